This is an optimization exercise on Yosys and OpenROAD, whose aim is a short achievable clock period and few clock cycles, not a production implementation. At most, simulation tests tie the RTL to the original design; equivalence was not proved. The runs stand in the order in which they began. Some may have run side by side, so a run need not build on the results above it, and the first need not be the original design. Not every run is shown, and edits may drop behaviour that the tests do not exercise. The RTL of runs 2 to 4 was laid out without a check of its function. Power and IR drop assume default switching activity.

## flow/config.mk

```make
export PLATFORM = sky130hd
export DESIGN_NAME = mips
export DESIGN_NICKNAME = mips
export VERILOG_FILES = /design/flow/design.v
export SDC_FILE = /design/flow/constraint.sdc
export NUM_CORES = 4
export LEC_CHECK = 0
export CAP_MARGIN = 20
export CORE_MARGIN = 2
export CORE_UTILIZATION = 40
export SLEW_MARGIN = 20
```

## flow/constraint.sdc

```tcl
create_clock -name core_clock -period 10.5 [get_ports {CK}]
set_input_delay 2.1000 -clock core_clock [delete_from_list [all_inputs] [get_ports {CK}]]
set_output_delay 2.1000 -clock core_clock [all_outputs]
set_load 0.01 [all_outputs]
```

## flow/design.v

```verilog
module mips(CK, RESET, DONE, OUTADDR, OUTDATA, OUTVALID, IADDR, INSTR);
	input CK;
	input RESET;
	output DONE;
	output [4:0] OUTADDR;
	output [31:0] OUTDATA;
	output OUTVALID;
	output [31:0] IADDR;
	input [31:0] INSTR;
	reg [31:0] OUTDATA;
	reg DONE;
	reg [4:0] OUTADDR;
	reg OUTVALID;
	reg [31:0] regarray [31:0];
	reg [31:0] dmem [31:0];
	reg [31:0] pc, instruction, pcinc, j_address, simm32, simm32sl2, b_result, readdata1, readdata2, aluout, b_address, nextpc, tempaddress, dataout, writedata;
	reg [27:0] j_shift;
	reg [25:0] j_tempaddress;
	reg [15:0] simm16;
	reg [5:0] opcode, funct;
	reg [4:0] rd, rt, rs, address, writereg;
	reg [1:0] aluop, alucontrol;
	reg outvalidtemp, regdst, jump, branch, memread, memtoreg, memwrite, alusrc, regwrite, aluzero;
	assign IADDR = pc;
	always @ (posedge CK)
	begin
		if (RESET == 1'b1)
		begin
			pc <= 32'd0;
			DONE <= 1'b0;
			OUTVALID <= 1'b0;
		end
		else
		begin
			instruction = INSTR;
			pcinc = pc + 32'h4;
			opcode = instruction[31:26];
			funct = instruction[5:0];
			rd = instruction[15:11];
			rt = instruction[20:16];
			rs = instruction[25:21];
			j_tempaddress = instruction[25:0];
			j_shift = {j_tempaddress,2'b00};
			j_address = {pcinc[31:28],j_shift};
			simm16 = instruction[15:0];
			simm32 = {{16{simm16[15]}},simm16};
			simm32sl2 = simm32 << 2;
			b_result = pcinc + simm32sl2;
			outvalidtemp = 1'b0;
			case(opcode)
			6'h0:  
			begin
				case(funct)
				6'h21:  
				begin
					regdst = 1'b1;
					jump = 1'b0;
					branch = 1'b0;
					memread = 1'b0;
					memtoreg = 1'b0;
					aluop = 2'b10;
					memwrite = 1'b0;
					alusrc = 1'b0;
					regwrite = 1'b1;
				end
				6'h2b:  
				begin
					regdst = 1'b1;
					jump = 1'b0;
					branch = 1'b0;
					memread = 1'b0;
					memtoreg = 1'b0;
					aluop = 2'b10;
					memwrite = 1'b0;
					alusrc = 1'b0;
					regwrite = 1'b1;
				end
				6'h23:  
				begin
					regdst = 1'b1;
					jump = 1'b0;
					branch = 1'b0;
					memread = 1'b0;
					memtoreg = 1'b0;
					aluop = 2'b10;
					memwrite = 1'b0;
					alusrc = 1'b0;
					regwrite = 1'b1;
				end
				6'hc:  
				begin
					regdst = 1'b1;
					jump = 1'b0;
					branch = 1'b0;
					memread = 1'b0;
					memtoreg = 1'b0;
					aluop = 2'b10;
					memwrite = 1'b0;
					alusrc = 1'b0;
					regwrite = 1'b0;
				end
				endcase
			end
			6'h9:  
			begin
				regdst = 1'b0;
				jump = 1'b0;
				branch = 1'b0;
				memread = 1'b0;
				memtoreg = 1'b0;
				aluop = 2'b00;					
				memwrite = 1'b0;					
				alusrc = 1'b1;					
				regwrite = 1'b1;					
			end
			6'h4:  
			begin
				regdst = 1'b0;
				jump = 1'b0;
				branch = 1'b1;
				memread = 1'b0;
				memtoreg = 1'b0;
				aluop = 2'b01;
				memwrite = 1'b0;
				alusrc = 1'b0;  
				regwrite = 1'b0;
			end
			6'h5:  
			begin
				regdst = 1'b0;
				jump = 1'b0;
				branch = 1'b1;
				memread = 1'b0;
				memtoreg = 1'b0;
				aluop = 2'b01;
				memwrite = 1'b0;
				alusrc = 1'b0;  
				regwrite = 1'b0;
			end
			6'h23:  
			begin
				regdst = 1'b0;
				jump = 1'b0;
				branch = 1'b0;
				memread = 1'b1;
				memtoreg = 1'b1;
				aluop = 2'b00;
				memwrite = 1'b0;
				alusrc = 1'b1;
				regwrite = 1'b1;
			end
			6'hb:  
			begin
				regdst = 1'b0;
				jump = 1'b0;
				branch = 1'b0;
				memread = 1'b0;
				memtoreg = 1'b0;
				aluop = 2'b11;
				memwrite = 1'b0;
				alusrc = 1'b1;
				regwrite = 1'b1;
			end
			6'h2b:  
			begin
				regdst = 1'b0;
				jump = 1'b0;
				branch = 1'b0;
				memread = 1'b0;
				memtoreg = 1'b0;
				aluop = 2'b00;
				memwrite = 1'b1;
				alusrc = 1'b1;
				regwrite = 1'b0;
				outvalidtemp = 1'b1;
			end
			6'h2:  
			begin
				regdst = 1'b0;
				jump = 1'b1;
				branch = 1'b0;
				memread = 1'b0;
				memtoreg = 1'b0;
				aluop = 2'b00;
				memwrite = 1'b0;
				alusrc = 1'b0;
				regwrite = 1'b0;
			end
			endcase
			OUTVALID <= outvalidtemp;
			readdata1 = (rs == 5'd0) ? 32'h0 : regarray[rs];
			readdata2 = (rt == 5'd0) ? 32'h0 : regarray[rt];
			case(aluop)
			2'b00:  
			begin
				alucontrol = 2'b00;
			end
			2'b01:  
			begin
				alucontrol = 2'b01;
			end
			2'b10:  
			begin
				case(funct)
				6'h21:  
				begin
					alucontrol = 2'b00;
				end
				6'h2b:  
				begin
					alucontrol = 2'b10;
				end
				6'h23:  
				begin
					alucontrol = 2'b01;
				end
				6'hc:  
				begin
					alucontrol = 2'b00;
				end
				endcase
			end
			2'b11:  
			begin
				alucontrol = 2'b10;
			end
			endcase
			case(alucontrol)
			2'b00:  
			begin
				if (alusrc == 1'b0)
				begin
					aluout = readdata1 + readdata2;
				end
				else
				begin
					aluout = readdata1 + simm32;
				end
			end
			2'b01:  
			begin
				if (alusrc == 1'b0)
				begin
					aluout = readdata1 - readdata2;
				end
				else
				begin
					aluout = readdata1 - simm32;
				end
			end
			2'b10:  
			begin
				if (alusrc == 1'b0)
				begin
				aluout = (readdata1 < readdata2) ? 1 : 0;	
				end
				if (alusrc == 1'b1)
				begin
				aluout = (readdata1 < simm32) ? 1 : 0;
				end
			end
			endcase
			if (aluout == 32'd0)
			begin
				aluzero = 1'b1;
			end
			else
			begin
				aluzero = 1'b0;
			end
			if (opcode == 6'h4)  
			begin
				b_address = (branch == 1'b1 && aluzero == 1'b1) ? b_result : pcinc;
			end
			if (opcode == 6'h5)  
			begin
				b_address = (branch == 1'b1 && aluzero == 1'b0) ? b_result : pcinc;
			end
			if (opcode == 6'h0 && funct == 6'hc)  
			begin
				nextpc = pc;
				DONE <= 1'b1;
			end
			else if (branch == 1'b1)  
			begin
				nextpc = b_address;
			end
			else if (jump == 1'b1)  
			begin
				nextpc = j_address;
			end
			else  
			begin
				nextpc = pcinc;
			end
			pc <= nextpc;
			tempaddress = (aluout >> 2);
			address = tempaddress[4:0];
			if (memwrite == 1'b1)
			begin
				dmem[address] <= readdata2;
				OUTDATA <= readdata2;
				OUTADDR <= address;
			end
			if (memread == 1'b1)
			begin
				dataout = dmem[address];
			end
			writereg = (regdst) ? rd : rt;
			writedata = (memtoreg) ? dataout : aluout;
			if (regwrite == 1'b1)
			begin
				regarray[writereg] <= writedata;
			end
		end
	end
endmodule
```

## flow/run.sh

```bash
#!/bin/bash
# synth_recipe.tcl (not shown) runs the flow's synth.tcl, then flattens the netlist and writes it again
# the make line also repeats each setting of config.mk as NAME=value (left out here)
make -C /OpenROAD-flow-scripts/flow DESIGN_CONFIG=/design/flow/config.mk WORK_HOME=/design/flow/orfs CLKGATE_MAP_FILE= SYNTH_SCRIPT=/design/flow/synth_recipe.tcl finish
```

==> results.py, run 1 <==
metrics = {
    "worst_setup_path": {
        "crit_top_cell": "buf_4",
        "critPathArrivalTime_ps": 9730,
        "end_kind": "flop",
        "path_max_fanout": 108,
        "r2r_setup_slack_ps": 2950,
        "critical_path_class": "in2reg",
        "max_stage_delay_ps": 710,
        "path_buf_inv": 5,
        "path_delay_family": "compound AO/OA/AOI/OAI gates",
        "worst_path_max_delay_cell": "buf_8",
        "worstSetupStartpointType": "input pin",
        "cp_cell_sequence": "buf_8, buf_4, mux4_2, mux4_2, mux2i_1, nor2_1, ha_1, a21oi_1, o211ai_1, a221oi_1, o211ai_1, o21a_1, a31o_2, a2111oi_0, buf_4, o32ai_1, or4bb_1, nor4_4, buf_4, xor2_4, buf_12, mux2_1, mux2_2",
        "cp.required_ps": 11100,
    },
    "logic_synthesis": {
        "synth-seq-area-share_pct": 64.5,
        "yosysWarningCount": 1,
        "synthCells": 6483,
        "synth.avg_cell_area_um2": 15.9,
        "synthDistinctLibCells": 91,
        "synth_area_um2": 103000,
        "synthFlopType": "edfxtp_1",
        "yosys.area.top_type": "edfxtp_1",
        "ys_async_sr_fraction_pct": 0,
        "synth_top_area_share_pct": 63.9,
        "ys_ff_latch": 2227,
        "synthTopCellsByArea": "edfxtp_1, mux4_2, nand2_1, ha_1, nand3_1",
        "synth-edff-count": 2193,
    },
    "power_and_ir_drop": {
        "leakagePower_nw": 38.6,
        "power_mw": 25.0,
        "ir_drop_v": 0.000170,
        "powerDensity_nw_per_um2": 212,
    },
    "floorplanning": {
        "die_x_um": 512,
        "coreArea_um2": 257000,
        "start_util_pct": 40.2,
        "pin_count": 105,
        "die_h_um": 512,
        "rows": 186,
        "dieArea_um2": 262000,
    },
    "place": {
        "dp_hpwl_mm": 195,
        "port_buffers": 104,
        "place_area_um2": 110000,
        "gp_congestion": 0.913,
    },
    "clock_tree": {
        "clock_sinks": 2227,
        "clk_pin_slew_ps": 60,
        "cts_root_buf": "clkbuf_16",
        "h-tree-depth": 4,
        "cts_buffers": 227,
        "cts_setup_buffers": 0,
        "clkLatencyLatePin_ps": 930,
        "cts_hold_buf": 0,
        "clock_path_buffers": 3,
        "cts_tree": "done",
        "post_cts_resized": 0,
    },
    "sta": {
        "worst_slew_pin_slew_ps": 1140,
        "hold_violations": 0,
        "final_min_period_over_clock_period_pct": 87.0,
        "maxSlewHeadroom_pct": 24.1,
        "hold_slack_ps": 483,
        "setup_viol": 0,
        "fin_skew_ps": 96.8,
        "rsz0062_at_grt": "no",
        "fin_crit_ps": 9130,
        "fmaxAchievable_ghz": 0.110,
        "drv_slew": 0,
        "setup_tns_ps": 0,
    },
    "cells_and_area": {
        "nets": 6850,
        "fin_area_um2": 118000,
        "drive_gt1_share_pct": 22.5,
        "area_delta_synth_final_pct": 14.1,
        "fill_cells": 21900,
    },
    "drt": {
        "dr_total_vias": 63700,
        "wl_mm": 321,
        "vias_per_cell": 6.21,
        "ant_nets": 0,
        "dr.pass1.iters": 6,
        "drt_iter0_drc": 7975,
        "post_drt_wl_per_cell_um": 31.3,
        "drcViolationCount": 0,
    },
    "global_route": {
        "grt_pass1_wl_mm": 459,
        "grt_pass1_vias": 62800,
        "antenna_found_initial": 10,
        "grt_max_degree": 111,
        "overflow": 0,
        "grt_usage_pct": 24.2,
    },
    "hold_path": {
        "hold_path.class": "reg2reg",
    },
    "flow_run": {
        "drv_cap": 0,
    },
    "run_status": {
        "status": "finished clean",
    },
}
-- tightest hold or removal path, cell delays in order, from the launching register on --
cell	delay [ps]
dfxtp_1	330
nor2_1	50
nor2_1	70
-- registers in the layout, summed over array words and instances, names as in the netlist, 2 cells and up --
register and flops:
OUTADDR 5, OUTDATA 32, alucontrol 2, aluop 2, aluout 32, b_address 32
dataout 32, dmem 1024, pc 32, regarray 1024
-- stage by stage --
stage / worst slack, ps / cells / utilization (%)
finish: 1370 / 10300 / 45.8
global route: 981 / 10300 / 45.8
CTS: 1370 / 10300 / 45.8
detailed placement: 455 / 9835 / 43.0
global placement: 523 / 9833 / 43.0
floorplan: 251 / 6483 / -
-- final cells by class --
type / count / area [µm²] / share of cell area (%)
sequential: 2227 / 66500 / 56.6
antenna: 6 / 15.0 / 0.0128
timing repair buffer: 379 / 3910 / 3.32
inverter: 114 / 445 / 0.379
tap: 3384 / 4230 / 3.60
clock inverter: 150 / 1350 / 1.14
clock buffer: 271 / 5890 / 5.01
multi-input combinational: 3736 / 35300 / 30.0
-- Yosys cell counts, types with 45 or more instances --
cell type / count
a21o_1: 45
o211ai_1: 63
buf_2: 55
buf_1: 80
mux2i_1: 85
a311oi_1: 90
a31oi_1: 73
o21ai_0: 140
and3_1: 79
xnor2_1: 92
inv_1: 108
mux4_2: 738
nand2_1: 880
nand3_1: 278
clkbuf_1: 259
nor2_1: 272
ha_1: 127
a21oi_1: 188
edfxtp_1: 2193
-- power by group --
| part | switching, mW | internal [mW] |
|---|---|---|
| combinational | 4.21 | 2.01 |
| clock | 3.57 | 4.34 |
| sequential | 0.0869 | 10.7 |
| total | 7.86 | 17.1 |
-- worst paths after layout --
path	startpoint	cells past startpoint	endpoint
max reg2reg	regarray[11][1]	23	b_address[27]
min reg2reg	DONE	2	DONE
max	INSTR[22]	23	b_address[27]
min	DONE	2	DONE
-- cells by family after synthesis --
family                     count (synthesis)  synth area share, %
DFF                                     2227                 64.5
and+or+nand+nor                         1711                 7.31
adders and majority gates                131                 1.62
AOI/OAI and AO/OA                        890                 5.94
buffers and inverters                    520                 2.01
muxes                                    873                 17.5
xor gates and xnor gates                 131                 1.12
-- per-layer routing --
layer / GRT usage (%) / part of all wire (%) / up-vias
met4: 7.86 / 3.4 / 2
met5: 0 / 0.0040 / -
li1: - / - / 26500
met2: 39.9 / 49 / 3201
met3: 4.04 / 8.4 / 519
met1: 32.7 / 40 / 33500
-- layout by cell type, fill, tap and decap left out, types with 34 or more instances in the layout --
| cell | instances |
|---|---|
| buf_12 | 58 |
| dfxtp_1 | 34 |
| xnor2_1 | 92 |
| clkdlybuf4s50_1 | 94 |
| nor2_1 | 204 |
| a311oi_1 | 90 |
| buf_4 | 214 |
| mux2_2 | 40 |
| and3_1 | 78 |
| o21ai_0 | 138 |
| o211ai_1 | 63 |
| clkinv_2 | 44 |
| a31oi_1 | 73 |
| clkbuf_1 | 42 |
| or2_2 | 41 |
| mux4_2 | 738 |
| xor2_1 | 38 |
| edfxtp_1 | 2193 |
| nand3_1 | 277 |
| clkbuf_16 | 229 |
| ha_1 | 127 |
| a21oi_1 | 184 |
| nand2_1 | 880 |
| mux2i_1 | 85 |
| inv_1 | 92 |
| nor2_4 | 67 |
| clkinv_1 | 70 |
| a21o_1 | 45 |
Testbench counts, summed over its fixed seeds: cycles 49,047.
==> run 2, diff against run 1 <==
==> flow/design.v (replaced) <==
module mips(CK, RESET, DONE, OUTADDR, OUTDATA, OUTVALID, IADDR, INSTR);
	input CK;
	input RESET;
	output DONE;
	output [4:0] OUTADDR;
	output [31:0] OUTDATA;
	output OUTVALID;
	output [31:0] IADDR;
	input [31:0] INSTR;
	reg [31:0] OUTDATA;
	reg DONE;
	reg [4:0] OUTADDR;
	reg OUTVALID;
	reg [31:0] regarray [1:31];
	reg [31:0] dmem [0:31];
	reg [9:0] fpc;
	reg [31:0] id_ir;
	reg [9:0] id_pc1, id_btgt;
	reg id_pred, id_valid;
	reg [31:0] ex_a, ex_b;
	reg ex_fwda, ex_fwdb;
	reg [6:0] ex_imm7;
	reg ex_add, ex_sub, ex_lt, ex_ld, ex_sw, ex_beq, ex_bne, ex_we, ex_pred, ex_offz;
	reg [4:0] ex_wdst;
	reg [9:0] ex_pc1, ex_btgt;
	reg ex_valid;
	reg [31:0] wb_val;
	reg [4:0] wb_rd;
	reg wb_we;
	assign IADDR = {20'd0, fpc, 2'b00};
	wire [5:0] f_op = INSTR[31:26];
	wire f_j = (f_op == 6'h02);
	wire f_beq = (f_op == 6'h04);
	wire f_bne = (f_op == 6'h05);
	wire f_pred = f_bne | (f_beq & INSTR[15]);
	wire [9:0] fpc1 = fpc + 10'd1;
	wire [9:0] f_btgt = fpc1 + INSTR[9:0];
	wire [5:0] d_op = id_ir[31:26];
	wire [5:0] d_fn = id_ir[5:0];
	wire [4:0] d_rs = id_ir[25:21];
	wire [4:0] d_rt = id_ir[20:16];
	wire [4:0] d_rd = id_ir[15:11];
	wire d_r = (d_op == 6'h00);
	wire d_addu = d_r & (d_fn == 6'h21);
	wire d_subu = d_r & (d_fn == 6'h23);
	wire d_sltu = d_r & (d_fn == 6'h2b);
	wire d_sys = d_r & (d_fn == 6'h0c);
	wire d_addiu = (d_op == 6'h09);
	wire d_sltiu = (d_op == 6'h0b);
	wire d_lw = (d_op == 6'h23);
	wire d_sw = (d_op == 6'h2b);
	wire d_beq = (d_op == 6'h04);
	wire d_bne = (d_op == 6'h05);
	wire d_immop = d_addiu | d_sltiu;
	wire [4:0] d_wdst = d_r ? d_rd : d_rt;
	wire d_we = (d_addu | d_subu | d_sltu | d_immop | d_lw) & (d_wdst != 5'd0);
	wire [31:0] d_imm = {{16{id_ir[15]}}, id_ir[15:0]};
	wire [31:0] d_rsv = (d_rs == 5'd0) ? 32'd0 : (wb_we && wb_rd == d_rs) ? wb_val : regarray[d_rs];
	wire [31:0] d_rtv = (d_rt == 5'd0) ? 32'd0 : (wb_we && wb_rd == d_rt) ? wb_val : regarray[d_rt];
	wire [31:0] x_a = ex_fwda ? wb_val : ex_a;
	wire [31:0] x_b = ex_fwdb ? wb_val : ex_b;
	wire [31:0] x_sum = x_a + x_b;
	wire [32:0] x_diff = {1'b0, x_a} - {1'b0, x_b};
	wire [6:0] x_ea = x_a[6:0] + ex_imm7;
	wire [4:0] x_maddr = x_ea[6:2];
	wire [31:0] x_ld = dmem[x_maddr];
	wire [31:0] x_res = ({32{ex_add}} & x_sum) | ({32{ex_sub}} & x_diff[31:0]) |
	                    {31'd0, ex_lt & x_diff[32]} | ({32{ex_ld}} & x_ld);
	wire x_eq = (x_a == x_b);
	wire x_taken = (ex_beq & x_eq) | (ex_bne & ~x_eq);
	wire x_redirect = ex_valid & (ex_beq | ex_bne) & (x_taken != ex_pred) & ~ex_offz;
	wire [9:0] x_rtgt = x_taken ? ex_btgt : ex_pc1;
	wire done_set = id_valid & d_sys & ~x_redirect;
	wire stop = DONE | done_set;
	always @ (posedge CK)
	begin
		if (RESET == 1'b1)
		begin
			fpc <= 10'd0;
			id_valid <= 1'b0;
			ex_valid <= 1'b0;
			wb_we <= 1'b0;
			DONE <= 1'b0;
			OUTVALID <= 1'b0;
		end
		else
		begin
			if (x_redirect)
				fpc <= x_rtgt;
			else if (f_j)
				fpc <= INSTR[9:0];
			else if (f_pred)
				fpc <= f_btgt;
			else
				fpc <= fpc1;
			id_valid <= ~x_redirect & ~stop;
			ex_valid <= id_valid & ~x_redirect & ~stop;
			wb_we <= ex_valid & ex_we;
			DONE <= stop;
			OUTVALID <= ex_valid & ex_sw;
		end
	end
	always @ (posedge CK)
	begin
		id_ir <= INSTR;
		id_pc1 <= fpc1;
		id_btgt <= f_btgt;
		id_pred <= f_pred;
		ex_a <= d_rsv;
		ex_b <= d_immop ? d_imm : d_rtv;
		ex_fwda <= ex_valid & ex_we & (ex_wdst == d_rs);
		ex_fwdb <= ex_valid & ex_we & (ex_wdst == d_rt) & ~d_immop;
		ex_imm7 <= id_ir[6:0];
		ex_add <= d_addu | d_addiu;
		ex_sub <= d_subu;
		ex_lt <= d_sltu | d_sltiu;
		ex_ld <= d_lw;
		ex_sw <= d_sw;
		ex_beq <= d_beq;
		ex_bne <= d_bne;
		ex_we <= d_we;
		ex_wdst <= d_wdst;
		ex_pred <= id_pred;
		ex_offz <= (id_ir[9:0] == 10'd0);
		ex_pc1 <= id_pc1;
		ex_btgt <= id_btgt;
		wb_val <= x_res;
		wb_rd <= ex_wdst;
		if (ex_valid && ex_sw && !RESET)
		begin
			dmem[x_maddr] <= x_b;
			OUTADDR <= x_maddr;
			OUTDATA <= x_b;
		end
		if (wb_we && !RESET)
			regarray[wb_rd] <= wb_val;
	end
endmodule
--- a/flow/config.mk
+++ b/flow/config.mk
@@ -5,7 +5,9 @@
 export SDC_FILE = /design/flow/constraint.sdc
 export NUM_CORES = 4
 export LEC_CHECK = 0
+export ABC_CLOCK_PERIOD_IN_PS = 2500
 export CAP_MARGIN = 20
 export CORE_MARGIN = 2
 export CORE_UTILIZATION = 40
+export SETUP_SLACK_MARGIN = 5
 export SLEW_MARGIN = 20
==> run 2 against run 1 <==
Compared with the run above:
- worst setup slack better by 3700 ps
- combinational power decreased by 43%
- synthesized cell count shrank 10%
- clock skew down 10 ps
- clock power increased by 5.9%
- final cell count down 9.0%
- global-route usage rose by 0.37 points
- fmax is 67% higher
==> results.py, run 2 <==
metrics = {
    "sta": {
        "rsz0062_at_grt": "yes",
        "hold_violations": 0,
        "drv_slew": 0,
        "setup_tns_ps": 0,
        "fmaxAchievable_ghz": 0.183,
        "worst_slew_pin_slew_ps": 1140,
        "final_min_period_over_clock_period_pct": 52.0,
        "fin_crit_ps": 5460,
        "maxSlewHeadroom_pct": 24.0,
        "setup_viol": 0,
        "fin_skew_ps": 86.5,
    },
    "cells_and_area": {
        "layout_common_cells": "edfxtp_1, mux4_2, mux2i_1",
        "fill_cells": 20500,
        "largest_reg_flops": 1024,
        "drive_gt1_share_pct": 22.0,
        "area_delta_synth_final_pct": 14.0,
        "fin_area_um2": 111000,
        "reg_top3": "dmem: 1024 flops, regarray: 992 flops",
        "nets": 6070,
        "final_common_cell": "edfxtp_1",
        "top_register": "dmem",
        "multi_input_area_um2": 29800,
        "ff_latch_area_um2": 66000,
    },
    "drt": {
        "ant_nets": 0,
        "vias_per_cell": 6.34,
        "drt_iter0_drc": 8768,
        "wl_mm": 308,
        "drcViolationCount": 0,
        "post_drt_wl_per_cell_um": 32.9,
        "dr.pass1.iters": 6,
        "dr_total_vias": 59200,
    },
    "clock_tree": {
        "clk_pin_slew_ps": 60,
        "clock_path_buffers": 3,
        "clock_sinks": 2266,
        "cts_root_buf": "clkbuf_16",
        "clkLatencyLatePin_ps": 930,
        "cts_tree": "done",
        "h-tree-depth": 4,
        "cts_buffers": 227,
    },
    "power_and_ir_drop": {
        "powerDensity_nw_per_um2": 201,
        "power_mw": 22.2,
        "ir_drop_v": 0.000187,
        "leakagePower_nw": 36.0,
    },
    "floorplanning": {
        "pin_count": 105,
        "start_util_pct": 40.3,
        "die_h_um": 497,
        "die_x_um": 497,
        "rows": 180,
        "coreArea_um2": 241000,
        "dieArea_um2": 247000,
    },
    "global_route": {
        "grt_max_degree": 96,
        "grt_pass1_vias": 58300,
        "grt_usage_pct": 24.6,
        "overflow": 0,
        "antenna_found_initial": 14,
        "grt_pass1_wl_mm": 434,
    },
    "logic_synthesis": {
        "synth.most_common_cell": "edfxtp_1",
        "synth-edff-count": 2053,
        "yosysWarningCount": 1,
        "synthAdderAreaFrac_pct": 1.08,
        "synth_top_family_by_area": "multiplexers",
        "synthFlopType": "edfxtp_1",
        "synth-seq-area-share_pct": 67.9,
        "synth_compound_area_share_pct": 7.66,
        "synth_area_um2": 97100,
        "yosys.area.top_type": "edfxtp_1",
        "synthTopCellsByArea": "edfxtp_1, mux4_2, dfxtp_1, mux2i_1, o22ai_1",
        "synthCells": 5829,
        "synth_top_area_share_pct": 63.5,
        "ys_ff_latch": 2266,
        "synth.avg_cell_area_um2": 16.7,
        "yosys.area_share.simple_pct": 4.06,
        "ys_async_sr_fraction_pct": 0,
        "synth_commonest_cells": "edfxtp_1, mux4_2, mux2i_1",
        "synthDistinctLibCells": 86,
        "synthXorXnorAreaFrac_pct": 0.397,
        "synthMuxAreaShare_pct": 16.6,
    },
    "worst_setup_path": {
        "end_kind": "flop",
        "cp.required_ps": 11310,
        "critPathArrivalTime_ps": 6270,
        "critical_path_class": "reg2reg",
        "worstSetupStartpointType": "flop",
        "path_max_fanout": 44,
    },
    "run_status": {
        "status": "finished clean",
    },
    "place": {
        "place_area_um2": 102000,
        "gp_congestion": 0.897,
        "port_buffers": 82,
        "dp_hpwl_mm": 182,
    },
    "hold_path": {
        "hold_path.class": "reg2reg",
    },
    "flow_run": {
        "drv_cap": 0,
    },
}
run 2: cell types whose count changed after synthesis, moves of 87 or more:
cell and delta:
mux2i_1 +219, o22ai_1 +217, mux4_2 -194, dfxtp_1 +179, nand3_1 -224, nor3_1 +87
edfxtp_1 -140, nand2_1 -622
run 2: final timing paths:
kind                  start    endpoint  slack [ps]  depth (start not counted)
setup / recovery    ex_fwda  wb_val[30]        5040                         13
hold / removal    id_pc1[3]   ex_pc1[3]         300                          0
setup reg to reg    ex_fwda  wb_val[30]        5040                         13
hold reg to reg   id_pc1[3]   ex_pc1[3]         300                          0
run 2: power by group:
group	internal, mW	switching [mW]	total [mW]
registers	10.2	0.103	10.3
logic	1.09	2.47	3.56
clock network	4.76	3.61	8.37
run 2: repair_timing:
action	4_1_cts	5_1_grt
gates cloned	9	2
hold buffers	0	0
setup buffers	17	5
setup endpoints to repair	657	155
resized for setup	23	10
pin swaps	15	5
run 2: cell families (layout without fill, tap and decap cells):
group                    count (synthesis)  in the layout
AO/OA/AOI/OAI                         1114           1114
XOR/XNOR                                44             44
adder cells (fa/ha/maj)                 82             82
buffers and inverters                  528            825
flip-flops                            2266           2266
multiplexers                           923            923
other                                    1             25
AND/OR/NAND/NOR                        871            881
run 2: metal layers:
| metal | vias up | track usage, % | routed length, µm |
|---|---|---|---|
| met4 | 6 | 8.61 | 11200 |
| met3 | 539 | 4.77 | 31700 |
| met5 | - | 0 | 39 |
| met1 | 31000 | 35.0 | 124000 |
| met2 | 3633 | 37.7 | 141000 |
| li1 | 24000 | - | - |
run 2: area by class of cell:
cell class | count | area share (%)
clock inverters | 134 | 1.43
inverters | 97 | 0.357
multi-input cells | 3066 | 26.9
repair buffers | 296 | 2.53
flip-flops and latches | 2266 | 59.6
well taps | 3185 | 3.60
clock buffers | 298 | 5.57
diodes | 3 | 0.00678
run 2: critical path, stage by stage (launching register included):
cell and delay, ps:
dfxtp_4 690, mux2_2 440, ha_2 640, inv_1 150, o22ai_1 340, o21a_1 370
or2_4 470, buf_4 600, nand2_1 120, a32o_1 300, a31oi_1 510, o311ai_0 330
buf_4 260, nand3_1 70
run 2: stage by stage:
| step | hold slack [ps] | instances | util, % | setup slack [ps] |
|---|---|---|---|---|
| after detailed placement | 312 | 8877 | 42.5 | 4040 |
| final | 300 | 9345 | 45.9 | 5040 |
| after CTS | 309 | 9335 | 45.9 | 5020 |
| after global routing | 329 | 9343 | 45.9 | 4980 |
| after floorplan | 310 | 5850 | - | 4350 |
| after global placement | 311 | 8869 | 42.4 | 3840 |
==> run 3, diff against run 2 <==
--- a/flow/design.v
+++ b/flow/design.v
@@ -126,13 +126,13 @@
 		ex_btgt <= id_btgt;
 		wb_val <= x_res;
 		wb_rd <= ex_wdst;
-		if (ex_valid && ex_sw && !RESET)
+		if (ex_valid && ex_sw)
 		begin
 			dmem[x_maddr] <= x_b;
 			OUTADDR <= x_maddr;
 			OUTDATA <= x_b;
 		end
-		if (wb_we && !RESET)
+		if (wb_we)
 			regarray[wb_rd] <= wb_val;
 	end
 endmodule
==> flow/flow/run.sh (new file) <==
#!/bin/bash
# Standard ORFS flow, with repair aiming for a much shorter period than the
# constraint's (setup margin) so the achieved period comes out short.
set -uo pipefail
bash standard.sh SETUP_SLACK_MARGIN=${MARGIN:-7.2} finish > standard.log 2>&1
==> flow/standard.sh (new file) <==
#!/bin/bash
# synth_recipe.tcl (not shown) runs the flow's synth.tcl, then flattens the netlist and writes it again
# the make line also repeats each setting of config.mk as NAME=value (left out here)
make -C /OpenROAD-flow-scripts/flow DESIGN_CONFIG=/design/flow/config.mk WORK_HOME=/design/flow/orfs CLKGATE_MAP_FILE= SYNTH_SCRIPT=/design/flow/synth_recipe.tcl "${@:-finish}"
--- a/flow/config.mk
+++ b/flow/config.mk
@@ -8,6 +8,5 @@
 export ABC_CLOCK_PERIOD_IN_PS = 2500
 export CAP_MARGIN = 20
 export CORE_MARGIN = 2
-export CORE_UTILIZATION = 40
-export SETUP_SLACK_MARGIN = 5
+export CORE_UTILIZATION = 60
 export SLEW_MARGIN = 20
removed: flow/run.sh
==> run 3 against run 2 <==
Compared with the run above:
- final cell count fell by 0.32%
- critical path depth rose by 8
- clock power rose by 1%
- combinational power rose by 59%
- non-clock buffer count rose by 622
- routed wire length rose by 26%
- sequential share of layout area fell by 6.3 points
- worst hold slack improved by 20 ps
- via count rose by 17%
- clock skew rose by 2.0 ps
- first-iteration DRC count rose by 45%
==> results.py, run 3 <==
metrics = {
    "worst_setup_path": {
        "worst_path_max_delay_cell": "dfxtp_4",
        "rr_endpoint": "wb_val[6]",
        "path_delay_family": "buffers and inverters",
        "cp.required_ps": 11270,
        "path_buf_inv": 9,
        "cp_cell_sequence": "buf_12, buf_6, mux2_4, ha_4, nand2_4, o311ai_4, buf_4, nor2_4, xor2_4, buf_6, buf_6, inv_16, buf_4, buf_8, buf_16, o21ai_1, nor3_2, nor2_4, nor3_2, a21oi_2, o22ai_1",
        "r2r_setup_slack_ps": 6460,
        "crit_top_cell": "buf_6",
        "r2r_start": "ex_fwda",
        "critPathArrivalTime_ps": 4810,
        "critical_path_class": "reg2reg",
        "cp_num_cells": 21,
        "rr_worst_depth": 21,
        "path_max_fanout": 5,
        "end_kind": "flop",
        "worstSetupStartpointType": "flop",
        "max_stage_delay_ps": 360,
    },
    "cells_and_area": {
        "reg_top3": "dmem: 1024 flops, regarray: 992 flops",
        "fill_cells": 8850,
        "fin_cells": 9315,
        "layout_common_cells": "edfxtp_1, mux4_2, nand2_1",
        "drive_gt1_share_pct": 33.6,
        "final_util_pct": 76.3,
        "nets": 7037,
        "top_register": "dmem",
        "fin_area_um2": 124000,
        "final_common_cell": "edfxtp_1",
        "area_delta_synth_final_pct": 26.8,
        "largest_reg_flops": 1024,
    },
    "floorplanning": {
        "dieArea_um2": 166000,
        "die_x_um": 407,
        "coreArea_um2": 162000,
        "die_h_um": 407,
        "rows": 148,
        "pin_count": 105,
        "start_util_pct": 60.2,
    },
    "drt": {
        "ant_nets": 0,
        "dr_total_vias": 69400,
        "dr.pass1.iters": 14,
        "drcViolationCount": 0,
        "drt_iter0_drc": 12700,
        "vias_per_cell": 7.45,
        "post_drt_wl_per_cell_um": 41.7,
        "wl_mm": 388,
    },
    "power_and_ir_drop": {
        "powerDensity_nw_per_um2": 199,
        "leakagePower_nw": 42.4,
        "pwr-share-comb_pct": 23.0,
        "p_seq_share_pct": 42.6,
        "ir_drop_v": 0.000186,
        "p_int_mw": 17.2,
        "p_sw_mw": 7.46,
        "power_mw": 24.7,
        "swShare_pct": 30.3,
        "p_clk_share_pct": 34.4,
    },
    "hold_path": {
        "hold_path.class": "reg2reg",
        "holdPathStages": 0,
        "hp-start": "id_pc1[2]",
        "whs_endpoint": "ex_pc1[2]",
    },
    "global_route": {
        "grt_max_degree": 65,
        "grt_pass1_vias": 65300,
        "grt_pass1_wl_mm": 494,
        "antenna_found_initial": 33,
        "overflow": 0,
        "grt_usage_pct": 42.6,
    },
    "sta": {
        "worst_slew_pin_slew_ps": 1280,
        "fmaxAchievable_ghz": 0.247,
        "fin_crit_ps": 4040,
        "setup_viol": 0,
        "fin_skew_ps": 88.5,
        "setup_ws_ps": 6460,
        "drv_slew": 0,
        "maxSlewHeadroom_pct": 14.1,
        "setup_tns_ps": 0,
        "hold_slack_ps": 320,
        "rsz0062_at_grt": "yes",
        "final_min_period_over_clock_period_pct": 38.5,
        "hold_violations": 0,
    },
    "clock_tree": {
        "clock_sinks": 2266,
        "cts_buffers": 225,
        "h-tree-depth": 4,
        "cts_hold_buf": 0,
        "cts_tree": "done",
        "clk_pin_slew_ps": 70,
        "clkLatencyLatePin_ps": 940,
        "cts_root_buf": "clkbuf_16",
        "clock_path_buffers": 3,
    },
    "logic_synthesis": {
        "synthTopCellsByArea": "edfxtp_1, mux4_2, dfxtp_1, mux2i_1, a21oi_1",
        "synth.most_common_cell": "edfxtp_1",
        "yosys.area.top_type": "edfxtp_1",
        "synth-edff-count": 2053,
        "yosysWarningCount": 1,
        "synth-seq-area-share_pct": 67.5,
        "synthDistinctLibCells": 92,
        "synthCells": 6179,
        "synth.avg_cell_area_um2": 15.8,
        "synth_top_area_share_pct": 63.1,
        "synth_area_um2": 97700,
        "ys_ff_latch": 2266,
        "synthFlopType": "edfxtp_1",
        "synth_commonest_cells": "edfxtp_1, mux4_2, nand2_1",
        "ys_async_sr_fraction_pct": 0,
    },
    "place": {
        "dp.cells": 8170,
        "gp_congestion": 0.897,
        "place_ws_ps": 4800,
        "place_area_um2": 102000,
        "port_buffers": 82,
        "dp_hpwl_mm": 172,
    },
    "flow_run": {
        "drv_cap": 0,
    },
    "run_status": {
        "status": "finished clean",
    },
}
==> run 3: changes by cell type in the layout (fill, tap and decap cells not counted), sizes merged, moves of 63 or more <==
| cell | before | now |
|---|---|---|
| buf | 213 | 841 |
| nand2 | 259 | 426 |
| nand3 | 54 | 165 |
| o22ai | 229 | 119 |
| nor2 | 288 | 383 |
| a21oi | 261 | 352 |
| mux4 | 544 | 481 |
==> run 3: cell families after synthesis <==
group	share of synthesized area, %
other cells	0.00384
simple gates	5.49
buf+inv	2.39
compound gates	7.55
xor+xnor	0.483
flops	67.5
mux	15.5
fa+ha+maj	1.07
==> run 3: how the worst max path moves through the flow <==
stage / start / to / slack, ps
after floorplan: INSTR[0] / fpc[6] / 6630
after global placement: ex_fwda / wb_val[4] / 4680
after detailed placement: ex_fwda / wb_val[29] / 4800
after CTS: OUTDATA[24] / OUTDATA[24] / 6720
after global routing: ex_fwda / wb_val[0] / 6440
final: ex_fwda / wb_val[6] / 6460
==> run 3: metal layers <==
| metal | global-route usage, % | routed length [µm] | part of all wire [%] | vias to the layer above |
|---|---|---|---|---|
| li1 | - | - | - | 26300 |
| met1 | 52.0 | 119000 | 31 | 34300 |
| met2 | 65.9 | 171000 | 44 | 6430 |
| met3 | 12.6 | 57600 | 15 | 2316 |
| met4 | 29.6 | 41200 | 11 | 18 |
| met5 | 0 | 227 | 0.058 | - |
==> run 3: power by group through the flow <==
stage	Combinational, mW	Sequential, mW	Clock, mW
after floorplan	2.13	10.6	0
after CTS	4.71	10.5	8.32
after global placement	3.24	10.7	0
after detailed placement	3.27	10.7	0
final	5.67	10.5	8.48
after global routing	5.63	10.5	8.77
==> run 3: area by class of cell <==
class	instances	area (µm²)	area share, %
Antenna cell	16	40.0	0.0323
Clock inverter	138	1440	1.16
Sequential cell	2266	66000	53.3
Inverter	83	507	0.409
Timing Repair Buffer	918	13200	10.6
Timing Repair inverter	20	173	0.139
Clock buffer	292	6200	5.01
Tap cell	2175	2720	2.20
Multi-Input combinational cell	3407	33500	27.1
==> run 3: what timing repair did <==
action,4_1_cts,5_1_grt
cloned,140,32
gates resized for setup,1175,259
pin swaps,183,156
setup endpoints to repair,1186,1309
setup buffers,362,164
==> run 4, diff against run 3 <==
--- a/flow/config.mk
+++ b/flow/config.mk
@@ -8,5 +8,5 @@
 export ABC_CLOCK_PERIOD_IN_PS = 2500
 export CAP_MARGIN = 20
 export CORE_MARGIN = 2
-export CORE_UTILIZATION = 60
+export CORE_UTILIZATION = 40
 export SLEW_MARGIN = 20
==> run 4 against run 3 <==
Compared with the run above:
- still clean on timing, DRC and antenna
- total power decreased by 1.6%
- utilization is 25 points lower
- clock skew fell by 35 ps
- final cell count increased by 10%
- non-clock buffer count is 50 lower
- sequential power is essentially flat
- critical endpoint is now wb_val[30]
- largest cell class unchanged
==> results.py, run 4 <==
metrics = {
    "run_status": {
        "status": "finished clean",
    },
    "clock_tree": {
        "h-tree-depth": 4,
        "cts_tree": "done",
        "clkLatencyLatePin_ps": 940,
        "cts_buffers": 222,
        "clock_path_buffers": 3,
        "cts_hold_buf": 0,
        "cts_root_buf": "clkbuf_16",
        "clock_sinks": 2266,
        "clk_pin_slew_ps": 70,
    },
    "cells_and_area": {
        "fin_cells": 10300,
        "nets": 6977,
        "layout_common_cells": "edfxtp_1, mux4_2, nand2_1",
        "top_register": "dmem",
        "final_common_cell": "edfxtp_1",
        "reg_top3": "dmem: 1024 flops, regarray: 992 flops",
        "fill_cells": 19000,
        "drive_gt1_share_pct": 32.4,
        "area_delta_synth_final_pct": 27.0,
        "largest_reg_flops": 1024,
    },
    "worst_setup_path": {
        "path_buf_inv": 4,
        "r2r_start": "ex_fwda",
        "cp-startpoint": "ex_fwda",
        "path_delay_family": "simple AND/OR/NAND/NOR gates",
        "max_stage_delay_ps": 550,
        "critPathArrivalTime_ps": 4830,
        "cp.required_ps": 11280,
        "end_kind": "flop",
        "path_max_fanout": 12,
        "worst_path_max_delay_cell": "or4_1",
        "cp_cell_sequence": "buf_12, mux2_4, ha_4, buf_6, nand2_4, o311ai_4, buf_6, o22ai_4, xnor2_4, nand2_4, buf_12, o311ai_2, nor2_2, or4_1",
        "critical_path_class": "reg2reg",
        "worstSetupStartpointType": "flop",
    },
    "floorplanning": {
        "pin_count": 105,
        "coreArea_um2": 243000,
        "start_util_pct": 40.2,
        "die_h_um": 498,
        "dieArea_um2": 248000,
        "rows": 181,
        "die_x_um": 498,
    },
    "hold_path": {
        "hp-start": "id_pc1[5]",
        "hold_path.class": "reg2reg",
    },
    "power_and_ir_drop": {
        "leakagePower_nw": 41.9,
        "ir_drop_v": 0.000168,
        "powerDensity_nw_per_um2": 196,
    },
    "flow_run": {
        "drv_cap": 0,
    },
    "logic_synthesis": {
        "synth_commonest_cells": "edfxtp_1, mux4_2, nand2_1",
        "synthDistinctLibCells": 92,
        "synth_top_area_share_pct": 63.1,
        "synthFlopType": "edfxtp_1",
        "synth_area_um2": 97700,
        "ys_async_sr_fraction_pct": 0,
        "yosysWarningCount": 1,
        "synthTopCellsByArea": "edfxtp_1, mux4_2, dfxtp_1, mux2i_1, a21oi_1",
        "synth.most_common_cell": "edfxtp_1",
        "yosys.area.top_type": "edfxtp_1",
        "synth.avg_cell_area_um2": 15.8,
        "synth-edff-count": 2053,
        "synth-seq-area-share_pct": 67.5,
        "ys_ff_latch": 2266,
        "synthCells": 6179,
    },
    "drt": {
        "vias_per_cell": 6.56,
        "post_drt_wl_per_cell_um": 36.8,
        "drcViolationCount": 0,
        "drt_iter0_drc": 11000,
        "dr.pass1.iters": 9,
        "dr_total_vias": 67400,
        "ant_nets": 0,
        "wl_mm": 378,
    },
    "sta": {
        "final_min_period_over_clock_period_pct": 38.5,
        "fin_crit_ps": 4040,
        "maxSlewHeadroom_pct": 17.2,
        "worst_slew_pin_slew_ps": 1230,
        "fmaxAchievable_ghz": 0.247,
        "setup_ws_ps": 6460,
        "setup_viol": 0,
        "rsz0062_at_grt": "yes",
        "setup_tns_ps": 0,
        "drv_slew": 0,
        "fin_skew_ps": 53.8,
        "hold_violations": 0,
        "hold_slack_ps": 325,
    },
    "place": {
        "gp_congestion": 0.856,
        "dp.cells": 9210,
        "port_buffers": 82,
        "dp_hpwl_mm": 173,
        "place_ws_ps": 4870,
    },
    "global_route": {
        "antenna_found_initial": 19,
        "overflow": 0,
        "grt_max_degree": 102,
        "grt_pass1_vias": 64700,
        "grt_pass1_wl_mm": 500,
        "grt_usage_pct": 28.4,
    },
}
==> run 4: cell counts after synthesis <==
No cell type changed its count.
==> run 4: power breakdown <==
| group | total, mW | internal (mW) | switching, mW | leakage (nW) |
|---|---|---|---|---|
| logic | 5.66 | 2.12 | 3.54 | 17.8 |
| clock network | 8.16 | 4.49 | 3.67 | 3.55 |
| registers | 10.5 | 10.2 | 0.212 | 20.5 |
==> run 4: final cells by class <==
cell class	instances	area, µm²	area share, %
clock inverters	115	1130	0.908
flip-flops and latches	2266	66000	53.2
multi-input cells	3406	33200	26.7
inverters	83	480	0.387
repair buffers	868	13000	10.4
clock buffers	304	6150	4.96
diodes	15	37.5	0.0303
repair inverters	14	114	0.0918
well taps	3202	4010	3.23
==> run 4: worst paths after layout <==
kind | end | slack, ps | depth (start not counted)
max | wb_val[30] | 6460 | 14
min | ex_pc1[5] | 320 | 0
max reg2reg | wb_val[30] | 6460 | 14
min reg2reg | ex_pc1[5] | 320 | 0
==> run 4: kinds of logic (layout without fill, tap and decap cells) <==
logic type	after synthesis	after routing	synth area share, %
buf+inv	537	1384	2.39
mux	902	903	15.5
compound gates	1117	1119	7.55
fa+ha+maj	82	82	1.07
xor+xnor	50	50	0.483
other cells	1	37	0.00384
simple gates	1224	1230	5.49
flops	2266	2266	67.5
==> run 4: worst reg2reg max path, delay by kind of cell (launching register included) <==
family                   cells  cell delay (ps)
AO/OA/AOI/OAI                3              880
XOR/XNOR                     1              310
adder cells (fa/ha/maj)      1              310
buffers and inverters        4              690
flip-flops                   1              450
multiplexers                 1              330
AND/OR/NAND/NOR              4              960
==> run 4: repair_timing <==
| action | 4_1_cts | 5_1_grt |
|---|---|---|
| pin swaps | 155 | 125 |
| buffers inserted | 357 | 93 |
| resized for setup | 1123 | 259 |
| gates cloned | 145 | 34 |
| endpoints found under the setup margin | 1187 | 1146 |
==> run 4: per-layer routing <==
metal / global-route usage (%) / wire (µm) / up-vias
li1: - / - / 26100
met2: 44.1 / 169000 / 5426
met1: 35.6 / 129000 / 34300
met5: 0 / 98 / -
met4: 16.3 / 30400 / 14
met3: 7.99 / 50300 / 1551
==> run 4: per-stage QoR <==
step                      total power [mW]  utilization [%]  cell area (µm²)
after global placement                14.0             42.4           103000
after global routing                  24.7             51.0           124000
after detailed placement              14.0             42.4           103000
after floorplan                       12.7                -            98700
after CTS                             23.4             49.8           121000
final                                 24.3             51.1           124000
==> run 5, diff against run 4 <==
--- a/flow/design.v
+++ b/flow/design.v
@@ -18,7 +18,6 @@
 	reg [9:0] id_pc1, id_btgt;
 	reg id_pred, id_valid;
 	reg [31:0] ex_a, ex_b;
-	reg ex_fwda, ex_fwdb;
 	reg [6:0] ex_imm7;
 	reg ex_add, ex_sub, ex_lt, ex_ld, ex_sw, ex_beq, ex_bne, ex_we, ex_pred, ex_offz;
 	reg [4:0] ex_wdst;
@@ -57,21 +56,33 @@
 	wire [31:0] d_imm = {{16{id_ir[15]}}, id_ir[15:0]};
 	wire [31:0] d_rsv = (d_rs == 5'd0) ? 32'd0 : (wb_we && wb_rd == d_rs) ? wb_val : regarray[d_rs];
 	wire [31:0] d_rtv = (d_rt == 5'd0) ? 32'd0 : (wb_we && wb_rd == d_rt) ? wb_val : regarray[d_rt];
-	wire [31:0] x_a = ex_fwda ? wb_val : ex_a;
-	wire [31:0] x_b = ex_fwdb ? wb_val : ex_b;
-	wire [31:0] x_sum = x_a + x_b;
-	wire [32:0] x_diff = {1'b0, x_a} - {1'b0, x_b};
-	wire [6:0] x_ea = x_a[6:0] + ex_imm7;
+	wire d_fwda = ex_valid & ex_we & (ex_wdst == d_rs);
+	wire d_fwdb = ex_valid & ex_we & (ex_wdst == d_rt) & ~d_immop;
+	wire [31:0] x_sum = ex_a + ex_b;
+	wire [32:0] x_diff = {1'b0, ex_a} - {1'b0, ex_b};
+	wire [6:0] x_ea = ex_a[6:0] + ex_imm7;
 	wire [4:0] x_maddr = x_ea[6:2];
 	wire [31:0] x_ld = dmem[x_maddr];
 	wire [31:0] x_res = ({32{ex_add}} & x_sum) | ({32{ex_sub}} & x_diff[31:0]) |
 	                    {31'd0, ex_lt & x_diff[32]} | ({32{ex_ld}} & x_ld);
-	wire x_eq = (x_a == x_b);
+	wire x_eq = (ex_a == ex_b);
 	wire x_taken = (ex_beq & x_eq) | (ex_bne & ~x_eq);
 	wire x_redirect = ex_valid & (ex_beq | ex_bne) & (x_taken != ex_pred) & ~ex_offz;
 	wire [9:0] x_rtgt = x_taken ? ex_btgt : ex_pc1;
 	wire done_set = id_valid & d_sys & ~x_redirect;
 	wire stop = DONE | done_set;
+	reg [9:0] f_next;
+	always @ (*)
+	begin
+		if (x_redirect)
+			f_next = x_rtgt;
+		else if (f_j)
+			f_next = INSTR[9:0];
+		else if (f_pred)
+			f_next = f_btgt;
+		else
+			f_next = fpc1;
+	end
 	always @ (posedge CK)
 	begin
 		if (RESET == 1'b1)
@@ -85,14 +96,7 @@
 		end
 		else
 		begin
-			if (x_redirect)
-				fpc <= x_rtgt;
-			else if (f_j)
-				fpc <= INSTR[9:0];
-			else if (f_pred)
-				fpc <= f_btgt;
-			else
-				fpc <= fpc1;
+			fpc <= f_next;
 			id_valid <= ~x_redirect & ~stop;
 			ex_valid <= id_valid & ~x_redirect & ~stop;
 			wb_we <= ex_valid & ex_we;
@@ -106,10 +110,8 @@
 		id_pc1 <= fpc1;
 		id_btgt <= f_btgt;
 		id_pred <= f_pred;
-		ex_a <= d_rsv;
-		ex_b <= d_immop ? d_imm : d_rtv;
-		ex_fwda <= ex_valid & ex_we & (ex_wdst == d_rs);
-		ex_fwdb <= ex_valid & ex_we & (ex_wdst == d_rt) & ~d_immop;
+		ex_a <= d_fwda ? x_res : d_rsv;
+		ex_b <= d_fwdb ? x_res : d_immop ? d_imm : d_rtv;
 		ex_imm7 <= id_ir[6:0];
 		ex_add <= d_addu | d_addiu;
 		ex_sub <= d_subu;
@@ -126,12 +128,10 @@
 		ex_btgt <= id_btgt;
 		wb_val <= x_res;
 		wb_rd <= ex_wdst;
+		OUTADDR <= x_maddr;
+		OUTDATA <= ex_b;
 		if (ex_valid && ex_sw)
-		begin
-			dmem[x_maddr] <= x_b;
-			OUTADDR <= x_maddr;
-			OUTDATA <= x_b;
-		end
+			dmem[x_maddr] <= ex_b;
 		if (wb_we)
 			regarray[wb_rd] <= wb_val;
 	end
==> flow/flow/run.sh (replaced) <==
#!/bin/bash
# Standard ORFS flow, with repair aiming for a much shorter period than the
# constraint's (setup margin) so the achieved period comes out short.
set -uo pipefail
bash standard.sh SETUP_SLACK_MARGIN=${MARGIN:-7.4} finish > standard.log 2>&1
--- a/flow/config.mk
+++ b/flow/config.mk
@@ -8,5 +8,5 @@
 export ABC_CLOCK_PERIOD_IN_PS = 2500
 export CAP_MARGIN = 20
 export CORE_MARGIN = 2
-export CORE_UTILIZATION = 40
+export CORE_UTILIZATION = 70
 export SLEW_MARGIN = 20
==> run 5 against run 4 <==
Compared with the run above:
- the run now fails in global routing
- area after synthesis increased by 0.98%
- synthesized cell count grew 6.2%
==> results.py, run 5 <==
metrics = {
    "run_status": {
        "haltStage": "global routing",
        "error": "[ERROR GRT-0232] Routing congestion too high. Check the congestion heatmap in the GUI.",
        "status": "aborted with a tool error",
    },
    "floorplanning": {
        "start_util_pct": 70.6,
        "pin_count": 105,
        "die_x_um": 379,
        "rows": 137,
        "die_h_um": 379,
    },
    "clock_tree": {
        "clock_path_buffers": 3,
        "cts_root_buf": "clkbuf_16",
        "clock_sinks": 2264,
        "h-tree-depth": 4,
        "cts_hold_buf": 0,
        "cts_buffers": 216,
    },
    "place": {
        "place_area_um2": 102000,
        "dp.cells": 8204,
        "gp_congestion": 0.939,
        "port_buffers": 82,
        "dp_hpwl_mm": 174,
    },
    "logic_synthesis": {
        "synth-seq-area-share_pct": 66.4,
        "synth_top_area_share_pct": 61.4,
        "synth-edff-count": 2016,
        "synthTopCellsByArea": "edfxtp_1, mux4_2, dfxtp_1, mux2i_1, o221ai_1",
        "synthMuxAreaShare_pct": 13.4,
        "yosys.area_share.simple_pct": 5.65,
        "synthFlopType": "edfxtp_1",
        "synthCells": 6563,
        "synth.most_common_cell": "edfxtp_1",
        "yosysWarningCount": 1,
        "synthXorXnorAreaFrac_pct": 0.450,
        "ys_async_sr_fraction_pct": 0,
        "ys_ff_latch": 2264,
        "synth_commonest_cells": "edfxtp_1, nand2_1, mux2i_1",
        "synth_compound_area_share_pct": 10.4,
        "yosys.area.top_type": "edfxtp_1",
        "synth_area_um2": 98600,
        "synth.avg_cell_area_um2": 15.0,
        "synthDistinctLibCells": 85,
        "synth_top_family_by_area": "multiplexers",
        "synthAdderAreaFrac_pct": 1.06,
    },
    "sta": {
        "grt_repair_worst_endpoint": "ex_a[4]$_DFF_P_/D",
        "endpoint_type": "sequential cell input",
    },
    "global_route": {
        "grt_max_degree": 97,
        "antenna_found_initial": 83,
        "grt_usage_pct": 82.3,
        "overflow": 236,
    },
}
run 5: per-layer routing:
| layer | track usage [%] | overflow |
|---|---|---|
| met4 | 72.7 | 92 |
| met2 | 91.9 | 76 |
| met5 | 65.4 | 6 |
| met3 | 76.4 | 34 |
| met1 | 83.3 | 28 |
run 5: worst max-delay path by stage:
stage | endpoint | slack (ps) | depth (start not counted)
detailed placement | ex_a[4] | 4500 | 12
CTS | ex_a[4] | 6900 | 13
floorplan | fpc[9] | 6530 | 10
global placement | ex_a[4] | 4620 | 12
run 5: what timing repair did:
item / CTS
pin swaps: 109
cloned: 48
endpoints found under the setup margin: 1188
hold endpoints to repair: 0
gates resized for setup: 759
buffers inserted: 233
run 5: kinds of logic after synthesis:
| family | count (synthesis) |
|---|---|
| DFF | 2264 |
| buffers and inverters | 609 |
| and+or+nand+nor | 1252 |
| other | 1 |
| xor gates and xnor gates | 49 |
| adders and majority gates | 82 |
| AOI/OAI and AO/OA | 1481 |
| muxes | 825 |
run 5: through the flow:
stage	power, mW	setup slack [ps]	utilization [%]
after detailed placement	14.1	4500	73.0
after floorplan	12.8	6530	-
after CTS	23.0	6900	82.2
after global placement	14.1	4620	73.0
run 5: power groups by stage:
stage,Combinational [mW],Sequential (mW),Clock (mW)
CTS,4.58,10.5,7.88
detailed placement,3.29,10.8,0
floorplan,2.17,10.6,0
global placement,3.25,10.8,0
Testbench counts for the RTL of run 5, summed over its fixed seeds: cycles 50,245.
==> run 6, diff against run 5 <==
==> flow/flow/run.sh (replaced) <==
#!/bin/bash
# Standard ORFS flow, with repair aiming for a much shorter period than the
# constraint's (setup margin) so the achieved period comes out short.
set -uo pipefail
bash standard.sh SETUP_SLACK_MARGIN=${MARGIN:-7.2} finish > standard.log 2>&1
--- a/flow/config.mk
+++ b/flow/config.mk
@@ -8,5 +8,7 @@
 export ABC_CLOCK_PERIOD_IN_PS = 2500
 export CAP_MARGIN = 20
 export CORE_MARGIN = 2
-export CORE_UTILIZATION = 70
+export CORE_UTILIZATION = 45
+export CTS_CLUSTER_DIAMETER = 80
+export CTS_CLUSTER_SIZE = 20
 export SLEW_MARGIN = 20
==> run 6 against run 5 <==
Compared with the run above:
- the run now finishes clean
- area after synthesis is the same
- synthesized cell count is the same
==> results.py, run 6 <==
metrics = {
    "run_status": {
        "status": "finished clean",
    },
    "worst_setup_path": {
        "cp_cell_sequence": "ha_4, buf_12, nand4_1, buf_6, a21o_4, nand2_8, buf_12, clkinv_16, buf_6, buf_8, mux2i_1, a221o_1, o211ai_1, nand4_1, o21ai_2, a22o_1",
        "critPathArrivalTime_ps": 4310,
        "rr_worst_depth": 16,
        "critical_path_class": "reg2reg",
        "path_delay_family": "compound AO/OA/AOI/OAI gates",
        "path_buf_inv": 6,
        "worst_path_max_delay_cell": "nand4_1",
        "r2r_start": "ex_a[2]",
        "worstSetupStartpointType": "flop",
        "max_stage_delay_ps": 410,
        "cp.required_ps": 11270,
        "cp-startpoint": "ex_a[2]",
        "cp_num_cells": 16,
        "path_max_fanout": 6,
        "end_kind": "flop",
    },
    "logic_synthesis": {
        "synth.most_common_cell": "edfxtp_1",
        "synth_top_area_share_pct": 61.4,
        "synth-seq-area-share_pct": 66.4,
        "synth.avg_cell_area_um2": 15.0,
        "synthFlopType": "edfxtp_1",
        "ys_async_sr_fraction_pct": 0,
        "yosysWarningCount": 1,
        "synth_commonest_cells": "edfxtp_1, nand2_1, mux2i_1",
        "synthTopCellsByArea": "edfxtp_1, mux4_2, dfxtp_1, mux2i_1, o221ai_1",
        "yosys.area.top_type": "edfxtp_1",
        "ys_ff_latch": 2264,
        "synth_area_um2": 98600,
        "synth-edff-count": 2016,
        "synthDistinctLibCells": 85,
        "synthCells": 6563,
    },
    "sta": {
        "hold_violations": 0,
        "setup_viol": 0,
        "maxSlewHeadroom_pct": 26.0,
        "worst_slew_pin_slew_ps": 1110,
        "fin_skew_ps": 31.1,
        "fmaxAchievable_ghz": 0.282,
        "drv_slew": 0,
        "rsz0062_at_grt": "yes",
        "fin_crit_ps": 3540,
        "setup_ws_ps": 6960,
        "final_min_period_over_clock_period_pct": 33.7,
        "setup_tns_ps": 0,
    },
    "cells_and_area": {
        "fin_cells": 9859,
        "top_register": "dmem",
        "layout_common_cells": "edfxtp_1, nand2_1, mux2i_1",
        "final_common_cell": "edfxtp_1",
        "largest_reg_flops": 1024,
        "area_delta_synth_final_pct": 17.7,
        "drive_gt1_share_pct": 25.4,
        "reg_top3": "dmem: 1024 flops, regarray: 992 flops",
        "fill_cells": 17300,
        "nets": 7011,
    },
    "drt": {
        "wl_mm": 353,
        "ant_nets": 0,
        "post_drt_wl_per_cell_um": 35.8,
        "drt_iter0_drc": 10600,
        "vias_per_cell": 6.80,
        "dr.pass1.iters": 8,
        "dr_total_vias": 67000,
        "drcViolationCount": 0,
    },
    "power_and_ir_drop": {
        "leakagePower_nw": 39.0,
        "powerDensity_nw_per_um2": 186,
        "ir_drop_v": 0.000197,
    },
    "clock_tree": {
        "cts_tree": "done",
        "clkLatencyLatePin_ps": 830,
        "clk_pin_slew_ps": 90,
        "cts_root_buf": "clkbuf_16",
        "clock_sinks": 2264,
        "cts_buffers": 135,
        "clock_path_buffers": 3,
        "cts_hold_buf": 0,
        "h-tree-depth": 4,
    },
    "floorplanning": {
        "rows": 171,
        "dieArea_um2": 223000,
        "die_h_um": 472,
        "coreArea_um2": 218000,
        "start_util_pct": 45.3,
        "pin_count": 105,
        "die_x_um": 472,
    },
    "place": {
        "dp_hpwl_mm": 183,
        "gp_congestion": 0.877,
        "port_buffers": 82,
        "place_ws_ps": 4760,
        "dp.cells": 9207,
    },
    "global_route": {
        "grt_max_degree": 81,
        "overflow": 0,
        "grt_usage_pct": 30.4,
        "grt_pass1_vias": 63700,
        "antenna_found_initial": 19,
        "grt_pass1_wl_mm": 483,
    },
    "flow_run": {
        "drv_cap": 0,
    },
    "hold_path": {
        "holdPathStages": 0,
        "hold_path.class": "reg2reg",
        "hp-start": "id_pc1[4]",
    },
}
-- run 6: cell counts after synthesis --
Identical to the previous run, type by type.
-- run 6: what timing repair did --
| action | CTS | global route |
|---|---|---|
| endpoints found under the hold margin | 0 | 0 |
| cloned | 51 | 19 |
| pin swaps | 131 | 140 |
| resized for setup | 807 | 276 |
| buffers inserted | 210 | 125 |
| setup endpoints to repair | 1186 | 457 |
-- run 6: area by class of cell --
class                      instances  area, µm²  share of cell area (%)
timing repair buffer             655       7990                    6.88
timing repair inverter             7        114                  0.0981
tap                             2854       3570                    3.08
sequential                      2264      65700                    56.6
multi-input combinational       3722      34100                    29.3
clock inverter                    27        309                   0.266
clock buffer                     214       3810                    3.28
antenna                            6       15.0                  0.0129
inverter                         110        500                   0.431
-- run 6: through the flow --
| stage | hold slack, ps | utilization [%] | total power [mW] | area [µm²] |
|---|---|---|---|---|
| final | 326 | 53.4 | 21.7 | 116000 |
| after global routing | 326 | 53.3 | 22.1 | 116000 |
| after CTS | 323 | 52.0 | 21.0 | 113000 |
| after detailed placement | 312 | 47.5 | 14.2 | 103000 |
| after global placement | 310 | 47.5 | 14.2 | 103000 |
| after floorplan | 310 | - | 12.8 | 99100 |
-- run 6: power by group --
part	leakage, nW	switching [mW]	total, mW	internal (mW)
clock network	1.99	3.05	5.69	2.64
registers	20.5	0.243	10.4	10.2
logic	16.5	3.41	5.53	2.12
total	39.0	6.70	21.7	14.9
-- run 6: per-layer routing --
metal / vias up / track usage (%) / part of all wire (%)
met2: 4508 / 48.5 / 47
met1: 34500 / 40.9 / 37
met3: 888 / 6.20 / 11
li1: 27100 / - / -
met4: 12 / 12.0 / 4.7
met5: - / 0 / 0.039
-- run 6: worst register-to-register path, cell delays in order (launching register included) --
cell	delay, ps
dfxtp_4	360
ha_4	280
buf_12	110
nand4_1	120
buf_6	160
a21o_4	250
nand2_8	110
buf_12	140
clkinv_16	90
buf_6	130
buf_8	130
mux2i_1	120
a221o_1	350
o211ai_1	250
nand4_1	420
o21ai_2	270
a22o_1	190
-- run 6: logic make-up (layout without fill, tap and decap cells) --
family,Yosys count,count (layout),synth area share [%]
simple gates,1252,1262,5.65
xor+xnor,49,49,0.450
fa+ha+maj,82,82,1.06
buf+inv,609,1013,2.59
compound gates,1481,1482,10.4
mux,825,825,13.4
flops,2264,2264,66.4
other cells,1,28,0.00380
-- run 6: worst paths after layout --
| kind | slack, ps | endpoint |
|---|---|---|
| setup / recovery | 6960 | ex_a[16] |
| hold / removal | 330 | ex_pc1[4] |
| setup reg to reg | 6960 | ex_a[16] |
| hold reg to reg | 330 | ex_pc1[4] |
==> run 7, diff against run 6 <==
==> flow/design.v (replaced) <==
module mips(CK, RESET, DONE, OUTADDR, OUTDATA, OUTVALID, IADDR, INSTR);
	input CK;
	input RESET;
	output DONE;
	output [4:0] OUTADDR;
	output [31:0] OUTDATA;
	output OUTVALID;
	output [31:0] IADDR;
	input [31:0] INSTR;
	reg [31:0] OUTDATA;
	reg DONE;
	reg [4:0] OUTADDR;
	reg OUTVALID;
	reg [31:0] regarray [1:31];
	reg [31:0] dmem [0:31];
	reg [9:0] fpc, fpc1;
	reg run;
	reg [31:0] id_ir;
	reg [31:1] id_rs_oh, id_rt_oh;	 
	reg id_bypa, id_bypb;		 
	reg id_fwda, id_fwdb;		 
	reg [9:0] id_pc1, id_btgt, id_btgt1;
	reg id_pred, id_valid;
	reg [31:0] ex_a, ex_b;
	reg [31:0] ex_sd;	 
	reg [31:0] ex_ldsel, ex_stsel;	 
	reg [4:0] ex_maddr;
	reg ex_add, ex_sub, ex_lt, ex_sw, ex_beq, ex_bne, ex_we, ex_pred, ex_offz;
	reg [4:0] ex_wdst;
	reg [9:0] ex_pc1, ex_btgt, ex_pc2, ex_btgt1;
	reg ex_valid;
	reg [31:0] wb_val;
	reg [4:0] wb_rd;
	reg wb_we;
	reg [31:1] wb_wsel;	 
	integer i;
	assign IADDR = {20'd0, fpc, 2'b00};
	wire [5:0] f_op = INSTR[31:26];
	wire f_j = (f_op == 6'h02);
	wire f_beq = (f_op == 6'h04);
	wire f_bne = (f_op == 6'h05);
	wire f_pred = f_bne | (f_beq & INSTR[15]);
	wire [9:0] fpc2 = fpc1 + 10'd1;
	wire [5:0] f_lo = {1'b0, fpc1[4:0]} + {1'b0, INSTR[4:0]};
	wire [5:0] f_lo1 = {1'b0, fpc2[4:0]} + {1'b0, INSTR[4:0]};
	wire [4:0] f_hi = fpc1[9:5] + INSTR[9:5];
	wire [4:0] f_hic = fpc1[9:5] + INSTR[9:5] + 5'd1;
	wire [4:0] f_hi1 = fpc2[9:5] + INSTR[9:5];
	wire [4:0] f_hi1c = fpc2[9:5] + INSTR[9:5] + 5'd1;
	wire [9:0] f_btgt = {f_lo[5] ? f_hic : f_hi, f_lo[4:0]};
	wire [9:0] f_btgt1 = {f_lo1[5] ? f_hi1c : f_hi1, f_lo1[4:0]};
	wire [5:0] d_op = id_ir[31:26];
	wire [5:0] d_fn = id_ir[5:0];
	wire [4:0] d_rs = id_ir[25:21];
	wire [4:0] d_rt = id_ir[20:16];
	wire [4:0] d_rd = id_ir[15:11];
	wire d_r = (d_op == 6'h00);
	wire d_addu = d_r & (d_fn == 6'h21);
	wire d_subu = d_r & (d_fn == 6'h23);
	wire d_sltu = d_r & (d_fn == 6'h2b);
	wire d_sys = d_r & (d_fn == 6'h0c);
	wire d_addiu = (d_op == 6'h09);
	wire d_sltiu = (d_op == 6'h0b);
	wire d_lw = (d_op == 6'h23);
	wire d_sw = (d_op == 6'h2b);
	wire d_beq = (d_op == 6'h04);
	wire d_bne = (d_op == 6'h05);
	wire d_immop = d_addiu | d_sltiu;
	wire [4:0] d_wdst = d_r ? d_rd : d_rt;
	wire d_we = (d_addu | d_subu | d_sltu | d_immop | d_lw) & (d_wdst != 5'd0);
	wire [31:0] d_imm = {{16{id_ir[15]}}, id_ir[15:0]};
	reg [31:0] d_rfa, d_rfb;
	always @ (*)
	begin
		d_rfa = 32'd0;
		d_rfb = 32'd0;
		for (i = 1; i < 32; i = i + 1)
		begin
			d_rfa = d_rfa | ({32{id_rs_oh[i]}} & regarray[i]);
			d_rfb = d_rfb | ({32{id_rt_oh[i]}} & regarray[i]);
		end
	end
	wire [31:0] d_rsv = id_bypa ? wb_val : d_rfa;
	wire [31:0] d_rtv = id_bypb ? wb_val : d_rfb;
	wire d_fwda = id_fwda;
	wire d_fwdb = id_fwdb & ~d_immop;
	wire stall = id_valid & (d_lw | d_sw) & id_fwda;
	wire [6:0] d_ea = d_rsv[6:0] + id_ir[6:0];
	wire [4:0] d_maddr = d_ea[6:2];
	wire [31:0] d_msel = 32'd1 << d_maddr;
	wire [31:0] x_sum = ex_a + ex_b;
	wire [32:0] x_diff = {1'b0, ex_a} - {1'b0, ex_b};
	reg [31:0] x_ld;
	always @ (*)
	begin
		x_ld = 32'd0;
		for (i = 0; i < 32; i = i + 1)
			x_ld = x_ld | ({32{ex_ldsel[i]}} & dmem[i]);
	end
	wire [31:0] x_res = ({32{ex_add}} & x_sum) | ({32{ex_sub}} & x_diff[31:0]) |
	                    {31'd0, ex_lt & x_diff[32]} | x_ld;
	wire x_eq = (ex_a == ex_b);
	wire x_taken = (ex_beq & x_eq) | (ex_bne & ~x_eq);
	wire x_redirect = ex_valid & (ex_beq | ex_bne) & (x_taken != ex_pred) & ~ex_offz;
	wire [9:0] x_rtgt = x_taken ? ex_btgt : ex_pc1;
	wire [9:0] x_rtgt1 = x_taken ? ex_btgt1 : ex_pc2;
	wire done_set = id_valid & d_sys & ~x_redirect;
	wire stop = ~run | done_set;
	reg [9:0] f_next, f_next1;
	always @ (*)
	begin
		if (x_redirect)
		begin
			f_next = x_rtgt;
			f_next1 = x_rtgt1;
		end
		else if (stall)
		begin
			f_next = fpc;
			f_next1 = fpc1;
		end
		else if (f_j)
		begin
			f_next = INSTR[9:0];
			f_next1 = INSTR[9:0] + 10'd1;
		end
		else if (f_pred)
		begin
			f_next = f_btgt;
			f_next1 = f_btgt1;
		end
		else
		begin
			f_next = fpc1;
			f_next1 = fpc2;
		end
	end
	always @ (posedge CK)
	begin
		if (RESET == 1'b1)
		begin
			fpc <= 10'd0;
			fpc1 <= 10'd1;
			run <= 1'b1;
			id_valid <= 1'b0;
			ex_valid <= 1'b0;
			wb_we <= 1'b0;
			wb_wsel <= 31'd0;
			DONE <= 1'b0;
			OUTVALID <= 1'b0;
		end
		else
		begin
			fpc <= f_next;
			fpc1 <= f_next1;
			run <= ~stop;
			if (!stall)
				id_valid <= ~x_redirect & ~stop;
			ex_valid <= id_valid & ~x_redirect & ~stop & ~stall;
			wb_we <= ex_valid & ex_we;
			for (i = 1; i < 32; i = i + 1)
				wb_wsel[i] <= ex_valid & ex_we & (ex_wdst == i);
			DONE <= stop;
			OUTVALID <= ex_valid & ex_sw;
		end
	end
	always @ (posedge CK)
	begin
		if (stall)
		begin
			id_bypa <= id_fwda;
			id_bypb <= id_fwdb;
			id_fwda <= 1'b0;
			id_fwdb <= 1'b0;
		end
		else
		begin
			id_ir <= INSTR;
			for (i = 1; i < 32; i = i + 1)
			begin
				id_rs_oh[i] <= (INSTR[25:21] == i);
				id_rt_oh[i] <= (INSTR[20:16] == i);
			end
			id_bypa <= ex_valid & ex_we & (ex_wdst == INSTR[25:21]);
			id_bypb <= ex_valid & ex_we & (ex_wdst == INSTR[20:16]);
			id_fwda <= id_valid & d_we & (d_wdst == INSTR[25:21]);
			id_fwdb <= id_valid & d_we & (d_wdst == INSTR[20:16]);
			id_pc1 <= fpc1;
			id_btgt <= f_btgt;
			id_btgt1 <= f_btgt1;
			id_pred <= f_pred;
		end
		ex_a <= d_fwda ? x_res : d_rsv;
		ex_b <= d_fwdb ? x_res : d_immop ? d_imm : d_rtv;
		ex_sd <= id_fwdb ? x_res : d_rtv;
		ex_ldsel <= {32{d_lw}} & d_msel;
		ex_stsel <= {32{d_sw}} & d_msel;
		ex_maddr <= d_maddr;
		ex_add <= d_addu | d_addiu;
		ex_sub <= d_subu;
		ex_lt <= d_sltu | d_sltiu;
		ex_sw <= d_sw;
		ex_beq <= d_beq;
		ex_bne <= d_bne;
		ex_we <= d_we;
		ex_wdst <= d_wdst;
		ex_pred <= id_pred;
		ex_offz <= (id_ir[9:0] == 10'd0);
		ex_pc1 <= id_pc1;
		ex_btgt <= id_btgt;
		ex_pc2 <= id_pc1 + 10'd1;
		ex_btgt1 <= id_btgt1;
		wb_val <= x_res;
		wb_rd <= ex_wdst;
		OUTADDR <= ex_maddr;
		OUTDATA <= ex_sd;
		for (i = 0; i < 32; i = i + 1)
			if (ex_valid && ex_stsel[i])
				dmem[i] <= ex_sd;
		for (i = 1; i < 32; i = i + 1)
			if (wb_wsel[i])
				regarray[i] <= wb_val;
	end
endmodule
==> run 7 against run 6 <==
Compared with the run above:
- via count is 6.4% higher
- clock power is 7.6% higher
- first-iteration DRC count is 40% higher
- utilization is 1.2 points lower
- area after synthesis is 1.5% lower
- routed wire length is 16% higher
- clock skew is 2.6 ps higher
- non-clock buffer count is 124 lower
- sequential power is 15% higher
- sequential share of layout area is 7.2 points higher
- clock-buffer cell count is 34 higher
- final cell count is 2.8% lower
- largest power group unchanged
- highest routed layer unchanged
==> results.py, run 7 <==
metrics = {
    "cells_and_area": {
        "fin_cells": 9579,
        "top_register": "dmem",
        "largest_reg_flops": 1024,
        "area_delta_synth_final_pct": 15.1,
        "nets": 6731,
        "fin_area_um2": 112000,
        "drive_gt1_share_pct": 19.8,
        "reg_top3": "dmem: 1024 flops, regarray: 992 flops",
        "final_util_pct": 52.1,
        "layout_common_cells": "edfxtp_1, a22oi_1, a22o_1",
        "final_common_cell": "edfxtp_1",
    },
    "power_and_ir_drop": {
        "powerDensity_nw_per_um2": 182,
        "ir_drop_v": 0.000194,
        "leakagePower_nw": 36.5,
        "power_mw": 20.4,
    },
    "worst_setup_path": {
        "max_stage_delay_ps": 510,
        "worst_path_max_delay_cell": "or4_4",
        "cp.required_ps": 11190,
        "end_kind": "flop",
        "critical_path_class": "reg2reg",
        "crit_top_cell": "a21o_1",
        "cp_cell_sequence": "inv_2, ha_4, inv_2, fa_2, a21o_1, a221o_1, a21o_1, a21oi_2, o21ai_2, a221oi_2, a31oi_4, or4_4, a21o_1, mux2_4",
        "critPathArrivalTime_ps": 4200,
        "path_max_fanout": 3,
        "r2r_setup_slack_ps": 6990,
        "worstSetupStartpointType": "flop",
    },
    "clock_tree": {
        "cts_buffers": 146,
        "clock_path_buffers": 3,
        "clock_sinks": 2484,
        "cts_tree": "done",
        "h-tree-depth": 4,
        "cts_root_buf": "clkbuf_16",
        "cts_hold_buf": 0,
        "clk_pin_slew_ps": 80,
        "clkLatencyLatePin_ps": 830,
    },
    "global_route": {
        "grt_pass1_vias": 66100,
        "overflow": 0,
        "antenna_found_initial": 24,
        "grt_pass1_wl_mm": 547,
        "grt_usage_pct": 36.1,
        "grt_max_degree": 66,
    },
    "drt": {
        "wl_mm": 410,
        "ant_nets": 0,
        "drt_iter0_drc": 14800,
        "drcViolationCount": 0,
        "dr_total_vias": 71300,
        "dr.pass1.iters": 9,
        "post_drt_wl_per_cell_um": 42.8,
        "vias_per_cell": 7.45,
    },
    "logic_synthesis": {
        "yosysWarningCount": 3,
        "synth_top_area_share_pct": 66.0,
        "synth_top_family_by_area": "compound AO/OA/AOI/OAI gates",
        "synth_commonest_cells": "edfxtp_1, a22oi_1, a221oi_1",
        "synthFlopType": "edfxtp_1",
        "ys_async_sr_fraction_pct": 0,
        "yosys.area.top_type": "edfxtp_1",
        "synthAdderAreaFrac_pct": 1.31,
        "synthCells": 6312,
        "synth_compound_area_share_pct": 16.4,
        "synth-edff-count": 2136,
        "ys_ff_latch": 2484,
        "synthDistinctLibCells": 96,
        "synthTopCellsByArea": "edfxtp_1, dfxtp_1, a22oi_1, a221oi_1, a22o_1",
        "synthMuxAreaShare_pct": 0.845,
        "synth_area_um2": 97100,
        "synthXorXnorAreaFrac_pct": 0.666,
        "synth-seq-area-share_pct": 73.2,
        "synth.avg_cell_area_um2": 15.4,
        "yosys.area_share.simple_pct": 5.34,
        "synth.most_common_cell": "edfxtp_1",
    },
    "sta": {
        "fmaxAchievable_ghz": 0.285,
        "hold_slack_ps": 332,
        "final_min_period_over_clock_period_pct": 33.5,
        "setup_viol": 0,
        "rsz0062_at_grt": "yes",
        "worst_slew_pin_slew_ps": 1170,
        "drv_slew": 0,
        "setup_tns_ps": 0,
        "setup_ws_ps": 6990,
        "fin_crit_ps": 3510,
        "fin_skew_ps": 33.7,
        "hold_violations": 0,
        "maxSlewHeadroom_pct": 21.9,
    },
    "floorplanning": {
        "pin_count": 105,
        "die_x_um": 469,
        "die_h_um": 469,
        "coreArea_um2": 215000,
        "start_util_pct": 45.3,
        "rows": 170,
        "dieArea_um2": 220000,
    },
    "run_status": {
        "status": "finished clean",
    },
    "place": {
        "place_area_um2": 102000,
        "dp_hpwl_mm": 211,
        "port_buffers": 82,
        "gp_congestion": 0.927,
        "dp.cells": 9066,
        "place_ws_ps": 5420,
    },
    "hold_path": {
        "hold_path.class": "reg2reg",
    },
    "flow_run": {
        "drv_cap": 0,
    },
}
-- run 7: final cells by class --
class | count | area (µm²)
fill | 17500 | 103000
sequential | 2484 | 71300
multi-input combinational | 3323 | 26800
timing repair buffer | 531 | 5180
clock buffer | 248 | 4190
tap | 2838 | 3550
inverter | 113 | 439
clock inverter | 22 | 264
antenna | 20 | 50.0
-- run 7: power by group --
| part | switching [mW] | internal, mW |
|---|---|---|
| logic | 1.34 | 0.895 |
| clock network | 3.33 | 2.80 |
| registers | 0.642 | 11.4 |
| total | 5.31 | 15.1 |
-- run 7: timing repair --
| item | CTS | global route |
|---|---|---|
| setup buffers | 124 | 78 |
| pin swaps | 115 | 163 |
| gates cloned | 15 | 5 |
| setup endpoints to repair | 315 | 216 |
| endpoints found under the hold margin | 0 | 0 |
| resized for setup | 749 | 274 |
-- run 7: routing by layer --
layer	vias to the layer above	GRT usage [%]	part of all wire [%]
li1	26600	-	-
met1	35700	45.7	34
met2	7032	54.4	43
met3	1923	13.3	15
met4	16	18.7	7.3
met5	-	0.346	0.052
-- run 7: cell families after synthesis --
| group | Yosys count |
|---|---|
| compound gates | 2039 |
| xor+xnor | 73 |
| fa+ha+maj | 98 |
| buf+inv | 533 |
| flops | 2484 |
| mux | 78 |
| other cells | 1 |
| simple gates | 1006 |
-- run 7: critical path: cells and delay by family (launching register included) --
family / cells / cell delay [ps]
buf+inv: 2 / 90
compound gates: 8 / 1680
mux: 1 / 290
simple gates: 1 / 510
fa+ha+maj: 2 / 480
flops: 1 / 330
-- run 7: path summary, 6_finish.rpt --
check / startpoint / to / depth (start not counted)
setup / recovery: ex_a[0] / ex_b[10] / 14
hold / removal: ex_maddr[0] / OUTADDR[0] / 0
setup reg to reg: ex_a[0] / ex_b[10] / 14
hold reg to reg: ex_maddr[0] / OUTADDR[0] / 0
Testbench counts for the RTL of run 7, summed over its fixed seeds: cycles 50,371.

## separate check: timing with driven ports
No port has a modelled driver above. Below, the same layouts with a new extraction and two added sets of constraints.
Step 1, drivers: a clkbuf_16 drives CK and a buf_2 each remaining input, both assumed.
Step 2 times the ports against the registers' clock, not the clock port: input delays grow and output delays shrink by t, the midpoint of the rising clock arrivals with the driver on.
a / b / c = ideal ports / drivers / drivers and shift; a / b = the first two.
run	t (ns)	slack for setup (ns)	hold slack, ns	clock arrival spread, ns	worst slew at a driven data input, ns
run 1	0.970	1.369 / 1.413 / 0.443	0.483 / 0.483 / 0.483	0.100 / 0.100	0.13
run 2	0.980	5.037 / 5.037 / 4.166	0.300 / 0.300 / 0.300	0.087 / 0.088	0.06
run 3	0.977	6.457 / 6.457 / 6.043	0.320 / 0.320 / 0.320	0.089 / 0.088	0.04
run 4	0.994	6.455 / 6.455 / 5.953	0.325 / 0.325 / 0.325	0.069 / 0.069	0.06
run 6	0.915	6.959 / 6.959 / 6.219	0.326 / 0.326 / 0.326	0.038 / 0.038	0.07
run 7	0.917	6.987 / 6.950 / 6.240	0.332 / 0.332 / 0.332	0.035 / 0.035	0.09
After both steps setup and hold are still met in every run listed. The setup slack of run 1, which loses most, moves by +0.044 ns with the drivers and by -0.926 ns with both steps.
